This design comes from an exercise in tuning for small area and a short achievable clock period on the open sky130 flow, not from production work. At most, simulation tests tie the RTL to the original design; equivalence was not proved. The runs stand in the order in which they began. Some may have run side by side, so a run need not build on the results above it, and the first need not be the original design. Some runs may be left out. An edit can pass the tests and still lose a function that they never use. No functional check of the RTL was part of runs 2 and 3.

File: constraint.sdc
create_clock -name core_clock -period 22.0 [get_ports {clk}]
set_input_delay 4.4000 -clock core_clock [delete_from_list [all_inputs] [get_ports {clk}]]
set_output_delay 4.4000 -clock core_clock [all_outputs]
set_load 0.01 [all_outputs]
File: config.mk
export PLATFORM = sky130hd
export DESIGN_NAME = cpu_cpu
export DESIGN_NICKNAME = cpu_cpu
export VERILOG_FILES = /design/flow/design.v
export SDC_FILE = /design/flow/constraint.sdc
export NUM_CORES = 4
export LEC_CHECK = 0
export CAP_MARGIN = 20
export CORE_MARGIN = 2
export CORE_UTILIZATION = 40
export SLEW_MARGIN = 20
File: design.v
module cpu_decoder(code, pc, opcode, regop1, regop2, immop1);
    localparam cpu_code_sz = 256;
    localparam cpu_pc_sz   =   8;
    localparam cpu_inst_opcode_sz = 5;
    localparam cpu_inst_regop_sz  = 3;
    localparam cpu_inst_immop_sz  = 8;
    localparam cpu_inst_opcode_imm =  0;
    localparam cpu_inst_opcode_out =  1;
    localparam cpu_inst_opcode_jmp =  2;
    localparam cpu_inst_opcode_imp =  3;
    localparam cpu_inst_opcode_jlt =  4;
    localparam cpu_inst_opcode_ilt =  5;
    localparam cpu_inst_opcode_jeq =  6;
    localparam cpu_inst_opcode_ieq =  7;
    localparam cpu_inst_opcode_jgt =  8;
    localparam cpu_inst_opcode_igt =  9;
    localparam cpu_inst_opcode_inc = 10;
    localparam cpu_inst_opcode_dec = 11;
    localparam cpu_inst_opcode_add = 12;
    localparam cpu_inst_opcode_sub = 13;
    localparam cpu_inst_opcode_mul = 14;
    localparam cpu_inst_opcode_div = 15;
    localparam cpu_inst_opcode_and = 16;
    localparam cpu_inst_opcode_or  = 17;
    localparam cpu_inst_opcode_xor = 18;
    localparam opsz = cpu_inst_opcode_sz;
    localparam rgsz = cpu_inst_regop_sz;
    localparam imsz = cpu_inst_immop_sz;
    input [cpu_code_sz - 1 : 0] code;
    input [cpu_pc_sz   - 1 : 0] pc;
    output wire [cpu_inst_opcode_sz - 1 : 0] opcode;
    output wire [cpu_inst_regop_sz  - 1 : 0] regop1, regop2;
    output wire [cpu_inst_immop_sz  - 1 : 0] immop1;
    wire [cpu_code_sz + 15 : 0] codex = {16'b0, code};
    wire [cpu_pc_sz : 0] pcx = {1'b0, pc};
    assign opcode = codex[pcx +: opsz];
    assign regop1 =
        opcode == cpu_inst_opcode_imm ? codex[pcx + opsz +: rgsz] :
        opcode == cpu_inst_opcode_out ? codex[pcx + opsz +: rgsz] :
        opcode == cpu_inst_opcode_imp ? codex[pcx + opsz +: rgsz] :
        opcode == cpu_inst_opcode_ilt ? codex[pcx + opsz +: rgsz] :
        opcode == cpu_inst_opcode_ieq ? codex[pcx + opsz +: rgsz] :
        opcode == cpu_inst_opcode_igt ? codex[pcx + opsz +: rgsz] :
        opcode == cpu_inst_opcode_inc ? codex[pcx + opsz +: rgsz] :
        opcode == cpu_inst_opcode_dec ? codex[pcx + opsz +: rgsz] :
        opcode == cpu_inst_opcode_add ? codex[pcx + opsz +: rgsz] :
        opcode == cpu_inst_opcode_sub ? codex[pcx + opsz +: rgsz] :
        opcode == cpu_inst_opcode_mul ? codex[pcx + opsz +: rgsz] :
        opcode == cpu_inst_opcode_div ? codex[pcx + opsz +: rgsz] :
        opcode == cpu_inst_opcode_and ? codex[pcx + opsz +: rgsz] :
        opcode == cpu_inst_opcode_or  ? codex[pcx + opsz +: rgsz] :
        opcode == cpu_inst_opcode_xor ? codex[pcx + opsz +: rgsz] :
        {rgsz{1'b0}};
    assign regop2 =
        opcode == cpu_inst_opcode_add ? codex[pcx + opsz + rgsz +: rgsz] :
        opcode == cpu_inst_opcode_sub ? codex[pcx + opsz + rgsz +: rgsz] :
        opcode == cpu_inst_opcode_mul ? codex[pcx + opsz + rgsz +: rgsz] :
        opcode == cpu_inst_opcode_div ? codex[pcx + opsz + rgsz +: rgsz] :
        opcode == cpu_inst_opcode_and ? codex[pcx + opsz + rgsz +: rgsz] :
        opcode == cpu_inst_opcode_or  ? codex[pcx + opsz + rgsz +: rgsz] :
        opcode == cpu_inst_opcode_xor ? codex[pcx + opsz + rgsz +: rgsz] :
        {rgsz{1'b0}};
    assign immop1 =
        opcode == cpu_inst_opcode_imm ? codex[pcx + opsz + rgsz +: imsz] :
        opcode == cpu_inst_opcode_jmp ? codex[pcx + opsz        +: imsz] :
        opcode == cpu_inst_opcode_jlt ? codex[pcx + opsz        +: imsz] :
        opcode == cpu_inst_opcode_jeq ? codex[pcx + opsz        +: imsz] :
        opcode == cpu_inst_opcode_jgt ? codex[pcx + opsz        +: imsz] :
        {imsz{1'b0}};
endmodule
module cpu_cpu(clk, reset, code, out);
    localparam cpu_code_sz = 256;
    localparam cpu_pc_sz   =   8;
    localparam cpu_reg_sz  =   8;
    localparam cpu_out_sz  =   8;
    localparam cpu_cmp_state_sz = 2;
    localparam cpu_cmp_state_lt = 0;
    localparam cpu_cmp_state_eq = 1;
    localparam cpu_cmp_state_gt = 2;
    localparam cpu_inst_opcode_sz = 5;
    localparam cpu_inst_regop_sz  = 3;
    localparam cpu_inst_immop_sz  = 8;
    localparam cpu_inst_opcode_imm =  0;
    localparam cpu_inst_opcode_out =  1;
    localparam cpu_inst_opcode_jmp =  2;
    localparam cpu_inst_opcode_imp =  3;
    localparam cpu_inst_opcode_jlt =  4;
    localparam cpu_inst_opcode_ilt =  5;
    localparam cpu_inst_opcode_jeq =  6;
    localparam cpu_inst_opcode_ieq =  7;
    localparam cpu_inst_opcode_jgt =  8;
    localparam cpu_inst_opcode_igt =  9;
    localparam cpu_inst_opcode_inc = 10;
    localparam cpu_inst_opcode_dec = 11;
    localparam cpu_inst_opcode_add = 12;
    localparam cpu_inst_opcode_sub = 13;
    localparam cpu_inst_opcode_mul = 14;
    localparam cpu_inst_opcode_div = 15;
    localparam cpu_inst_opcode_and = 16;
    localparam cpu_inst_opcode_or  = 17;
    localparam cpu_inst_opcode_xor = 18;
    localparam cpu_inst_sz_imm = cpu_inst_opcode_sz + cpu_inst_regop_sz + cpu_inst_immop_sz;
    localparam cpu_inst_sz_out = cpu_inst_opcode_sz + cpu_inst_regop_sz;
    localparam cpu_inst_sz_jmp = cpu_inst_opcode_sz + cpu_inst_immop_sz;
    localparam cpu_inst_sz_imp = cpu_inst_opcode_sz + cpu_inst_regop_sz;
    localparam cpu_inst_sz_jlt = cpu_inst_opcode_sz + cpu_inst_immop_sz;
    localparam cpu_inst_sz_ilt = cpu_inst_opcode_sz + cpu_inst_regop_sz;
    localparam cpu_inst_sz_jeq = cpu_inst_opcode_sz + cpu_inst_immop_sz;
    localparam cpu_inst_sz_ieq = cpu_inst_opcode_sz + cpu_inst_regop_sz;
    localparam cpu_inst_sz_jgt = cpu_inst_opcode_sz + cpu_inst_immop_sz;
    localparam cpu_inst_sz_igt = cpu_inst_opcode_sz + cpu_inst_regop_sz;
    localparam cpu_inst_sz_inc = cpu_inst_opcode_sz + cpu_inst_regop_sz;
    localparam cpu_inst_sz_dec = cpu_inst_opcode_sz + cpu_inst_regop_sz;
    localparam cpu_inst_sz_add = cpu_inst_opcode_sz + cpu_inst_regop_sz + cpu_inst_regop_sz;
    localparam cpu_inst_sz_sub = cpu_inst_opcode_sz + cpu_inst_regop_sz + cpu_inst_regop_sz;
    localparam cpu_inst_sz_mul = cpu_inst_opcode_sz + cpu_inst_regop_sz + cpu_inst_regop_sz;
    localparam cpu_inst_sz_div = cpu_inst_opcode_sz + cpu_inst_regop_sz + cpu_inst_regop_sz;
    localparam cpu_inst_sz_and = cpu_inst_opcode_sz + cpu_inst_regop_sz + cpu_inst_regop_sz;
    localparam cpu_inst_sz_or  = cpu_inst_opcode_sz + cpu_inst_regop_sz + cpu_inst_regop_sz;
    localparam cpu_inst_sz_xor = cpu_inst_opcode_sz + cpu_inst_regop_sz + cpu_inst_regop_sz;
    input clk, reset;
    input  [cpu_code_sz - 1 : 0] code;
    output reg [cpu_out_sz  - 1 : 0] out;
    reg [cpu_pc_sz        - 1 : 0] pc;
    reg [cpu_reg_sz       - 1 : 0] regs [ 0 : 7 ];
    reg [cpu_cmp_state_sz - 1 : 0] cmp_state;
    wire [cpu_inst_opcode_sz - 1 : 0] opcode;
    wire [cpu_inst_regop_sz  - 1 : 0] regop1, regop2;
    wire [cpu_inst_immop_sz  - 1 : 0] immop1;
    wire [cpu_reg_sz - 1 : 0] r1 = regs[regop1];
    wire [cpu_reg_sz - 1 : 0] r2 = regs[regop2];
    wire [cpu_reg_sz - 1 : 0] diff = r1 - r2;
    wire [cpu_reg_sz - 1 : 0] r2_after = (regop1 == regop2) ? diff : r2;
    cpu_decoder decoder(code, pc, opcode, regop1, regop2, immop1);
    always @(posedge clk)
    if (reset)
        pc <= 0;
    else
    case (opcode)
        cpu_inst_opcode_imm : begin
            regs[regop1] <= immop1;
            pc <= pc + cpu_inst_sz_imm;
        end
        cpu_inst_opcode_out : begin
            out <= r1;
            pc <= pc + cpu_inst_sz_out;
        end
        cpu_inst_opcode_jmp :
            pc <= immop1;
        cpu_inst_opcode_imp :
            pc <= r1;
        cpu_inst_opcode_jlt :
            if (cmp_state == cpu_cmp_state_lt) pc <= immop1;
            else pc <= pc + cpu_inst_sz_jlt;
        cpu_inst_opcode_ilt :
            if (cmp_state == cpu_cmp_state_lt) pc <= r1;
            else pc <= pc + cpu_inst_sz_ilt;
        cpu_inst_opcode_jeq :
            if (cmp_state == cpu_cmp_state_eq) pc <= immop1;
            else pc <= pc + cpu_inst_sz_jeq;
        cpu_inst_opcode_ieq :
            if (cmp_state == cpu_cmp_state_eq) pc <= r1;
            else pc <= pc + cpu_inst_sz_ieq;
        cpu_inst_opcode_jgt :
            if (cmp_state == cpu_cmp_state_gt) pc <= immop1;
            else pc <= pc + cpu_inst_sz_jgt;
        cpu_inst_opcode_igt :
            if (cmp_state == cpu_cmp_state_gt) pc <= r1;
            else pc <= pc + cpu_inst_sz_igt;
        cpu_inst_opcode_inc : begin
            regs[regop1] <= r1 + 1;
            pc <= pc + cpu_inst_sz_inc;
        end
        cpu_inst_opcode_dec : begin
            regs[regop1] <= r1 - 1;
            pc <= pc + cpu_inst_sz_dec;
        end
        cpu_inst_opcode_add : begin
            regs[regop1] <= r1 + r2;
            pc <= pc + cpu_inst_sz_add;
        end
        cpu_inst_opcode_sub : begin
            regs[regop1] <= diff;
            cmp_state    <= diff <  r2_after ? 0 :
                            diff == r2_after ? 1 :
                                               2 ;
            pc <= pc + cpu_inst_sz_sub;
        end
        cpu_inst_opcode_mul : begin
            regs[regop1] <= r1 * r2;
            pc <= pc + cpu_inst_sz_mul;
        end
        cpu_inst_opcode_div : begin
            regs[regop1] <= (r2 == 0) ? {cpu_reg_sz{1'b1}} : r1 / r2;
            pc <= pc + cpu_inst_sz_div;
        end
        cpu_inst_opcode_and : begin
            regs[regop1] <= r1 & r2;
            pc <= pc + cpu_inst_sz_and;
        end
        cpu_inst_opcode_or  : begin
            regs[regop1] <= r1 | r2;
            pc <= pc + cpu_inst_sz_or ;
        end
        cpu_inst_opcode_xor : begin
            regs[regop1] <= r1 ^ r2;
            pc <= pc + cpu_inst_sz_xor;
        end
        default : ;
    endcase
endmodule
File: run.sh
#!/bin/bash
# synth_recipe.tcl (not shown) runs the flow's synth.tcl, then flattens the netlist and writes it again
# the make line also repeats each setting of config.mk as NAME=value (left out here)
make -C /OpenROAD-flow-scripts/flow DESIGN_CONFIG=/design/flow/config.mk WORK_HOME=/design/flow/orfs CLKGATE_MAP_FILE= SYNTH_SCRIPT=/design/flow/synth_recipe.tcl finish
==> results.py, run 1 <==
metrics = {
    "logic_synthesis": {
        "yosysTopAreaCell": "mux4_2",
        "ys_seq_area_share_pct": 6.47,
        "synth_top_family_by_area": "multiplexers",
        "synth_compound_area_share_pct": 17.4,
        "synth_common_cells": "mux4_2, mux2i_1, nor2_1",
        "synthSimpleGateAreaFrac_pct": 12.9,
        "syn-instance-count": 3735,
        "synth-xor-area-share_pct": 1.42,
        "synth_cell_type_count": 131,
        "synth.net_count": 4100,
        "syn-cell-area_um2": 36800,
        "yosysWarningCount": 1,
        "synth-edff-count": 74,
        "synthArstFlopShare_pct": 0,
        "synth_fa_ha_area_share_pct": 3.92,
        "synthTopCellsByArea": "mux4_2, mux2i_1, edfxtp_1, ha_1, nor2_1",
        "synthMostInstantiatedCell": "mux4_2",
        "muxShareOfSynthArea_pct": 50.7,
        "avgSynthCellArea_um2": 9.86,
        "synth_top_area_share_pct": 35.8,
        "synthFlopType": "edfxtp_1",
        "synth-seq-cells": 82,
    },
    "floorplan": {
        "die_y_um": 307,
        "rows": 111,
        "die_w_um": 307,
        "io_pins": 266,
        "die_area_um2": 94500,
        "coreArea_um2": 91400,
        "initial_core_util_pct": 40.3,
    },
    "clocking": {
        "cts_buffers": 9,
        "htreeDepth": 3,
        "cts_max_path_buffers": 2,
        "clk_latency_ns": 0.37,
        "hold_buffers": 0,
        "cts_tree": "done",
        "numClockSinks": 82,
        "clk_pin_slew_worst_paths_ns": 0.07,
        "root_buffer": "clkbuf_16",
    },
    "setup_path": {
        "cp_data_arrival_time_ns": 20.74,
        "cp-start-kind": "primary input",
        "path_class": "primary input to flop",
        "path_delay_family": "compound AO/OA/AOI/OAI gates",
        "endpoint_kind": "flop",
        "critical_path.max_stage_delay_ns": 0.82,
        "crit_slowest_cell": "clkdlybuf4s50_1",
        "path_common_cell": "o21a_1",
        "crit_buf_inv": 2,
        "critPathRequiredTime_ns": 22.09,
        "cp_max_fo": 13,
    },
    "route": {
        "dr.pass1.iters": 9,
        "ant_nets": 0,
        "drc_errors": 0,
        "avgViaCountPerCell": 8.00,
        "routed_wl_mm": 211,
        "first_iter_violations": 7663,
        "vias": 40000,
        "routedWlPerCell_um": 42.1,
    },
    "sta": {
        "drv_slew": 0,
        "rsz0062_at_grt": "no",
        "hold_viol_final": 0,
        "fmax_mhz": 48.4,
        "min_period_ns": 20.65,
        "maxSlewHeadroom_pct": 16.4,
        "worstMarginPinSlew_ns": 1.25,
        "skew_ns": 0.0217,
        "tns_ns": 0,
        "setup_viol": 0,
        "final.period_utilization_pct": 93.9,
    },
    "finish": {
        "seq_area_um2": 2400,
        "areaGrowthSynthToFinish_pct": 10.6,
        "fillers": 8780,
        "drive_above_1_share_pct": 26.2,
        "nets": 4163,
        "multiInputGateArea_um2": 31900,
    },
    "run": {
        "drv_cap": 0,
    },
    "place": {
        "hpwl_mm": 154,
        "io_buffers": 265,
        "gp_congestion": 1.12,
    },
    "global_routing": {
        "grt_max_degree": 145,
        "grt_pass1_wl_mm": 294,
        "grt_use_total_pct": 43.3,
        "overflow": 0,
        "antenna_found_initial": 22,
        "grt_pass1_vias": 37600,
    },
    "run_status": {
        "status": "no timing/DRC/antenna violations",
    },
    "worst_hold_path": {
        "hp-class": "flop to flop",
    },
}
==> what timing repair did <==
| action | CTS | global route |
|---|---|---|
| endpoints found under the setup margin | 0 | 8 |
| setup buffers | 0 | 6 |
| gates resized for setup | 0 | 14 |
==> placed cells by master (no fill, tap or decap), drive strengths merged, types with 14 or more instances in the layout <==
cell / instances
o221ai: 19
edfxtp: 74
nor2: 314
o32ai: 15
a22oi: 102
diode: 16
or3: 17
a2111oi: 16
o211ai: 38
nor2b: 43
a211oi: 52
or2: 14
fa: 14
xnor2: 36
o22ai: 61
nand2b: 42
o31ai: 14
a21o: 14
mux4: 586
a22o: 19
nand3: 69
and3: 26
nor3: 87
clkdlybuf4s50: 261
mux2: 87
nor4: 23
mux2i: 447
a31oi: 35
nand2: 266
xor2: 16
and2: 33
o21ai: 138
a221oi: 22
o21a: 24
buf: 206
nand4: 22
a21oi: 167
inv: 76
ha: 93
==> metrics by stage <==
stage          hold WS [ns]  area [um^2]  std cells  utilization [%]  worst slack [ns]
4_1_cts               0.672        40600       4982             44.4              1.29
2_1_floorplan         0.708        36800       3735                -              3.43
6_report              0.657        40700       5005             44.6              1.35
5_1_grt               0.711        40700       4992             44.5             0.118
3_3_place_gp          0.670        40300       4966             44.1              1.20
3_5_place_dp          0.659        40300       4966             44.1             0.953
==> kinds of logic (layout without fill, tap and decap cells) <==
| group | Yosys count | after routing |
|---|---|---|
| AO/OA/AOI/OAI | 882 | 882 |
| XOR/XNOR | 53 | 53 |
| adder cells (fa/ha/maj) | 107 | 107 |
| buffers and inverters | 497 | 565 |
| flip-flops | 82 | 82 |
| multiplexers | 1120 | 1120 |
| other | 0 | 16 |
| AND/OR/NAND/NOR | 994 | 994 |
==> flip-flops by register name, indices dropped and copies added (netlist names) <==
| signal | flops |
|---|---|
| out | 8 |
| regs | 64 |
| pc | 8 |
| cmp_state | 2 |
==> worst register-to-register path, delay by kind of cell (launching register included) <==
kind | cells | cell delay, ns
fa+ha+maj | 8 | 2.71
buf+inv | 3 | 1.10
compound gates | 36 | 7.76
mux | 4 | 1.14
flops | 1 | 0.70
simple gates | 27 | 5.04
==> final timing paths <==
check / from / to / slack [ns] / depth (start not counted)
worst max register to register: pc[1]$_SDFFE_PP0P_ / regs[4][0]$_DFFE_PP_ / 3.29 / 78
worst max-delay path: code[215] / regs[4][0]$_DFFE_PP_ / 1.35 / 74
worst min-delay path: pc[6]$_SDFFE_PP0P_ / pc[6]$_SDFFE_PP0P_ / 0.66 / 2
worst min register to register: pc[6]$_SDFFE_PP0P_ / pc[6]$_SDFFE_PP0P_ / 0.66 / 2
==> metal layers <==
metal	wire length (um)	global-route usage, %	vias to the layer above
li1	-	-	15300
met1	71900	52.8	19600
met2	85300	60.9	4079
met3	35800	20.8	960
met4	17400	27.6	32
met5	206	0	-
==> cell type report <==
type                    count  area share [%]
diodes                     16          0.0983
clock buffers              10           0.562
clock inverters             6           0.157
inverters                  78           0.734
multi-input cells        3156            78.4
flip-flops and latches     82            5.90
well taps                1186            3.64
repair buffers            471            10.5
Power of run 1 is left out: the tool's default activity adds up to more than one toggle a clock period on the data nets, which glitch-free logic cannot reach.
==> run 2: changes to the inputs <==
==> design.v (replaced) <==
module cpu_aoi222(a0, s0, a1, s1, a2, s2, y);
    input a0, s0, a1, s1, a2, s2;
    output y;
    assign y = ~((a0 & s0) | (a1 & s1) | (a2 & s2));
endmodule
module cpu_sel8_tail(d6, s6, d7, s7, n0, n1, y);
    input d6, s6, d7, s7, n0, n1;
    output y;
    assign y = ~(n0 & n1 & ~((d6 & s6) | (d7 & s7)));
endmodule
module cpu_sel7_tail(d6, s6, n0, n1, y);
    input d6, s6, n0, n1;
    output y;
    assign y = ~(n0 & n1 & ~(d6 & s6));
endmodule
module cpu_sel8(d, s, y);
    input [7:0] d, s;
    output y;
    wire n0, n1;
    cpu_aoi222    u0(d[0], s[0], d[1], s[1], d[2], s[2], n0);
    cpu_aoi222    u1(d[3], s[3], d[4], s[4], d[5], s[5], n1);
    cpu_sel8_tail u2(d[6], s[6], d[7], s[7], n0, n1, y);
endmodule
module cpu_sel7(d, s, y);
    input [6:0] d, s;
    output y;
    wire n0, n1;
    cpu_aoi222    u0(d[0], s[0], d[1], s[1], d[2], s[2], n0);
    cpu_aoi222    u1(d[3], s[3], d[4], s[4], d[5], s[5], n1);
    cpu_sel7_tail u2(d[6], s[6], n0, n1, y);
endmodule
module cpu_sel4(d, s, y);
    input [3:0] d, s;
    output y;
    assign y = |(d & s);
endmodule
module cpu_decoder(code, pc, inst);
    input  [255:0] code;
    input  [7:0]   pc;
    output [15:0]  inst;
    wire [7:0] sh = 8'b1 << pc[7:5];
    wire [7:0] sm = 8'b1 << pc[4:2];
    wire [3:0] sl = 4'b1 << pc[1:0];
    wire [46:0] s1;
    wire [18:0] s2;
    genvar j, k;
    generate
        for (j = 0; j < 32; j = j + 1) begin : g1
            wire [7:0] t;
            for (k = 0; k < 8; k = k + 1) begin : g1k
                assign t[k] = code[32 * k + j];
            end
            cpu_sel8 u(.d(t), .s(sh), .y(s1[j]));
        end
        for (j = 32; j < 47; j = j + 1) begin : g1e
            wire [6:0] t;
            for (k = 0; k < 7; k = k + 1) begin : g1k
                assign t[k] = code[32 * k + j];
            end
            cpu_sel7 u(.d(t), .s(sh[6:0]), .y(s1[j]));
        end
        for (j = 0; j < 19; j = j + 1) begin : g2
            wire [7:0] t;
            for (k = 0; k < 8; k = k + 1) begin : g2k
                assign t[k] = s1[4 * k + j];
            end
            cpu_sel8 u(.d(t), .s(sm), .y(s2[j]));
        end
        for (j = 0; j < 16; j = j + 1) begin : g3
            cpu_sel4 u(.d(s2[j +: 4]), .s(sl), .y(inst[j]));
        end
    endgenerate
endmodule
module cpu_div(a, b, quo);
    input  [7:0] a, b;
    output [7:0] quo;
    wire [9:0] b1 = {2'b0, b};
    wire [9:0] b2 = {1'b0, b, 1'b0};
    wire [9:0] b3 = b1 + b2;
    wire [7:0] rem [0:4];
    assign rem[4] = 8'b0;
    genvar s;
    generate
        for (s = 3; s >= 0; s = s - 1) begin : gs
            localparam W = 8 - 2 * s;
            wire [W-1:0] x;
            if (W == 2) begin : gx2
                assign x = a[2*s +: 2];
            end else begin : gxn
                assign x = {rem[s + 1][W-3:0], a[2*s +: 2]};
            end
            wire hz1 = b1[9:W] == 0;
            wire hz2 = b2[9:W] == 0;
            wire hz3 = b3[9:W] == 0;
            wire [W:0] d1 = {1'b0, x} - {1'b0, b1[W-1:0]};
            wire [W:0] d2 = {1'b0, x} - {1'b0, b2[W-1:0]};
            wire [W:0] d3 = {1'b0, x} - {1'b0, b3[W-1:0]};
            wire ge1 = hz1 & ~d1[W];
            wire ge2 = hz2 & ~d2[W];
            wire ge3 = hz3 & ~d3[W];
            assign quo[2*s+1] = ge2;
            assign quo[2*s]   = ge3 | (ge1 & ~ge2);
            wire [W-1:0] r = ge3 ? d3[W-1:0] : ge2 ? d2[W-1:0] : ge1 ? d1[W-1:0] : x;
            if (W == 8) begin : gr8
                assign rem[s] = r;
            end else begin : grn
                assign rem[s] = {{(8-W){1'b0}}, r};
            end
        end
    endgenerate
endmodule
module cpu_mul(a, b, p);
    input  [7:0] a, b;
    output [7:0] p;
    assign p = a * b;
endmodule
module cpu_rdport(regs, sel, q);
    input  [63:0] regs;
    input  [7:0]  sel;
    output [7:0]  q;
    genvar j, k;
    generate
        for (j = 0; j < 8; j = j + 1) begin : g
            wire [7:0] t;
            for (k = 0; k < 8; k = k + 1) begin : gk
                assign t[k] = regs[8 * k + j];
            end
            cpu_sel8 u(t, sel, q[j]);
        end
    endgenerate
endmodule
module cpu_cpu(clk, reset, code, out);
    input clk, reset;
    input  [255:0] code;
    output reg [7:0] out;
    reg [7:0] pc;
    reg [7:0] regs [0:7];
    reg [1:0] cmp_state;
    wire [15:0] inst;
    cpu_decoder decoder(.code(code), .pc(pc), .inst(inst));
    wire [4:0] op    = inst[4:0];
    wire [2:0] ra    = inst[7:5];
    wire [2:0] rb    = inst[10:8];
    wire [7:0] imm_i = inst[15:8];
    wire [7:0] imm_j = inst[12:5];
    wire [7:0] ra_oh = 8'b1 << ra;
    wire [7:0] rb_oh = 8'b1 << rb;
    wire [63:0] rflat = {regs[7], regs[6], regs[5], regs[4],
                         regs[3], regs[2], regs[1], regs[0]};
    wire [7:0] a, b;
    cpu_rdport rda(.regs(rflat), .sel(ra_oh), .q(a));
    cpu_rdport rdb(.regs(rflat), .sel(rb_oh), .q(b));
    wire op_inc = op == 5'd10;
    wire op_dec = op == 5'd11;
    wire op_add = op == 5'd12;
    wire op_sub = op == 5'd13;
    wire [7:0] addb = op_add ? b : op_sub ? ~b : {8{op_dec}};
    wire [7:0] sum  = a + addb + {7'b0, op_inc | op_sub};
    wire same = ra == rb;
    wire lt = !same && (sum < b);
    wire eq = same || (sum == b);
    wire [7:0] prod, quo;
    cpu_mul mul(.a(a), .b(b), .p(prod));
    cpu_div div(.a(a), .b(b), .quo(quo));
    reg [7:0] res;
    always @* begin
        case (op)
            5'd14:   res = prod;
            5'd15:   res = quo;
            5'd16:   res = a & b;
            5'd17:   res = a | b;
            5'd18:   res = a ^ b;
            5'd0:    res = imm_i;
            default: res = sum;
        endcase
    end
    wire wr = op == 5'd0 || (op >= 5'd10 && op <= 5'd18);
    reg taken;
    always @* begin
        case (op)
            5'd4, 5'd5: taken = cmp_state == 2'd0;
            5'd6, 5'd7: taken = cmp_state == 2'd1;
            5'd8, 5'd9: taken = cmp_state == 2'd2;
            5'd2, 5'd3: taken = 1'b1;
            default:    taken = 1'b0;
        endcase
    end
    reg [4:0] len;
    always @* begin
        case (op)
            5'd0:                 len = 5'd16;
            5'd1, 5'd5, 5'd7, 5'd9,
            5'd10, 5'd11:         len = 5'd8;
            5'd4, 5'd6, 5'd8:     len = 5'd13;
            5'd12, 5'd13, 5'd14, 5'd15,
            5'd16, 5'd17, 5'd18:  len = 5'd11;
            default:              len = 5'd0;
        endcase
    end
    wire [7:0] target = op[0] ? a : imm_j;
    wire [7:0] pc_seq = pc + {3'b0, len};
    integer k;
    always @(posedge clk) begin
        if (reset)
            pc <= 8'd0;
        else if (taken)
            pc <= target;
        else
            pc <= pc_seq;
        if (!reset) begin
            for (k = 0; k < 8; k = k + 1)
                if (wr && ra_oh[k])
                    regs[k] <= res;
            if (op_sub)
                cmp_state <= lt ? 2'd0 : eq ? 2'd1 : 2'd2;
            if (op == 5'd1)
                out <= a;
        end
    end
endmodule
--- a/config.mk
+++ b/config.mk
@@ -7,5 +7,7 @@
 export LEC_CHECK = 0
 export CAP_MARGIN = 20
 export CORE_MARGIN = 2
-export CORE_UTILIZATION = 40
+export CORE_UTILIZATION = 70
 export SLEW_MARGIN = 20
+export SYNTH_HIERARCHICAL = 1
+export SYNTH_MINIMUM_KEEP_SIZE = 0
==> results.py, run 2 <==
metrics = {
    "floorplan": {
        "io_pins": 266,
        "initial_core_util_pct": 71.4,
        "die_w_um": 129,
        "rows": 45,
        "die_y_um": 129,
    },
    "run_status": {
        "status": "did not finish",
        "stop_error": "[ERROR GPL-0301] Utilization 100.157 % exceeds 100%.",
        "failed_stage": "global placement (3_3_place_gp)",
    },
    "logic_synthesis": {
        "synthMostInstantiatedCell": "a222oi_1",
        "syn-instance-count": 1187,
        "synth_top_area_share_pct": 20.5,
        "synth.net_count": 1583,
        "synth-edff-count": 74,
        "syn-cell-area_um2": 10900,
        "synthArstFlopShare_pct": 0,
        "yosysTopAreaCell": "edfxtp_1",
        "avgSynthCellArea_um2": 9.14,
        "synthTopCellsByArea": "edfxtp_1, a222oi_1, ha_1, a22oi_1, fa_1",
        "synth-seq-cells": 82,
        "yosysWarningCount": 9,
        "synthFlopType": "edfxtp_1",
        "ys_seq_area_share_pct": 21.9,
        "synth_common_cells": "a222oi_1, ha_1, a22oi_1",
        "synth_cell_type_count": 77,
    },
    "place": {
        "io_buffers": 265,
    },
}
-- run 2: cell count changes after synthesis, moves of 102 or more --
cell / delta
nand2_1: -167
clkbuf_1: -148
a222oi_1: +161
o21ai_0: -102
mux2i_1: -439
a21oi_1: -105
mux4_2: -586
nor2_1: -262
-- run 2: cells by family after synthesis --
logic type      after synthesis  share of synthesized area (%)
xor+xnor                     53                           4.60
fa+ha+maj                   138                           17.6
mux                          16                           1.60
buf+inv                      96                           3.75
compound gates              454                           34.0
flops                        82                           21.9
simple gates                348                           16.5
-- run 2: Yosys stat by module, one instance, submodules excluded, a selection --
module | cell area [um^2] | times used
cpu_aoi222 | 10.0 | 164
cpu_sel4 | 18.8 | 16
cpu_mul | 885 | 1
cpu_sel7_tail | 8.76 | 15
cpu_sel8_tail | 12.5 | 67
cpu_cpu | 4540 | 1
==> run 3: changes to the inputs <==
--- a/config.mk
+++ b/config.mk
@@ -6,8 +6,11 @@
 export NUM_CORES = 4
 export LEC_CHECK = 0
 export CAP_MARGIN = 20
+export CELL_PAD_IN_SITES_DETAIL_PLACEMENT = 0
+export CELL_PAD_IN_SITES_GLOBAL_PLACEMENT = 0
 export CORE_MARGIN = 2
-export CORE_UTILIZATION = 70
+export CORE_UTILIZATION = 75
+export PLACE_DENSITY = 0.85
 export SLEW_MARGIN = 20
 export SYNTH_HIERARCHICAL = 1
 export SYNTH_MINIMUM_KEEP_SIZE = 0
==> results.py, run 3 <==
metrics = {
    "logic_synthesis": {
        "ys_seq_area_share_pct": 21.9,
        "synth_common_cells": "a222oi_1, ha_1, a22oi_1",
        "synth_cell_type_count": 77,
        "synthMostInstantiatedCell": "a222oi_1",
        "synth-edff-count": 74,
        "yosysWarningCount": 9,
        "synth.net_count": 1583,
        "synth_top_area_share_pct": 20.5,
        "synthFlopType": "edfxtp_1",
        "syn-instance-count": 1187,
        "avgSynthCellArea_um2": 9.14,
        "yosysTopAreaCell": "edfxtp_1",
        "synthTopCellsByArea": "edfxtp_1, a222oi_1, ha_1, a22oi_1, fa_1",
        "syn-cell-area_um2": 10900,
        "synth-seq-cells": 82,
        "synthArstFlopShare_pct": 0,
    },
    "floorplan": {
        "rows": 43,
        "initial_core_util_pct": 77.6,
        "io_pins": 266,
        "die_y_um": 124,
        "die_w_um": 124,
    },
    "run_status": {
        "stop_error": "[ERROR GPL-0301] Utilization 108.917 % exceeds 100%.",
        "status": "did not finish",
        "failed_stage": "global placement (3_3_place_gp)",
    },
    "place": {
        "io_buffers": 265,
    },
}
[run 3: cell counts after synthesis]
No cell type changed its count.
[run 3: cells by family after synthesis]
logic type / share of synthesized area (%)
buffers and inverters: 3.75
flip-flops: 21.9
adder cells (fa/ha/maj): 17.6
multiplexers: 1.60
AO/OA/AOI/OAI: 34.0
XOR/XNOR: 4.60
AND/OR/NAND/NOR: 16.5
[run 3: Yosys stat by module (local to each module, per instance), a selection]
module,area (um^2),cells,copies in the design,flip-flops and latches
cpu_cpu,4540,397,1,82
cpu_div,2370,292,1,0
cpu_mul,885,102,1,0
cpu_decoder,153,20,1,0
cpu_sel4,18.8,3,16,0
cpu_sel8_tail,12.5,2,67,0
cpu_aoi222,10.0,1,164,0
cpu_sel7_tail,8.76,2,15,0
==> run 4: changes to the inputs <==
--- a/design.v
+++ b/design.v
@@ -77,6 +77,10 @@
     wire [9:0] b1 = {2'b0, b};
     wire [9:0] b2 = {1'b0, b, 1'b0};
     wire [9:0] b3 = b1 + b2;
+    wire [9:0] nb1 = ~b1, nb2 = ~b2, nb3 = ~b3;
+    wire [3:0] hz1 = {1'b1, b[7:6] == 0, b[7:4] == 0, b[7:2] == 0};
+    wire [3:0] hz2 = {~b[7], b[7:5] == 0, b[7:3] == 0, b[7:1] == 0};
+    wire [3:0] hz3 = {b <= 8'd85, b <= 8'd21, b <= 8'd5, b <= 8'd1};
     wire [7:0] rem [0:4];
     assign rem[4] = 8'b0;
     genvar s;
@@ -89,18 +93,37 @@
             end else begin : gxn
                 assign x = {rem[s + 1][W-3:0], a[2*s +: 2]};
             end
-            wire hz1 = b1[9:W] == 0;
-            wire hz2 = b2[9:W] == 0;
-            wire hz3 = b3[9:W] == 0;
-            wire [W:0] d1 = {1'b0, x} - {1'b0, b1[W-1:0]};
-            wire [W:0] d2 = {1'b0, x} - {1'b0, b2[W-1:0]};
-            wire [W:0] d3 = {1'b0, x} - {1'b0, b3[W-1:0]};
-            wire ge1 = hz1 & ~d1[W];
-            wire ge2 = hz2 & ~d2[W];
-            wire ge3 = hz3 & ~d3[W];
+            wire [W:0] d1, d2, d3;
+            wire ge1, ge2, ge3;
+            if (W == 8) begin : gc
+                wire [W:0] w1, w2, w3;
+                assign w1[0] = 1'b0;
+                assign w2[0] = 1'b0;
+                assign w3[0] = 1'b0;
+                genvar i;
+                for (i = 0; i < W; i = i + 1) begin : gw
+                    assign w1[i+1] = (~x[i] & b1[i]) | ((~x[i] | b1[i]) & w1[i]);
+                    assign w2[i+1] = (~x[i] & b2[i]) | ((~x[i] | b2[i]) & w2[i]);
+                    assign w3[i+1] = (~x[i] & b3[i]) | ((~x[i] | b3[i]) & w3[i]);
+                end
+                assign d1 = {W+1{1'b0}};
+                assign d2 = {W+1{1'b0}};
+                assign d3 = {W+1{1'b0}};
+                assign ge1 = hz1[3-s] & ~w1[W];
+                assign ge2 = hz2[3-s] & ~w2[W];
+                assign ge3 = hz3[3-s] & ~w3[W];
+            end else begin : gs
+                assign d1 = {1'b0, x} + {1'b1, nb1[W-1:0]} + 1'b1;
+                assign d2 = {1'b0, x} + {1'b1, nb2[W-1:0]} + 1'b1;
+                assign d3 = {1'b0, x} + {1'b1, nb3[W-1:0]} + 1'b1;
+                assign ge1 = hz1[3-s] & ~d1[W];
+                assign ge2 = hz2[3-s] & ~d2[W];
+                assign ge3 = hz3[3-s] & ~d3[W];
+            end
             assign quo[2*s+1] = ge2;
             assign quo[2*s]   = ge3 | (ge1 & ~ge2);
-            wire [W-1:0] r = ge3 ? d3[W-1:0] : ge2 ? d2[W-1:0] : ge1 ? d1[W-1:0] : x;
+            wire [W-1:0] r = ({W{ge3}} & d3[W-1:0]) | ({W{ge2 & ~ge3}} & d2[W-1:0]) |
+                             ({W{ge1 & ~ge2}} & d1[W-1:0]) | ({W{~ge1}} & x);
             if (W == 8) begin : gr8
                 assign rem[s] = r;
             end else begin : grn
@@ -109,10 +132,32 @@
         end
     endgenerate
 endmodule
+module cpu_fa(a, b, ci, s, c);
+    input a, b, ci;
+    output s, c;
+    assign {c, s} = a + b + ci;
+endmodule
 module cpu_mul(a, b, p);
     input  [7:0] a, b;
     output [7:0] p;
-    assign p = a * b;
+    wire [7:0] r [0:7];
+    genvar i;
+    generate
+        for (i = 0; i < 8; i = i + 1) begin : gr
+            assign r[i] = (a & {8{b[i]}}) << i;
+        end
+    endgenerate
+    wire [7:0] s1 = r[0] ^ r[1] ^ r[2];
+    wire [7:0] c1 = ((r[0] & r[1]) | (r[0] & r[2]) | (r[1] & r[2])) << 1;
+    wire [7:0] s2 = r[3] ^ r[4] ^ r[5];
+    wire [7:0] c2 = ((r[3] & r[4]) | (r[3] & r[5]) | (r[4] & r[5])) << 1;
+    wire [7:0] s3 = s1 ^ c1 ^ s2;
+    wire [7:0] c3 = ((s1 & c1) | (s1 & s2) | (c1 & s2)) << 1;
+    wire [7:0] s4 = c2 ^ r[6] ^ r[7];
+    wire [7:0] c4 = ((c2 & r[6]) | (c2 & r[7]) | (r[6] & r[7])) << 1;
+    wire [7:0] s5 = s3 ^ c3 ^ s4;
+    wire [7:0] c5 = ((s3 & c3) | (s3 & s4) | (c3 & s4)) << 1;
+    assign p = s5 + c5 + c4;
 endmodule
 module cpu_rdport(regs, sel, q);
     input  [63:0] regs;
@@ -128,6 +173,101 @@
             cpu_sel8 u(t, sel, q[j]);
         end
     endgenerate
+endmodule
+module cpu_ha(a, b, s, c);
+    input a, b;
+    output s, c;
+    assign {c, s} = a + b;
+endmodule
+module cpu_sel6(d, s, y);
+    input [5:0] d, s;
+    output y;
+    wire n0, n1;
+    cpu_aoi222 u0(d[0], s[0], d[1], s[1], d[2], s[2], n0);
+    cpu_aoi222 u1(d[3], s[3], d[4], s[4], d[5], s[5], n1);
+    assign y = ~(n0 & n1);
+endmodule
+module cpu_sel3(d, s, y);
+    input [2:0] d, s;
+    output y;
+    wire n;
+    cpu_aoi222 u(d[0], s[0], d[1], s[1], d[2], s[2], n);
+    assign y = ~n;
+endmodule
+module cpu_adder(a, b, en_b, inv, cin, sum, g, p);
+    input  [7:0] a, b;
+    input        en_b, inv, cin;
+    output [7:0] sum, g, p;
+    wire [7:0] bb = (b & {8{en_b}}) ^ {8{inv}};
+    wire [8:0] c;
+    assign c[0] = cin;
+    genvar i;
+    generate
+        for (i = 0; i < 8; i = i + 1) begin : g_bit
+            cpu_ha h(.a(a[i]), .b(bb[i]), .s(p[i]), .c(g[i]));
+            assign c[i+1] = g[i] | (p[i] & c[i]);
+        end
+    endgenerate
+    assign sum = p ^ c[7:0];
+endmodule
+module cpu_cmp(a, d, b, same, lt, eq);
+    input  [7:0] a, d, b;
+    input        same;
+    output       lt, eq;
+    wire [8:0] w;
+    assign w[0] = 1'b0;
+    genvar i;
+    generate
+        for (i = 0; i < 8; i = i + 1) begin : g
+            assign w[i+1] = (~d[i] & b[i]) | ((~d[i] | b[i]) & w[i]);
+        end
+    endgenerate
+    assign lt = !same && w[8];
+    assign eq = same || (a == {b[6:0], 1'b0});
+endmodule
+module cpu_ctrl(op, reset, cmp_state, pc, en_b, inv, cin, s_res, wr, s_pc, is_out, is_sub, seq);
+    input  [4:0] op;
+    input        reset;
+    input  [1:0] cmp_state;
+    input  [7:0] pc;
+    output       en_b, inv, cin;
+    output [5:0] s_res;
+    output       wr;
+    output [2:0] s_pc;
+    output       is_out, is_sub;
+    output [7:0] seq;
+    wire z43 = ~op[4] & ~op[3];
+    wire o01 = ~op[4] & op[3];
+    wire lg  = op[4] & ~op[3] & ~op[2] & ~(op[1] & op[0]);
+    wire as  = o01 & (op[2] ? ~op[1] : op[1]);
+    wire is_imm = z43 & ~op[2] & ~op[1] & ~op[0];
+    wire is_mul = o01 & op[2] & op[1] & ~op[0];
+    wire is_div = o01 & op[2] & op[1] & op[0];
+    wire is_add = o01 & op[2] & ~op[1] & ~op[0];
+    assign is_out = z43 & ~op[2] & ~op[1] & op[0];
+    assign is_sub = o01 & op[2] & ~op[1] & op[0];
+    assign en_b = is_add | is_sub | lg;
+    assign inv  = as & op[0];
+    assign cin  = as & (op[2] ~^ op[0]);
+    assign s_res = {as, lg & (op[1] | op[0]), lg & ~op[1], is_imm, is_div, is_mul};
+    assign wr = is_imm | as | is_mul | is_div | lg;
+    wire jr = ~op[4] & (op[3] ? ~op[2] & ~op[1] : op[2] | op[1]);
+    wire [1:0] k = op[3] ? 2'd2 : {1'b0, op[1]};
+    wire tk = jr & (z43 & ~op[2] | cmp_state == k);
+    assign s_pc = {!reset && !tk, !reset && tk && !op[0], !reset && tk && op[0]};
+    reg [4:0] len;
+    always @* begin
+        case (op)
+            5'd0:                 len = 5'd16;
+            5'd1, 5'd5, 5'd7, 5'd9,
+            5'd10, 5'd11:         len = 5'd8;
+            5'd4, 5'd6, 5'd8:     len = 5'd13;
+            5'd12, 5'd13, 5'd14, 5'd15,
+            5'd16, 5'd17, 5'd18:  len = 5'd11;
+            default:              len = 5'd0;
+        endcase
+    end
+    assign seq = pc + {3'b0, len};
 endmodule
 module cpu_cpu(clk, reset, code, out);
     input clk, reset;
@@ -150,70 +290,36 @@
     wire [7:0] a, b;
     cpu_rdport rda(.regs(rflat), .sel(ra_oh), .q(a));
     cpu_rdport rdb(.regs(rflat), .sel(rb_oh), .q(b));
-    wire op_inc = op == 5'd10;
-    wire op_dec = op == 5'd11;
-    wire op_add = op == 5'd12;
-    wire op_sub = op == 5'd13;
-    wire [7:0] addb = op_add ? b : op_sub ? ~b : {8{op_dec}};
-    wire [7:0] sum  = a + addb + {7'b0, op_inc | op_sub};
-    wire same = ra == rb;
-    wire lt = !same && (sum < b);
-    wire eq = same || (sum == b);
-    wire [7:0] prod, quo;
+    wire en_b, inv, cin, wr, is_out, is_sub;
+    wire [5:0] s_res;
+    wire [2:0] s_pc;
+    wire [7:0] seq;
+    cpu_ctrl ctrl(.op(op), .reset(reset), .cmp_state(cmp_state), .pc(pc),
+                  .en_b(en_b), .inv(inv), .cin(cin), .s_res(s_res), .wr(wr),
+                  .s_pc(s_pc), .is_out(is_out), .is_sub(is_sub), .seq(seq));
+    wire [7:0] sum, g, p, prod, quo, res, pc_next;
+    wire lt, eq;
+    cpu_adder adder(.a(a), .b(b), .en_b(en_b), .inv(inv), .cin(cin), .sum(sum), .g(g), .p(p));
+    cpu_cmp cmp(.a(a), .d(sum), .b(b), .same(ra == rb), .lt(lt), .eq(eq));
     cpu_mul mul(.a(a), .b(b), .p(prod));
     cpu_div div(.a(a), .b(b), .quo(quo));
-    reg [7:0] res;
-    always @* begin
-        case (op)
-            5'd14:   res = prod;
-            5'd15:   res = quo;
-            5'd16:   res = a & b;
-            5'd17:   res = a | b;
-            5'd18:   res = a ^ b;
-            5'd0:    res = imm_i;
-            default: res = sum;
-        endcase
-    end
-    wire wr = op == 5'd0 || (op >= 5'd10 && op <= 5'd18);
-    reg taken;
-    always @* begin
-        case (op)
-            5'd4, 5'd5: taken = cmp_state == 2'd0;
-            5'd6, 5'd7: taken = cmp_state == 2'd1;
-            5'd8, 5'd9: taken = cmp_state == 2'd2;
-            5'd2, 5'd3: taken = 1'b1;
-            default:    taken = 1'b0;
-        endcase
-    end
-    reg [4:0] len;
-    always @* begin
-        case (op)
-            5'd0:                 len = 5'd16;
-            5'd1, 5'd5, 5'd7, 5'd9,
-            5'd10, 5'd11:         len = 5'd8;
-            5'd4, 5'd6, 5'd8:     len = 5'd13;
-            5'd12, 5'd13, 5'd14, 5'd15,
-            5'd16, 5'd17, 5'd18:  len = 5'd11;
-            default:              len = 5'd0;
-        endcase
-    end
-    wire [7:0] target = op[0] ? a : imm_j;
-    wire [7:0] pc_seq = pc + {3'b0, len};
+    genvar j;
+    generate
+        for (j = 0; j < 8; j = j + 1) begin : g_res
+            cpu_sel6 ur(.d({sum[j], p[j], g[j], imm_i[j], quo[j], prod[j]}), .s(s_res), .y(res[j]));
+            cpu_sel3 up(.d({seq[j], imm_j[j], a[j]}), .s(s_pc), .y(pc_next[j]));
+        end
+    endgenerate
     integer k;
     always @(posedge clk) begin
-        if (reset)
-            pc <= 8'd0;
-        else if (taken)
-            pc <= target;
-        else
-            pc <= pc_seq;
+        pc <= pc_next;
         if (!reset) begin
             for (k = 0; k < 8; k = k + 1)
                 if (wr && ra_oh[k])
                     regs[k] <= res;
-            if (op_sub)
+            if (is_sub)
                 cmp_state <= lt ? 2'd0 : eq ? 2'd1 : 2'd2;
-            if (op == 5'd1)
+            if (is_out)
                 out <= a;
         end
     end
==> flow/run.sh (new file) <==
#!/bin/bash
# Standard layout, with the smallest buffer on the ports and timing repair
# aiming 7 ns past the clock period.
set -euo pipefail
bash standard.sh "BUFFER_PORTS_ARGS=-buffer_cell sky130_fd_sc_hd__buf_1" SETUP_SLACK_MARGIN=7 finish > make_finish.log 2>&1
==> standard.sh (new file) <==
#!/bin/bash
# synth_recipe.tcl (not shown) runs the flow's synth.tcl, then flattens the netlist and writes it again
# the make line also repeats each setting of config.mk as NAME=value (left out here)
make -C /OpenROAD-flow-scripts/flow DESIGN_CONFIG=/design/flow/config.mk WORK_HOME=/design/flow/orfs CLKGATE_MAP_FILE= SYNTH_SCRIPT=/design/flow/synth_recipe.tcl "${@:-finish}"
==> config.mk (replaced) <==
export PLATFORM = sky130hd
export DESIGN_NAME = cpu_cpu
export DESIGN_NICKNAME = cpu_cpu
export VERILOG_FILES = /design/flow/design.v
export SDC_FILE = /design/flow/constraint.sdc
export NUM_CORES = 4
export LEC_CHECK = 0
export CAP_MARGIN = 20
export CORE_MARGIN = 2
export CORE_UTILIZATION = 50
export CTS_BUF_LIST = sky130_fd_sc_hd__clkbuf_8
export SLEW_MARGIN = 20
export SYNTH_HIERARCHICAL = 1
export SYNTH_MINIMUM_KEEP_SIZE = 0
removed: run.sh
==> results.py, run 4 <==
metrics = {
    "route": {
        "dr.pass1.iters": 16,
        "first_iter_violations": 2150,
        "drc_errors": 0,
        "avgViaCountPerCell": 7.06,
        "routedWlPerCell_um": 22.5,
        "vias": 11900,
        "ant_nets": 0,
        "routed_wl_mm": 37.9,
    },
    "logic_synthesis": {
        "synth_common_cells": "a222oi_1, a22oi_1, nand2_1",
        "synth_top_family_by_area": "compound AO/OA/AOI/OAI gates",
        "synthTopCellsByArea": "edfxtp_1, a222oi_1, ha_1, a22oi_1, fa_1",
        "synth_top_area_share_pct": 21.4,
        "synthArstFlopShare_pct": 0,
        "synthMostInstantiatedCell": "a222oi_1",
        "syn-instance-count": 1127,
        "ys_seq_area_share_pct": 22.9,
        "synth-edff-count": 74,
        "synth_compound_area_share_pct": 35.1,
        "synthSimpleGateAreaFrac_pct": 18.5,
        "synth-xor-area-share_pct": 4.83,
        "syn-cell-area_um2": 10400,
        "muxShareOfSynthArea_pct": 0.397,
        "synth.net_count": 1488,
        "synth_fa_ha_area_share_pct": 14.6,
        "avgSynthCellArea_um2": 9.22,
        "yosysTopAreaCell": "edfxtp_1",
        "synth_cell_type_count": 84,
        "synthFlopType": "edfxtp_1",
        "synth-seq-cells": 82,
        "yosysWarningCount": 11,
    },
    "floorplan": {
        "rows": 52,
        "die_w_um": 148,
        "coreArea_um2": 20300,
        "die_y_um": 148,
        "io_pins": 266,
        "die_area_um2": 22000,
        "initial_core_util_pct": 51.2,
    },
    "finish": {
        "areaGrowthSynthToFinish_pct": 16.2,
        "layout_commonest_cell": "buf_1",
        "seq_area_um2": 2380,
        "final_cell_mix": "buf_1, a222oi_1, a22oi_1, nand2_1, nand3_1",
        "regMostFlops": "regs",
        "nets": 1767,
        "reg_top3": "regs x64, out x8, pc x8",
        "drive_above_1_share_pct": 7.16,
        "fillers": 1873,
        "diodes": 0,
        "largest_register_ff_count": 64,
        "multiInputGateArea_um2": 7740,
        "fin_util_pct": 59.5,
    },
    "setup_path": {
        "critical_path.max_stage_delay_ns": 0.54,
        "path_common_cell": "a222oi_1",
        "worstSetupEndpoint": "regs[5][0]$_DFFE_PP_",
        "endpoint_kind": "flop",
        "cp-start-kind": "primary input",
        "critPathRequiredTime_ns": 22.06,
        "startpoint": "code[18]",
        "rr_startpoint": "pc[7]$_DFF_P_",
        "reg2reg_setup_slack_ns": 10.55,
        "cp_data_arrival_time_ns": 14.40,
        "rr_worst_depth": 36,
        "r2r_end": "regs[5][0]$_DFFE_PP_",
        "crit_slowest_cell": "a222oi_1",
        "cp_max_fo": 12,
        "path_class": "primary input to flop",
    },
    "sta": {
        "fmax_mhz": 69.8,
        "drv_slew": 0,
        "setup_viol": 0,
        "hold_viol_final": 0,
        "skew_ns": 0.0118,
        "maxSlewHeadroom_pct": 30.6,
        "worstMarginPinSlew_ns": 1.04,
        "tns_ns": 0,
        "rsz0062_at_grt": "no",
        "min_period_ns": 14.34,
        "final.period_utilization_pct": 65.2,
    },
    "global_routing": {
        "grt_pass1_vias": 10800,
        "grt_use_total_pct": 33.4,
        "grt_max_degree": 48,
        "grt_pass1_wl_mm": 58.7,
        "antenna_found_initial": 0,
        "overflow": 0,
    },
    "clocking": {
        "cts_max_path_buffers": 2,
        "numClockSinks": 82,
        "cts_buffers": 9,
        "htreeDepth": 3,
        "clk_latency_ns": 0.37,
        "root_buffer": "clkbuf_8",
        "clk_pin_slew_worst_paths_ns": 0.09,
        "cts_tree": "done",
    },
    "place": {
        "hpwl_mm": 28.1,
        "io_buffers": 265,
        "gp_congestion": 0.936,
    },
    "run": {
        "drv_cap": 0,
    },
    "run_status": {
        "status": "no timing/DRC/antenna violations",
    },
    "worst_hold_path": {
        "hp-class": "flop to flop",
        "worstHoldStart": "pc[0]$_DFF_P_",
    },
}
run 4: layout make-up:
class                      count  area share (%)
clock buffer                   9            1.03
clock inverter                 7           0.580
inverter                      63            1.99
multi-input combinational    960            64.1
sequential                    82            19.7
tap                          270            2.80
timing repair buffer         290            9.79
run 4: worst min path at each step:
stage	end	slack [ns]	depth (start not counted)
floorplan	pc[0]$_DFF_P_	0.63	3
global placement	pc[0]$_DFF_P_	0.66	3
detailed placement	pc[0]$_DFF_P_	0.69	3
CTS	pc[0]$_DFF_P_	0.71	3
global route	pc[0]$_DFF_P_	0.78	3
finish	pc[0]$_DFF_P_	0.71	3
run 4: layer usage:
metal  global-route usage [%]  vias up  share of wire, %
li1                         -     5400                 -
met1                     48.6     5626                42
met2                     52.0      771                44
met3                     3.13       79                10
met4                     11.8        0               3.5
met5                        0        -                 0
run 4: cell families after synthesis:
group	after synthesis
flops	82
xor+xnor	54
mux	4
compound gates	423
simple gates	372
buf+inv	85
fa+ha+maj	107
run 4: modules after synthesis (local to each module, per instance), a selection:
| module | cell area (um^2) | copies in the design | cells inside | flip-flops and latches |
|---|---|---|---|---|
| cpu_cpu | 2640 | 1 | 127 | 82 |
| cpu_cmp | 224 | 1 | 35 | 0 |
| cpu_sel3 | 3.75 | 8 | 1 | 0 |
| cpu_aoi222 | 10.0 | 188 | 1 | 0 |
| cpu_sel8_tail | 12.5 | 67 | 2 | 0 |
| cpu_sel4 | 18.8 | 16 | 3 | 0 |
run 4: repair_timing:
item	in CTS	in global routing
gates resized for setup	0	15
setup buffers	0	3
setup endpoints to repair	0	16
hold buffers	0	0
run 4: worst max-delay path, delay by kind of cell:
kind / cells / cell delay (ns)
buf+inv: 3 / 0.55
simple gates: 13 / 3.69
compound gates: 17 / 4.91
fa+ha+maj: 3 / 0.81
run 4: metrics by stage:
step / hold slack [ns] / cell area (um^2) / cells / setup WS [ns]
floorplan: 0.628 / 10400 / 1127 / 8.30
global placement: 0.663 / 11800 / 1662 / 7.34
detailed placement: 0.689 / 11800 / 1662 / 7.17
CTS: 0.713 / 12000 / 1678 / 7.53
global route: 0.776 / 12100 / 1681 / 7.08
finish: 0.712 / 12100 / 1681 / 7.66
Power of run 4 is left out for the same reason.
==> run 5: changes to the inputs <==
--- a/design.v
+++ b/design.v
@@ -3,31 +3,15 @@
     output y;
     assign y = ~((a0 & s0) | (a1 & s1) | (a2 & s2));
 endmodule
-module cpu_sel8_tail(d6, s6, d7, s7, n0, n1, y);
-    input d6, s6, d7, s7, n0, n1;
-    output y;
-    assign y = ~(n0 & n1 & ~((d6 & s6) | (d7 & s7)));
-endmodule
-module cpu_sel7_tail(d6, s6, n0, n1, y);
-    input d6, s6, n0, n1;
-    output y;
-    assign y = ~(n0 & n1 & ~(d6 & s6));
-endmodule
 module cpu_sel8(d, s, y);
     input [7:0] d, s;
     output y;
-    wire n0, n1;
-    cpu_aoi222    u0(d[0], s[0], d[1], s[1], d[2], s[2], n0);
-    cpu_aoi222    u1(d[3], s[3], d[4], s[4], d[5], s[5], n1);
-    cpu_sel8_tail u2(d[6], s[6], d[7], s[7], n0, n1, y);
+    assign y = |(d & s);
 endmodule
 module cpu_sel7(d, s, y);
     input [6:0] d, s;
     output y;
-    wire n0, n1;
-    cpu_aoi222    u0(d[0], s[0], d[1], s[1], d[2], s[2], n0);
-    cpu_aoi222    u1(d[3], s[3], d[4], s[4], d[5], s[5], n1);
-    cpu_sel7_tail u2(d[6], s[6], n0, n1, y);
+    assign y = |(d & s);
 endmodule
 module cpu_sel4(d, s, y);
     input [3:0] d, s;
==> flow/run.sh (replaced) <==
#!/bin/bash
# Standard layout, with the smallest buffer on the ports and timing repair
# aiming 8.5 ns past the clock period.
set -euo pipefail
bash standard.sh "BUFFER_PORTS_ARGS=-buffer_cell sky130_fd_sc_hd__buf_1" SETUP_SLACK_MARGIN=8.5 finish > make_finish.log 2>&1
==> results.py, run 5 <==
metrics = {
    "run_status": {
        "status": "no timing/DRC/antenna violations",
    },
    "finish": {
        "regMostFlops": "regs",
        "drive_above_1_share_pct": 10.1,
        "nets": 1847,
        "largest_register_ff_count": 64,
        "reg_top3": "regs x64, out x8, pc x8",
        "areaGrowthSynthToFinish_pct": 19.8,
        "layout_commonest_cell": "a22oi_1",
        "final_cell_mix": "a22oi_1, buf_1, ha_1, edfxtp_1",
    },
    "global_routing": {
        "overflow": 0,
        "busiest_layer": "met2",
        "grt_pass1_wl_mm": 63.7,
        "antenna_found_initial": 1,
        "grt_max_degree": 48,
        "grtUsageMet1_pct": 48.9,
        "grt_pass1_vias": 11500,
        "met2_usage_pct": 58.0,
        "met3_usage_pct": 4.60,
        "grt_use_total_pct": 36.3,
    },
    "place": {
        "gp_congestion": 0.946,
        "io_buffers": 265,
        "hpwl_mm": 31.2,
    },
    "clocking": {
        "cts_max_path_buffers": 2,
        "numClockSinks": 82,
        "clk_latency_ns": 0.37,
        "cts_buffers": 9,
        "cts_tree": "done",
        "clk_pin_slew_worst_paths_ns": 0.10,
        "htreeDepth": 3,
        "root_buffer": "clkbuf_8",
    },
    "sta": {
        "final.period_utilization_pct": 59.6,
        "worstMarginPinSlew_ns": 1.16,
        "tns_ns": 0,
        "maxSlewHeadroom_pct": 22.2,
        "hold_viol_final": 0,
        "setup_viol": 0,
        "min_period_ns": 13.12,
        "drv_slew": 0,
        "rsz0062_at_grt": "no",
        "skew_ns": 0.0162,
        "fmax_mhz": 76.2,
    },
    "route": {
        "dr.pass1.iters": 8,
        "ant_nets": 0,
        "vias": 12300,
        "routed_wl_mm": 41.5,
        "first_iter_violations": 1656,
        "drc_errors": 0,
        "routedWlPerCell_um": 23.5,
        "avgViaCountPerCell": 6.97,
    },
    "setup_path": {
        "path_class": "primary input to flop",
        "cp_data_arrival_time_ns": 13.30,
        "rr_worst_depth": 43,
        "critical_path.max_stage_delay_ns": 0.47,
        "r2r_end": "regs[2][0]$_DFFE_PP_",
        "critPathRequiredTime_ns": 22.18,
        "path_common_cell": "inv_1",
        "rr_startpoint": "pc[5]$_DFF_P_",
        "cp-start-kind": "primary input",
        "crit_buf_inv": 8,
        "cp_max_fo": 21,
        "path_delay_family": "compound AO/OA/AOI/OAI gates",
        "reg2reg_setup_slack_ns": 11.52,
        "endpoint_kind": "flop",
        "crit_slowest_cell": "or4_1",
    },
    "logic_synthesis": {
        "synthFlopType": "edfxtp_1",
        "synth_cell_type_count": 81,
        "avgSynthCellArea_um2": 8.96,
        "ys_seq_area_share_pct": 22.5,
        "yosysWarningCount": 11,
        "synth_common_cells": "a22oi_1, ha_1, nand2_1",
        "synth-edff-count": 74,
        "synth_top_area_share_pct": 23.7,
        "synthMostInstantiatedCell": "a22oi_1",
        "syn-cell-area_um2": 10600,
        "yosysTopAreaCell": "a22oi_1",
        "synthTopCellsByArea": "a22oi_1, edfxtp_1, ha_1, fa_1, nand4_1",
        "synthArstFlopShare_pct": 0,
        "synth.net_count": 1541,
        "syn-instance-count": 1180,
        "synth-seq-cells": 82,
    },
    "floorplan": {
        "coreArea_um2": 20900,
        "rows": 53,
        "die_area_um2": 22300,
        "die_w_um": 149,
        "io_pins": 266,
        "die_y_um": 149,
        "initial_core_util_pct": 50.6,
    },
    "worst_hold_path": {
        "min_delay_path_depth": 3,
        "hp-class": "flop to flop",
        "worstHoldEndpoint": "pc[0]$_DFF_P_",
        "worstHoldStart": "pc[0]$_DFF_P_",
    },
    "run": {
        "drv_cap": 0,
    },
}
[run 5: worst max-delay path by stage]
stage | to | start | depth (start not counted) | slack, ns
6_report | regs[2][0]$_DFFE_PP_ | code[32] | 42 | 8.88
5_1_grt | regs[2][0]$_DFFE_PP_ | code[32] | 43 | 8.43
4_1_cts | regs[2][0]$_DFFE_PP_ | code[134] | 41 | 8.53
3_5_place_dp | regs[2][0]$_DFFE_PP_ | code[13] | 40 | 6.96
3_3_place_gp | regs[2][0]$_DFFE_PP_ | code[13] | 40 | 7.23
2_1_floorplan | regs[0][1]$_DFFE_PP_ | code[32] | 42 | 8.61
[run 5: per-layer routing]
metal	up-vias	routed length [um]
met5	-	0
met4	0	2020
met3	118	3540
met2	797	19200
met1	5866	16700
li1	5533	-
[run 5: cell type report]
cell class | count | area [um^2]
diodes | 1 | 2.50
clock buffers | 9 | 124
clock inverters | 7 | 73.8
fillers | 1922 | 8220
inverters | 65 | 258
multi-input cells | 1011 | 8090
flip-flops and latches | 82 | 2380
well taps | 275 | 344
repair buffers | 317 | 1400
[run 5: repair_timing]
item | 4_1_cts | 5_1_grt
resized for setup | 25 | 31
cloned | 0 | 0
pin swaps | 6 | 18
setup endpoints to repair | 16 | 16
hold buffers | 0 | 0
setup buffers | 9 | 13
[run 5: kinds of logic after synthesis]
family | Yosys count | share of synthesized area, %
xor gates and xnor gates | 59 | 5.23
AOI/OAI and AO/OA | 502 | 36.4
muxes | 1 | 0.106
DFF | 82 | 22.5
buffers and inverters | 87 | 3.73
and+or+nand+nor | 339 | 17.4
adders and majority gates | 110 | 14.6
[run 5: modules after synthesis, one instance, submodules excluded, excerpt]
module,flops+latches,times used,cells inside
cpu_ctrl,0,1,82
cpu_sel6,0,8,1
cpu_sel3,0,8,1
cpu_decoder,0,1,20
cpu_mul,0,1,81
cpu_cpu,82,1,127
cpu_adder,0,1,33
cpu_sel7,0,15,4
cpu_aoi222,0,24,1
cpu_cmp,0,1,35
cpu_sel4,0,16,3
cpu_sel8,0,67,5
cpu_ha,0,8,1
cpu_div,0,1,311
[run 5: per-stage QoR]
stage / hold WS, ns / std cells / cell area, um^2 / util [%] / worst slack, ns
2_1_floorplan: 0.628 / 1180 / 10600 / - / 8.61
5_1_grt: 0.726 / 1767 / 12700 / 60.7 / 8.43
3_5_place_dp: 0.674 / 1728 / 12100 / 57.7 / 6.96
3_3_place_gp: 0.669 / 1728 / 12100 / 57.7 / 7.23
6_report: 0.708 / 1767 / 12700 / 60.7 / 8.88
4_1_cts: 0.699 / 1753 / 12400 / 59.5 / 8.53
[run 5: worst reg2reg max path: cells and delay by family, from the launching register on]
kind	cells	cell delay (ns)
compound gates	15	2.67
fa+ha+maj	6	1.78
buf+inv	8	1.04
flops	1	0.62
simple gates	14	4.22
Power of run 5 is left out for the same reason.
==> run 6: changes to the inputs <==
--- a/design.v
+++ b/design.v
@@ -61,7 +61,60 @@
     wire [9:0] b1 = {2'b0, b};
     wire [9:0] b2 = {1'b0, b, 1'b0};
     wire [9:0] b3 = b1 + b2;
-    wire [9:0] nb1 = ~b1, nb2 = ~b2, nb3 = ~b3;
+    wire [9:0] nb1 = ~b1, nb2 = ~b2;
+    reg [3:0] t3w4;
+    always @* begin
+        case (b[2:0])
+            3'd0: t3w4 = 4'd0;
+            3'd1: t3w4 = 4'd3;
+            3'd2: t3w4 = 4'd6;
+            3'd3: t3w4 = 4'd9;
+            3'd4: t3w4 = 4'd12;
+            3'd5: t3w4 = 4'd15;
+            3'd6: t3w4 = 4'd2;
+            3'd7: t3w4 = 4'd5;
+            default: t3w4 = 4'd0;
+        endcase
+    end
+    reg [5:0] t3w6;
+    always @* begin
+        case (b[4:0])
+            5'd0: t3w6 = 6'd0;
+            5'd1: t3w6 = 6'd3;
+            5'd2: t3w6 = 6'd6;
+            5'd3: t3w6 = 6'd9;
+            5'd4: t3w6 = 6'd12;
+            5'd5: t3w6 = 6'd15;
+            5'd6: t3w6 = 6'd18;
+            5'd7: t3w6 = 6'd21;
+            5'd8: t3w6 = 6'd24;
+            5'd9: t3w6 = 6'd27;
+            5'd10: t3w6 = 6'd30;
+            5'd11: t3w6 = 6'd33;
+            5'd12: t3w6 = 6'd36;
+            5'd13: t3w6 = 6'd39;
+            5'd14: t3w6 = 6'd42;
+            5'd15: t3w6 = 6'd45;
+            5'd16: t3w6 = 6'd48;
+            5'd17: t3w6 = 6'd51;
+            5'd18: t3w6 = 6'd54;
+            5'd19: t3w6 = 6'd57;
+            5'd20: t3w6 = 6'd60;
+            5'd21: t3w6 = 6'd63;
+            5'd22: t3w6 = 6'd2;
+            5'd23: t3w6 = 6'd5;
+            5'd24: t3w6 = 6'd8;
+            5'd25: t3w6 = 6'd11;
+            5'd26: t3w6 = 6'd14;
+            5'd27: t3w6 = 6'd17;
+            5'd28: t3w6 = 6'd20;
+            5'd29: t3w6 = 6'd23;
+            5'd30: t3w6 = 6'd26;
+            5'd31: t3w6 = 6'd29;
+            default: t3w6 = 6'd0;
+        endcase
+    end
+    wire [9:0] nb3 = ~b3;
     wire [3:0] hz1 = {1'b1, b[7:6] == 0, b[7:4] == 0, b[7:2] == 0};
     wire [3:0] hz2 = {~b[7], b[7:5] == 0, b[7:3] == 0, b[7:1] == 0};
     wire [3:0] hz3 = {b <= 8'd85, b <= 8'd21, b <= 8'd5, b <= 8'd1};
@@ -77,6 +130,16 @@
             end else begin : gxn
                 assign x = {rem[s + 1][W-3:0], a[2*s +: 2]};
             end
+            wire [W-1:0] m3;
+            if (W == 2) begin : gm2
+                assign m3 = {b[0], b[0]};
+            end else if (W == 4) begin : gm4
+                assign m3 = t3w4;
+            end else if (W == 6) begin : gm6
+                assign m3 = t3w6;
+            end else begin : gm8
+                assign m3 = b3[W-1:0];
+            end
             wire [W:0] d1, d2, d3;
             wire ge1, ge2, ge3;
             if (W == 8) begin : gc
@@ -99,7 +162,7 @@
             end else begin : gs
                 assign d1 = {1'b0, x} + {1'b1, nb1[W-1:0]} + 1'b1;
                 assign d2 = {1'b0, x} + {1'b1, nb2[W-1:0]} + 1'b1;
-                assign d3 = {1'b0, x} + {1'b1, nb3[W-1:0]} + 1'b1;
+                assign d3 = {1'b0, x} + {1'b1, ~m3} + 1'b1;
                 assign ge1 = hz1[3-s] & ~d1[W];
                 assign ge2 = hz2[3-s] & ~d2[W];
                 assign ge3 = hz3[3-s] & ~d3[W];
==> results.py, run 6 <==
metrics = {
    "run_status": {
        "status": "no timing/DRC/antenna violations",
    },
    "floorplan": {
        "rows": 53,
        "die_area_um2": 22500,
        "initial_core_util_pct": 50.9,
        "io_pins": 266,
        "coreArea_um2": 21000,
        "die_y_um": 150,
        "die_w_um": 150,
    },
    "setup_path": {
        "path_class": "primary input to flop",
        "startpoint": "code[186]",
        "cp_data_arrival_time_ns": 13.12,
        "rr_worst_depth": 40,
        "path_delay_family": "compound AO/OA/AOI/OAI gates",
        "r2r_end": "regs[6][0]$_DFFE_PP_",
        "crit_buf_inv": 7,
        "crit_slowest_cell": "or3b_4",
        "critPathRequiredTime_ns": 22.06,
        "reg2reg_setup_slack_ns": 11.60,
        "rr_startpoint": "pc[5]$_DFF_P_",
        "endpoint_kind": "flop",
        "critical_path.max_stage_delay_ns": 0.47,
        "cp-start-kind": "primary input",
        "cp_max_fo": 14,
    },
    "route": {
        "ant_nets": 0,
        "vias": 12200,
        "avgViaCountPerCell": 6.80,
        "routed_wl_mm": 40.8,
        "first_iter_violations": 1396,
        "routedWlPerCell_um": 22.7,
        "dr.pass1.iters": 9,
        "drc_errors": 0,
    },
    "sta": {
        "skew_ns": 0.0109,
        "drv_slew": 0,
        "worstMarginPinSlew_ns": 1.27,
        "fmax_mhz": 76.6,
        "fin_worst_hold_slack_ns": 0.740,
        "hold_viol_final": 0,
        "min_period_ns": 13.06,
        "rsz0062_at_grt": "no",
        "final.period_utilization_pct": 59.4,
        "tns_ns": 0,
        "setup_ws_ns": 8.94,
        "maxSlewHeadroom_pct": 15.3,
        "setup_viol": 0,
    },
    "logic_synthesis": {
        "syn-instance-count": 1192,
        "synth_top_area_share_pct": 23.2,
        "yosysTopAreaCell": "a22oi_1",
        "synthArstFlopShare_pct": 0,
        "synth_common_cells": "a22oi_1, ha_1, nand2_1",
        "synthTopCellsByArea": "a22oi_1, edfxtp_1, ha_1, fa_1, nand4_1",
        "synth-edff-count": 74,
        "yosysWarningCount": 11,
        "ys_seq_area_share_pct": 22.3,
        "synth.net_count": 1556,
        "avgSynthCellArea_um2": 8.95,
        "syn-cell-area_um2": 10700,
        "synthMostInstantiatedCell": "a22oi_1",
        "synthFlopType": "edfxtp_1",
        "synth-seq-cells": 82,
        "synth_cell_type_count": 88,
    },
    "worst_hold_path": {
        "worstHoldEndpoint": "pc[0]$_DFF_P_",
        "min_delay_path_depth": 3,
        "hp-class": "flop to flop",
        "worstHoldStart": "pc[0]$_DFF_P_",
    },
    "finish": {
        "final_cell_mix": "a22oi_1, buf_1, ha_1, edfxtp_1, buf_4",
        "areaGrowthSynthToFinish_pct": 21.8,
        "diodes": 0,
        "reg_top3": "regs x64, out x8, pc x8",
        "drive_above_1_share_pct": 13.2,
        "layout_commonest_cell": "a22oi_1",
        "largest_register_ff_count": 64,
        "regMostFlops": "regs",
        "nets": 1884,
    },
    "global_routing": {
        "grt_max_degree": 48,
        "grt_pass1_wl_mm": 62.1,
        "grt_pass1_vias": 11300,
        "overflow": 0,
        "grt_use_total_pct": 35.0,
        "antenna_found_initial": 0,
    },
    "clocking": {
        "clk_pin_slew_worst_paths_ns": 0.09,
        "clk_latency_ns": 0.36,
        "root_buffer": "clkbuf_8",
        "numClockSinks": 82,
        "cts_buffers": 9,
        "cts_max_path_buffers": 2,
        "cts_tree": "done",
        "htreeDepth": 3,
    },
    "place": {
        "gp_congestion": 0.953,
        "io_buffers": 265,
        "hpwl_mm": 30.4,
        "post-place-ws_ns": 7.34,
    },
    "run": {
        "drv_cap": 0,
    },
}
run 6: layout make-up:
class | count | area, um^2
sequential | 82 | 2380
tap | 275 | 344
clock buffer | 9 | 124
inverter | 69 | 283
timing repair buffer | 340 | 1590
clock inverter | 7 | 73.8
fill | 1894 | 7960
multi-input combinational | 1018 | 8200
run 6: logic make-up (layout without fill, tap and decap cells):
| logic type | Yosys count | count (layout) | synth area share [%] |
|---|---|---|---|
| fa+ha+maj | 114 | 114 | 14.9 |
| xor+xnor | 56 | 56 | 4.80 |
| buf+inv | 93 | 425 | 3.90 |
| mux | 3 | 3 | 0.281 |
| simple gates | 340 | 341 | 17.5 |
| flops | 82 | 82 | 22.3 |
| compound gates | 504 | 504 | 36.3 |
run 6: worst max path at each step:
stage | endpoint | slack, ns | cells past startpoint
floorplan | regs[0][0]$_DFFE_PP_ | 9.11 | 38
global placement | regs[0][0]$_DFFE_PP_ | 7.28 | 38
detailed placement | regs[0][0]$_DFFE_PP_ | 7.34 | 39
CTS | regs[6][0]$_DFFE_PP_ | 8.52 | 40
global route | regs[6][0]$_DFFE_PP_ | 8.45 | 42
finish | regs[6][0]$_DFFE_PP_ | 8.94 | 39
run 6: per-stage QoR:
stage | cells | utilization (%) | instance area (um^2)
after floorplan | 1192 | - | 10700
after global placement | 1732 | 57.6 | 12100
after detailed placement | 1732 | 57.6 | 12100
after CTS | 1752 | 59.4 | 12400
after global routing | 1800 | 62.0 | 13000
final | 1800 | 62.0 | 13000
run 6: modules after synthesis, one instance, submodules excluded, excerpt:
module	cell area [um^2]	flops+latches	cells	times used
cpu_sel3	3.75	0	1	8
cpu_sel6	3.75	0	1	8
cpu_sel8	36.3	0	5	67
cpu_div	2500	0	322	1
cpu_cmp	224	0	35	1
cpu_adder	256	0	33	1
cpu_ha	12.5	0	1	8
run 6: worst min-delay path: stages, from the launching register on:
cell and delay, ns:
dfxtp_1 0.41, ha_1 0.17, a222oi_1 0.09, inv_1 0.05
run 6: repair_timing:
item                                    4_1_cts  5_1_grt
endpoints found under the setup margin       16       16
hold buffers                                  0        0
resized for setup                            28       53
pin swaps                                     2       32
gates cloned                                  0        1
setup buffers                                 4       47
run 6: layer usage:
metal	up-vias	global-route usage (%)	wire length, um	share of wire (%)
met3	99	6.07	3600	8.8
met1	5779	46.3	16400	40
li1	5594	-	-	-
met4	0	13.6	1560	3.8
met2	761	57.1	19300	47
met5	-	0	0	0
Power of run 6 is left out for the same reason.
==> run 7: changes to the inputs <==
==> design.v: back to that of run 5 <==
==> flow/run.sh (replaced) <==
#!/bin/bash
# Standard layout, with the smallest buffer on the ports and timing repair
# aiming 10 ns past the clock period.
set -euo pipefail
bash standard.sh "BUFFER_PORTS_ARGS=-buffer_cell sky130_fd_sc_hd__buf_1" SETUP_SLACK_MARGIN=10 finish > make_finish.log 2>&1
==> results.py, run 7 <==
metrics = {
    "sta": {
        "rsz0062_at_grt": "yes",
        "min_period_ns": 12.71,
        "fmax_mhz": 78.7,
        "tns_ns": 0,
        "drv_slew": 0,
        "setup_viol": 0,
        "worstMarginPinSlew_ns": 0.980,
        "hold_viol_final": 0,
        "final.period_utilization_pct": 57.8,
        "maxSlewHeadroom_pct": 34.7,
        "skew_ns": 0.0158,
    },
    "logic_synthesis": {
        "yosysTopAreaCell": "a22oi_1",
        "synth_top_area_share_pct": 23.7,
        "avgSynthCellArea_um2": 8.96,
        "syn-cell-area_um2": 10600,
        "synth-edff-count": 74,
        "ys_seq_area_share_pct": 22.5,
        "synth_cell_type_count": 81,
        "synthFlopType": "edfxtp_1",
        "synthArstFlopShare_pct": 0,
        "synth_common_cells": "a22oi_1, ha_1, nand2_1",
        "synthMostInstantiatedCell": "a22oi_1",
        "syn-instance-count": 1180,
        "synth.net_count": 1541,
        "synthTopCellsByArea": "a22oi_1, edfxtp_1, ha_1, fa_1, nand4_1",
        "yosysWarningCount": 11,
        "synth-seq-cells": 82,
    },
    "floorplan": {
        "initial_core_util_pct": 50.6,
        "rows": 53,
        "die_y_um": 149,
        "die_area_um2": 22300,
        "io_pins": 266,
        "die_w_um": 149,
        "coreArea_um2": 20900,
    },
    "setup_path": {
        "endpoint_kind": "flop",
        "critPathRequiredTime_ns": 22.06,
        "rr_worst_depth": 42,
        "crit_slowest_cell": "a222oi_1",
        "critical_path.max_stage_delay_ns": 0.40,
        "cp_max_fo": 8,
        "cp-start-kind": "primary input",
        "path_common_cell": "buf_4",
        "path_class": "primary input to flop",
        "cp_data_arrival_time_ns": 12.78,
    },
    "global_routing": {
        "overflow": 0,
        "grt_pass1_vias": 12400,
        "grt_use_total_pct": 39.9,
        "grt_max_degree": 48,
        "grt_pass1_wl_mm": 69.4,
        "antenna_found_initial": 5,
    },
    "route": {
        "vias": 13300,
        "first_iter_violations": 1824,
        "routedWlPerCell_um": 24.6,
        "avgViaCountPerCell": 6.97,
        "routed_wl_mm": 47.1,
        "dr.pass1.iters": 10,
        "drc_errors": 0,
        "ant_nets": 0,
    },
    "clocking": {
        "clk_pin_slew_worst_paths_ns": 0.09,
        "root_buffer": "clkbuf_8",
        "cts_max_path_buffers": 2,
        "cts_tree": "done",
        "cts_buffers": 9,
        "htreeDepth": 3,
        "clk_latency_ns": 0.36,
        "numClockSinks": 82,
    },
    "worst_hold_path": {
        "min_delay_path_depth": 3,
        "hp-class": "flop to flop",
    },
    "finish": {
        "drive_above_1_share_pct": 24.1,
        "fillers": 1710,
        "nets": 1988,
        "regMostFlops": "regs",
        "final_cell_mix": "a22oi_1, buf_1, buf_4, edfxtp_1, nand4_1",
        "reg_top3": "regs x64, out x8, pc x8",
        "layout_commonest_cell": "a22oi_1",
        "final_cells": 1912,
        "largest_register_ff_count": 64,
        "areaGrowthSynthToFinish_pct": 37.5,
    },
    "place": {
        "dp_cells": 1727,
        "gp_congestion": 0.959,
        "hpwl_mm": 32.4,
        "io_buffers": 265,
    },
    "run": {
        "drv_cap": 0,
    },
    "run_status": {
        "status": "no timing/DRC/antenna violations",
    },
}
-- run 7: changes by cell type in the layout (fill, tap and decap cells not counted), sizes merged, moves of 5 or more --
cell	before	now
a21oi	32	27
buf	340	455
diode	0	5
nand2b	5	10
nor2b	17	12
a21o	11	17
-- run 7: path summary, 6_finish.rpt --
| kind | startpoint | endpoint | slack [ns] |
|---|---|---|---|
| max | code[88] | regs[6][0]$_DFFE_PP_ | 9.29 |
| min reg2reg | pc[0]$_DFF_P_ | pc[0]$_DFF_P_ | 0.73 |
| min | pc[0]$_DFF_P_ | pc[0]$_DFF_P_ | 0.73 |
| max reg2reg | pc[5]$_DFF_P_ | regs[6][0]$_DFFE_PP_ | 11.76 |
-- run 7: layout make-up --
class                      count  area [um^2]  area share [%]
multi-input combinational   1013         8720            60.0
timing repair buffer         456         2600            17.9
sequential                    82         2380            16.4
tap                          275          344            2.37
inverter                      65          293            2.01
clock buffer                   9          124           0.852
clock inverter                 7         66.3           0.456
antenna                        5         12.5          0.0860
-- run 7: Yosys stat by module (local to each module, per instance), excerpt --
module	times used	cell area, um^2
cpu_cpu	1	2640
cpu_div	1	2390
cpu_mul	1	768
cpu_ctrl	1	559
cpu_adder	1	256
cpu_cmp	1	224
cpu_decoder	1	153
cpu_sel8	67	36.3
cpu_sel7	15	30.0
cpu_sel4	16	18.8
cpu_ha	8	12.5
cpu_aoi222	24	10.0
cpu_sel3	8	3.75
cpu_sel6	8	3.75
-- run 7: critical path: cells and delay by family --
family / cells / cell delay, ns
AOI/OAI and AO/OA: 16 / 3.53
adders and majority gates: 3 / 0.83
buffers and inverters: 11 / 1.73
and+or+nand+nor: 12 / 2.25
-- run 7: kinds of logic after synthesis --
family	share of synthesized area (%)
buffers and inverters	3.73
xor gates and xnor gates	5.23
DFF	22.5
adders and majority gates	14.6
AOI/OAI and AO/OA	36.4
and+or+nand+nor	17.4
muxes	0.106
-- run 7: repair_timing --
item | CTS | global route
endpoints found under the setup margin | 29 | 34
hold buffers | 0 | 0
resized for setup | 141 | 52
buffers inserted | 109 | 51
pin swaps | 102 | 85
gates cloned | 2 | 1
endpoints found under the hold margin | 0 | 0
-- run 7: per-layer routing --
layer	part of all wire (%)	GRT usage [%]	wire (um)
met1	38	51.3	17700
met2	47	65.0	22200
met3	10	6.37	4770
met4	5.3	20.1	2480
met5	0	0	0
-- run 7: stage by stage --
stage	area (um^2)	hold slack (ns)	setup slack (ns)	utilization, %
after global routing	14500	0.786	8.92	69.6
after global placement	12200	0.660	8.21	58.3
final	14500	0.733	9.29	69.6
after CTS	13900	0.702	9.70	66.4
after floorplan	10800	0.628	9.69	-
after detailed placement	12200	0.680	8.16	58.3
Power of run 7 is left out for the same reason.
==> run 8: changes to the inputs <==
==> flow/run.sh (replaced) <==
#!/bin/bash
# Standard layout, with the smallest buffer on the ports and timing repair
# aiming 8 ns past the clock period.
set -euo pipefail
bash standard.sh "BUFFER_PORTS_ARGS=-buffer_cell sky130_fd_sc_hd__buf_1" SETUP_SLACK_MARGIN=8 finish > make_finish.log 2>&1
==> results.py, run 8 <==
metrics = {
    "setup_path": {
        "path_common_cell": "nand4_1",
        "critPathRequiredTime_ns": 22.20,
        "r2r_end": "regs[1][0]$_DFFE_PP_",
        "cp-start-kind": "primary input",
        "endpoint_kind": "flop",
        "rr_startpoint": "pc[5]$_DFF_P_",
        "path_class": "primary input to flop",
        "critical_path.max_stage_delay_ns": 0.47,
        "cp_max_fo": 18,
        "rr_worst_depth": 42,
        "reg2reg_setup_slack_ns": 11.30,
        "crit_slowest_cell": "or4_1",
        "cp_data_arrival_time_ns": 13.63,
    },
    "finish": {
        "regMostFlops": "regs",
        "reg_top3": "regs x64, out x8, pc x8",
        "final_cell_mix": "a22oi_1, buf_1, ha_1, edfxtp_1, nand2_1",
        "areaGrowthSynthToFinish_pct": 18.7,
        "nets": 1833,
        "fin_util_pct": 60.1,
        "layout_commonest_cell": "a22oi_1",
        "largest_register_ff_count": 64,
        "drive_above_1_share_pct": 9.07,
    },
    "route": {
        "drc_errors": 0,
        "dr.pass1.iters": 9,
        "routedWlPerCell_um": 23.6,
        "routed_wl_mm": 41.4,
        "ant_nets": 0,
        "vias": 12200,
        "avgViaCountPerCell": 6.98,
        "first_iter_violations": 1667,
    },
    "logic_synthesis": {
        "synth-edff-count": 74,
        "avgSynthCellArea_um2": 8.96,
        "synth_top_area_share_pct": 23.7,
        "synthMostInstantiatedCell": "a22oi_1",
        "synthArstFlopShare_pct": 0,
        "ys_seq_area_share_pct": 22.5,
        "synth.net_count": 1541,
        "synth_common_cells": "a22oi_1, ha_1, nand2_1",
        "yosysWarningCount": 11,
        "synthTopCellsByArea": "a22oi_1, edfxtp_1, ha_1, fa_1, nand4_1",
        "syn-instance-count": 1180,
        "synth_cell_type_count": 81,
        "syn-cell-area_um2": 10600,
        "yosysTopAreaCell": "a22oi_1",
        "synth-seq-cells": 82,
        "synthFlopType": "edfxtp_1",
    },
    "global_routing": {
        "grt_use_total_pct": 36.0,
        "overflow": 0,
        "grt_pass1_vias": 11300,
        "grt_pass1_wl_mm": 63.1,
        "antenna_found_initial": 1,
        "grt_max_degree": 48,
    },
    "clocking": {
        "root_buffer": "clkbuf_8",
        "clk_pin_slew_worst_paths_ns": 0.09,
        "cts_tree": "done",
        "hold_buffers": 0,
        "cts_max_path_buffers": 2,
        "clk_latency_ns": 0.36,
        "htreeDepth": 3,
        "cts_buffers": 9,
        "numClockSinks": 82,
    },
    "floorplan": {
        "io_pins": 266,
        "coreArea_um2": 20900,
        "die_area_um2": 22300,
        "rows": 53,
        "die_w_um": 149,
        "die_y_um": 149,
        "initial_core_util_pct": 50.6,
    },
    "sta": {
        "tns_ns": 0,
        "min_period_ns": 13.43,
        "setup_viol": 0,
        "fmax_mhz": 74.5,
        "skew_ns": 0.0166,
        "final.period_utilization_pct": 61.0,
        "maxSlewHeadroom_pct": 24.2,
        "drv_slew": 0,
        "rsz0062_at_grt": "no",
        "worstMarginPinSlew_ns": 1.13,
        "hold_viol_final": 0,
    },
    "run_status": {
        "status": "no timing/DRC/antenna violations",
    },
    "worst_hold_path": {
        "hp-class": "flop to flop",
        "worstHoldEndpoint": "pc[0]$_DFF_P_",
        "worstHoldStart": "pc[0]$_DFF_P_",
        "min_delay_path_depth": 3,
    },
    "place": {
        "gp_congestion": 0.972,
        "io_buffers": 265,
        "hpwl_mm": 31.2,
    },
    "run": {
        "drv_cap": 0,
    },
}
==> run 8: worst max-delay path, delay by kind of cell <==
family	cells	cell delay, ns
and+or+nand+nor	12	2.67
adders and majority gates	6	2.02
AOI/OAI and AO/OA	16	3.50
buffers and inverters	7	0.99
==> run 8: cell families after synthesis <==
group | after synthesis | share of synthesized area (%)
AO/OA/AOI/OAI | 502 | 36.4
multiplexers | 1 | 0.106
AND/OR/NAND/NOR | 339 | 17.4
XOR/XNOR | 59 | 5.23
buffers and inverters | 87 | 3.73
flip-flops | 82 | 22.5
adder cells (fa/ha/maj) | 110 | 14.6
==> run 8: modules after synthesis, one instance, submodules excluded, excerpt <==
| module | flip-flops and latches | times used | cell area (um^2) | cells |
|---|---|---|---|---|
| cpu_cpu | 82 | 1 | 2640 | 127 |
| cpu_decoder | 0 | 1 | 153 | 20 |
| cpu_mul | 0 | 1 | 768 | 81 |
| cpu_adder | 0 | 1 | 256 | 33 |
| cpu_aoi222 | 0 | 24 | 10.0 | 1 |
| cpu_sel7 | 0 | 15 | 30.0 | 4 |
| cpu_cmp | 0 | 1 | 224 | 35 |
| cpu_sel6 | 0 | 8 | 3.75 | 1 |
| cpu_sel4 | 0 | 16 | 18.8 | 3 |
| cpu_sel3 | 0 | 8 | 3.75 | 1 |
| cpu_ctrl | 0 | 1 | 559 | 82 |
| cpu_div | 0 | 1 | 2390 | 311 |
| cpu_sel8 | 0 | 67 | 36.3 | 5 |
| cpu_ha | 0 | 8 | 12.5 | 1 |
==> run 8: how the worst max path moves through the flow <==
stage	from	endpoint	slack [ns]	cells after the start
finish	code[125]	regs[1][0]$_DFFE_PP_	8.57	41
global route	code[34]	regs[1][0]$_DFFE_PP_	8.01	42
CTS	code[32]	regs[1][0]$_DFFE_PP_	8.01	40
detailed placement	code[125]	regs[0][0]$_DFFE_PP_	6.64	40
global placement	code[125]	regs[0][0]$_DFFE_PP_	6.91	40
floorplan	code[32]	regs[0][1]$_DFFE_PP_	8.42	42
==> run 8: area by class of cell <==
class	instances	area, um^2
multi-input combinational	1011	8060
timing repair buffer	303	1290
inverter	65	255
clock buffer	9	124
sequential	82	2380
clock inverter	7	106
fill	1911	8330
tap	275	344
antenna	1	2.50
==> run 8: per-layer routing <==
metal,vias to the layer above,share of wire (%),track usage [%]
met5,-,0,0
met3,81,8.7,4.48
met4,0,3.2,12.0
met1,5841,41,49.7
li1,5509,-,-
met2,804,47,58.4
==> run 8: what timing repair did <==
action | 4_1_cts | 5_1_grt
pin swaps | 4 | 12
cloned | 0 | 0
setup endpoints to repair | 16 | 16
setup buffers | 6 | 7
gates resized for setup | 19 | 32
==> run 8: per-stage QoR <==
stage | cell area, um^2 | worst slack, ns | instances | hold WS (ns)
global placement | 12000 | 6.91 | 1723 | 0.657
global route | 12600 | 8.01 | 1753 | 0.747
finish | 12600 | 8.57 | 1753 | 0.706
detailed placement | 12000 | 6.64 | 1723 | 0.684
floorplan | 10600 | 8.42 | 1180 | 0.628
CTS | 12400 | 8.01 | 1745 | 0.705
Power of run 8 is left out for the same reason.
==> run 9: changes to the inputs <==
==> flow/run.sh (replaced) <==
#!/bin/bash
# Standard layout, with the smallest buffer on the ports and timing repair
# aiming 9 ns past the clock period.
set -euo pipefail
bash standard.sh "BUFFER_PORTS_ARGS=-buffer_cell sky130_fd_sc_hd__buf_1" SETUP_SLACK_MARGIN=9 finish > make_finish.log 2>&1
==> results.py, run 9 <==
metrics = {
    "sta": {
        "hold_viol_final": 0,
        "worstMarginPinSlew_ns": 1.10,
        "rsz0062_at_grt": "no",
        "setup_viol": 0,
        "tns_ns": 0,
        "final.period_utilization_pct": 58.0,
        "drv_slew": 0,
        "maxSlewHeadroom_pct": 26.3,
        "fmax_mhz": 78.4,
        "min_period_ns": 12.75,
        "skew_ns": 0.0210,
    },
    "setup_path": {
        "critical_path.max_stage_delay_ns": 0.46,
        "cp_max_fo": 8,
        "critPathRequiredTime_ns": 22.22,
        "path_class": "primary input to flop",
        "crit_slowest_cell": "or4_1",
        "rr_startpoint": "pc[5]$_DFF_P_",
        "cp_data_arrival_time_ns": 12.97,
        "r2r_end": "regs[2][0]$_DFFE_PP_",
        "reg2reg_setup_slack_ns": 12.07,
        "rr_worst_depth": 43,
        "cp-start-kind": "primary input",
        "endpoint_kind": "flop",
    },
    "logic_synthesis": {
        "syn-instance-count": 1180,
        "synth_common_cells": "a22oi_1, ha_1, nand2_1",
        "synthFlopType": "edfxtp_1",
        "yosysWarningCount": 11,
        "synth-seq-cells": 82,
        "avgSynthCellArea_um2": 8.96,
        "syn-cell-area_um2": 10600,
        "synthMostInstantiatedCell": "a22oi_1",
        "ys_seq_area_share_pct": 22.5,
        "synthArstFlopShare_pct": 0,
        "synthTopCellsByArea": "a22oi_1, edfxtp_1, ha_1, fa_1, nand4_1",
        "synth.net_count": 1541,
        "synth_top_area_share_pct": 23.7,
        "synth-edff-count": 74,
        "yosysTopAreaCell": "a22oi_1",
        "synth_cell_type_count": 81,
    },
    "global_routing": {
        "met3_usage_pct": 5.21,
        "grt_max_degree": 48,
        "grt_pass1_vias": 11400,
        "antenna_found_initial": 1,
        "overflow": 0,
        "grt_use_total_pct": 37.1,
        "busiest_layer": "met2",
        "grtUsageMet1_pct": 49.6,
        "grt_pass1_wl_mm": 64.7,
        "met2_usage_pct": 59.6,
    },
    "place": {
        "hpwl_mm": 31.7,
        "io_buffers": 265,
        "gp_congestion": 0.985,
    },
    "clocking": {
        "cts_tree": "done",
        "cts_buffers": 9,
        "root_buffer": "clkbuf_8",
        "hold_buffers": 0,
        "numClockSinks": 82,
        "clk_pin_slew_worst_paths_ns": 0.11,
        "cts_max_path_buffers": 2,
        "htreeDepth": 3,
        "clk_latency_ns": 0.38,
    },
    "finish": {
        "regMostFlops": "regs",
        "largest_register_ff_count": 64,
        "drive_above_1_share_pct": 16.5,
        "reg_top3": "regs x64, out x8, pc x8",
        "final_cell_mix": "a22oi_1, buf_1, buf_4, edfxtp_1",
        "layout_commonest_cell": "a22oi_1",
        "nets": 1916,
        "areaGrowthSynthToFinish_pct": 27.4,
    },
    "floorplan": {
        "rows": 53,
        "io_pins": 266,
        "initial_core_util_pct": 50.6,
        "coreArea_um2": 20900,
        "die_y_um": 149,
        "die_w_um": 149,
        "die_area_um2": 22300,
    },
    "route": {
        "dr.pass1.iters": 11,
        "vias": 12700,
        "first_iter_violations": 1704,
        "drc_errors": 0,
        "routedWlPerCell_um": 24.1,
        "ant_nets": 0,
        "routed_wl_mm": 44.3,
        "avgViaCountPerCell": 6.93,
    },
    "run": {
        "drv_cap": 0,
    },
    "worst_hold_path": {
        "hp-class": "flop to flop",
        "worstHoldEndpoint": "pc[0]$_DFF_P_",
        "worstHoldStart": "pc[0]$_DFF_P_",
        "min_delay_path_depth": 3,
    },
    "run_status": {
        "status": "no timing/DRC/antenna violations",
    },
}
-- run 9: cells by family after synthesis --
group,after synthesis,synth area share (%)
compound gates,502,36.4
simple gates,339,17.4
fa+ha+maj,110,14.6
buf+inv,87,3.73
flops,82,22.5
xor+xnor,59,5.23
mux,1,0.106
-- run 9: worst max-delay path by stage --
stage          startpoint                   end  slack (ns)  depth (start not counted)
2_1_floorplan    code[32]  regs[0][1]$_DFFE_PP_        9.03                         42
3_3_place_gp    code[177]  regs[0][0]$_DFFE_PP_        7.74                         40
3_5_place_dp    code[177]  regs[0][1]$_DFFE_PP_        7.48                         41
4_1_cts          code[33]  regs[2][0]$_DFFE_PP_        9.01                         42
5_1_grt          code[32]  regs[7][1]$_DFFE_PP_        8.88                         41
6_report         code[36]  regs[2][0]$_DFFE_PP_        9.25                         42
-- run 9: per-stage QoR --
stage	hold slack (ns)	utilization [%]	setup slack, ns	cells	area [um^2]
3_3_place_gp	0.689	57.9	7.74	1727	12100
4_1_cts	0.742	60.4	9.01	1760	12600
6_report	0.749	64.5	9.25	1837	13500
5_1_grt	0.808	64.5	8.88	1836	13500
3_5_place_dp	0.722	57.9	7.48	1727	12100
2_1_floorplan	0.628	-	9.03	1180	10600
-- run 9: cell type report --
type	instances	area, um^2
Antenna cell	2	5.00
Clock buffer	9	124
Clock inverter	7	81.3
Fill cell	1841	7420
Inverter	65	280
Multi-Input combinational cell	1013	8280
Sequential cell	82	2380
Tap cell	275	344
Timing Repair Buffer	384	1980
-- run 9: metal layers --
metal / routed length [um] / up-vias
li1: - / 5669
met1: 17500 / 6053
met2: 20300 / 875
met3: 4130 / 134
met4: 2340 / 0
met5: 0 / -
-- run 9: modules after synthesis (local to each module, per instance), a selection --
| module | flops+latches | area (um^2) |
|---|---|---|
| cpu_aoi222 | 0 | 10.0 |
| cpu_ha | 0 | 12.5 |
| cpu_decoder | 0 | 153 |
| cpu_div | 0 | 2390 |
| cpu_sel3 | 0 | 3.75 |
| cpu_sel4 | 0 | 18.8 |
| cpu_mul | 0 | 768 |
| cpu_adder | 0 | 256 |
| cpu_sel8 | 0 | 36.3 |
| cpu_sel6 | 0 | 3.75 |
| cpu_cmp | 0 | 224 |
| cpu_cpu | 82 | 2640 |
| cpu_sel7 | 0 | 30.0 |
| cpu_ctrl | 0 | 559 |
-- run 9: worst max-delay path, delay by kind of cell --
kind	cells	cell delay (ns)
compound gates	15	3.27
simple gates	13	2.51
fa+ha+maj	6	1.82
buf+inv	8	0.93
-- run 9: repair_timing --
action	CTS	global route
cloned	0	4
pin swaps	16	67
setup buffers	17	71
setup endpoints to repair	16	16
resized for setup	42	63
Power of run 9 is left out for the same reason.
==> run 10: changes to the inputs <==
==> flow/run.sh (replaced) <==
#!/bin/bash
# Standard layout, with the smallest buffer on the ports and timing repair
# aiming 8.5 ns past the clock period.
set -euo pipefail
bash standard.sh "BUFFER_PORTS_ARGS=-buffer_cell sky130_fd_sc_hd__buf_1" SETUP_SLACK_MARGIN=8.5 finish > make_finish.log 2>&1
--- a/config.mk
+++ b/config.mk
@@ -7,7 +7,7 @@
 export LEC_CHECK = 0
 export CAP_MARGIN = 20
 export CORE_MARGIN = 2
-export CORE_UTILIZATION = 50
+export CORE_UTILIZATION = 60
 export CTS_BUF_LIST = sky130_fd_sc_hd__clkbuf_8
 export SLEW_MARGIN = 20
 export SYNTH_HIERARCHICAL = 1
==> results.py, run 10 <==
metrics = {
    "logic_synthesis": {
        "syn-cell-area_um2": 10600,
        "synth_cell_type_count": 81,
        "synth_common_cells": "a22oi_1, ha_1, nand2_1",
        "ys_seq_area_share_pct": 22.5,
        "synthTopCellsByArea": "a22oi_1, edfxtp_1, ha_1, fa_1, nand4_1",
        "synth.net_count": 1541,
        "synth-edff-count": 74,
        "synthMostInstantiatedCell": "a22oi_1",
        "synth-seq-cells": 82,
        "synth_top_area_share_pct": 23.7,
        "avgSynthCellArea_um2": 8.96,
        "synthFlopType": "edfxtp_1",
        "yosysWarningCount": 11,
        "yosysTopAreaCell": "a22oi_1",
        "syn-instance-count": 1180,
        "synthArstFlopShare_pct": 0,
    },
    "route": {
        "dr.pass1.iters": 9,
        "ant_nets": 0,
        "first_iter_violations": 2155,
        "drc_errors": 0,
        "routedWlPerCell_um": 22.5,
        "vias": 12600,
        "routed_wl_mm": 39.0,
        "avgViaCountPerCell": 7.29,
    },
    "clocking": {
        "cts_max_path_buffers": 2,
        "cts_tree": "done",
        "root_buffer": "clkbuf_8",
        "clk_pin_slew_worst_paths_ns": 0.10,
        "cts_buffers": 9,
        "clk_latency_ns": 0.37,
        "numClockSinks": 82,
        "htreeDepth": 3,
    },
    "place": {
        "place_area_um2": 12000,
        "io_buffers": 265,
        "gp_congestion": 0.974,
        "hpwl_mm": 28.3,
    },
    "finish": {
        "diodes": 0,
        "final_cell_mix": "a22oi_1, buf_1, ha_1, edfxtp_1, nand4_1",
        "regMostFlops": "regs",
        "drive_above_1_share_pct": 11.8,
        "layout_commonest_cell": "a22oi_1",
        "largest_register_ff_count": 64,
        "areaGrowthSynthToFinish_pct": 21.1,
        "nets": 1865,
        "reg_top3": "regs x64, out x8, pc x8",
        "final_cell_area_um2": 12800,
    },
    "setup_path": {
        "critical_path.max_stage_delay_ns": 0.46,
        "crit_slowest_cell": "or4_1",
        "cp-start-kind": "primary input",
        "endpoint_kind": "flop",
        "cp_max_fo": 8,
        "path_class": "primary input to flop",
        "critPathRequiredTime_ns": 22.17,
        "cp_data_arrival_time_ns": 13.44,
    },
    "global_routing": {
        "grt_use_total_pct": 39.6,
        "grt_pass1_vias": 11300,
        "grt_max_degree": 48,
        "antenna_found_initial": 0,
        "overflow": 0,
        "grt_pass1_wl_mm": 58.9,
    },
    "sta": {
        "tns_ns": 0,
        "final.period_utilization_pct": 60.3,
        "hold_viol_final": 0,
        "drv_slew": 0,
        "skew_ns": 0.0130,
        "rsz0062_at_grt": "no",
        "setup_viol": 0,
        "maxSlewHeadroom_pct": 22.4,
        "worstMarginPinSlew_ns": 1.16,
        "fin_worst_hold_slack_ns": 0.704,
        "min_period_ns": 13.26,
        "fmax_mhz": 75.4,
    },
    "floorplan": {
        "die_y_um": 137,
        "rows": 48,
        "initial_core_util_pct": 61.4,
        "io_pins": 266,
        "die_area_um2": 18700,
        "die_w_um": 137,
        "coreArea_um2": 17200,
    },
    "run_status": {
        "status": "no timing/DRC/antenna violations",
    },
    "run": {
        "drv_cap": 0,
    },
    "worst_hold_path": {
        "hp-class": "flop to flop",
    },
}
[run 10: cell types whose count changed in the layout (fill, tap and decap cells not counted), sizes merged]
cell / previous run / this run
clkbuf: 11 / 9
diode: 2 / 0
nand2: 80 / 79
clkinvlp: 7 / 6
clkinv: 3 / 2
inv: 62 / 64
buf: 382 / 334
[run 10: kinds of logic (layout without fill, tap and decap cells)]
kind of cell	count (synthesis)	in the layout	synth area share, %
AOI/OAI and AO/OA	502	502	36.4
xor gates and xnor gates	59	59	5.23
adders and majority gates	110	110	14.6
buffers and inverters	87	415	3.73
DFF	82	82	22.5
muxes	1	1	0.106
and+or+nand+nor	339	340	17.4
[run 10: timing repair]
item                       4_1_cts  5_1_grt
pin swaps                        7       36
hold buffers                     0        0
gates cloned                     0        1
resized for setup               26       45
setup endpoints to repair       16       16
buffers inserted                 7       36
[run 10: metal layers]
metal / up-vias / share of wire [%] / track usage [%]
li1: 5585 / - / -
met1: 5844 / 38 / 53.9
met2: 1065 / 46 / 64.4
met3: 140 / 12 / 5.44
met4: 0 / 3.8 / 14.6
met5: - / 0 / 0
[run 10: Yosys stat by module, one instance, submodules excluded, excerpt]
module,area (um^2),times used,cells,flip-flops and latches
cpu_sel3,3.75,8,1,0
cpu_ha,12.5,8,1,0
cpu_mul,768,1,81,0
cpu_sel4,18.8,16,3,0
cpu_cmp,224,1,35,0
cpu_div,2390,1,311,0
cpu_sel6,3.75,8,1,0
cpu_sel7,30.0,15,4,0
[run 10: worst paths after layout]
| path | start | end | slack (ns) | cells after the start |
|---|---|---|---|---|
| setup / recovery | code[32] | regs[3][0]$_DFFE_PP_ | 8.74 | 44 |
| hold / removal | pc[0]$_DFF_P_ | pc[0]$_DFF_P_ | 0.70 | 3 |
| setup reg to reg | pc[5]$_DFF_P_ | regs[3][0]$_DFFE_PP_ | 11.37 | 43 |
| hold reg to reg | pc[0]$_DFF_P_ | pc[0]$_DFF_P_ | 0.70 | 3 |
[run 10: area by class of cell]
class / instances / area [um^2]
clock inverters: 7 / 73.8
fillers: 1328 / 4430
repair buffers: 334 / 1550
inverters: 65 / 262
clock buffers: 9 / 124
well taps: 225 / 282
multi-input cells: 1012 / 8130
flip-flops and latches: 82 / 2380
[run 10: worst max-delay path: cells and delay by family]
family                     cells  cell delay, ns
AOI/OAI and AO/OA             17            3.75
buffers and inverters          9            1.31
adders and majority gates      5            1.50
and+or+nand+nor               13            2.50
[run 10: metrics by stage]
stage / std cells / setup slack (ns) / util [%]
floorplan: 1180 / 8.61 / -
global placement: 1674 / 7.29 / 69.4
detailed placement: 1674 / 7.09 / 69.4
CTS: 1697 / 8.53 / 71.6
global route: 1734 / 8.38 / 74.3
finish: 1734 / 8.74 / 74.3
Power of run 10 is left out for the same reason.
==> run 11: changes to the inputs <==
--- a/config.mk
+++ b/config.mk
@@ -7,7 +7,7 @@
 export LEC_CHECK = 0
 export CAP_MARGIN = 20
 export CORE_MARGIN = 2
-export CORE_UTILIZATION = 60
+export CORE_UTILIZATION = 45
 export CTS_BUF_LIST = sky130_fd_sc_hd__clkbuf_8
 export SLEW_MARGIN = 20
 export SYNTH_HIERARCHICAL = 1
==> results.py, run 11 <==
metrics = {
    "place": {
        "post-place-ws_ns": 6.83,
        "gp_congestion": 0.929,
        "io_buffers": 265,
        "place_area_um2": 12100,
        "hpwl_mm": 32.0,
    },
    "worst_hold_path": {
        "hp-class": "flop to flop",
        "worstHoldStart": "pc[0]$_DFF_P_",
    },
    "setup_path": {
        "path_common_cell": "nand4_1",
        "startpoint": "code[90]",
        "critPathRequiredTime_ns": 22.08,
        "path_class": "primary input to flop",
        "crit_buf_inv": 6,
        "endpoint_kind": "flop",
        "rr_startpoint": "pc[5]$_DFF_P_",
        "critical_path.max_stage_delay_ns": 0.46,
        "cp_data_arrival_time_ns": 13.10,
        "path_delay_family": "compound AO/OA/AOI/OAI gates",
        "cp_max_fo": 9,
        "cp-start-kind": "primary input",
        "crit_slowest_cell": "a2111oi_4",
    },
    "clocking": {
        "cts_max_path_buffers": 2,
        "cts_buffers": 9,
        "clk_latency_ns": 0.38,
        "clk_pin_slew_worst_paths_ns": 0.10,
        "numClockSinks": 82,
        "hold_buffers": 0,
        "htreeDepth": 3,
        "root_buffer": "clkbuf_8",
        "cts_tree": "done",
    },
    "global_routing": {
        "grt_use_total_pct": 33.7,
        "grt_pass1_vias": 11600,
        "grt_max_degree": 48,
        "grt_pass1_wl_mm": 65.3,
        "antenna_found_initial": 4,
        "overflow": 0,
    },
    "finish": {
        "nets": 1878,
        "areaGrowthSynthToFinish_pct": 23.6,
        "fillers": 2237,
        "seq_area_um2": 2380,
        "largest_register_ff_count": 64,
        "drive_above_1_share_pct": 13.2,
        "reg_top3": "regs x64, out x8, pc x8",
        "regMostFlops": "regs",
        "final_cell_area_um2": 13100,
        "layout_commonest_cell": "a22oi_1",
        "final_cell_mix": "a22oi_1, buf_1, buf_4, ha_1, edfxtp_1",
        "fin_util_pct": 56.2,
        "multiInputGateArea_um2": 8160,
    },
    "logic_synthesis": {
        "avgSynthCellArea_um2": 8.96,
        "synth_top_area_share_pct": 23.7,
        "synthTopCellsByArea": "a22oi_1, edfxtp_1, ha_1, fa_1, nand4_1",
        "synth-seq-cells": 82,
        "ys_seq_area_share_pct": 22.5,
        "synthFlopType": "edfxtp_1",
        "synthArstFlopShare_pct": 0,
        "yosysWarningCount": 11,
        "synth-edff-count": 74,
        "synth_common_cells": "a22oi_1, ha_1, nand2_1",
        "yosysTopAreaCell": "a22oi_1",
        "synthMostInstantiatedCell": "a22oi_1",
        "syn-instance-count": 1180,
        "synth.net_count": 1541,
        "synth_cell_type_count": 81,
        "syn-cell-area_um2": 10600,
    },
    "route": {
        "first_iter_violations": 1629,
        "avgViaCountPerCell": 6.74,
        "ant_nets": 0,
        "drc_errors": 0,
        "dr.pass1.iters": 10,
        "vias": 12400,
        "routedWlPerCell_um": 23.3,
        "routed_wl_mm": 43.0,
    },
    "floorplan": {
        "die_area_um2": 24700,
        "die_y_um": 157,
        "coreArea_um2": 23300,
        "rows": 56,
        "die_w_um": 157,
        "io_pins": 266,
        "initial_core_util_pct": 45.5,
    },
    "run": {
        "drv_cap": 0,
    },
    "sta": {
        "final.period_utilization_pct": 59.1,
        "setup_viol": 0,
        "min_period_ns": 13.01,
        "hold_viol_final": 0,
        "maxSlewHeadroom_pct": 21.3,
        "setup_ws_ns": 8.99,
        "worstMarginPinSlew_ns": 1.18,
        "tns_ns": 0,
        "skew_ns": 0.0134,
        "fmax_mhz": 76.9,
        "drv_slew": 0,
        "rsz0062_at_grt": "no",
    },
    "run_status": {
        "status": "no timing/DRC/antenna violations",
    },
}
## run 11: repair_timing
item | CTS | global route
gates cloned | 0 | 2
pin swaps | 8 | 41
endpoints found under the setup margin | 16 | 16
resized for setup | 31 | 54
setup buffers | 7 | 46
## run 11: worst reg2reg max path: cells and delay by family (launching register included)
kind | cells | cell delay (ns)
adders and majority gates | 6 | 1.85
AOI/OAI and AO/OA | 15 | 3.18
DFF | 1 | 0.62
buffers and inverters | 5 | 0.66
and+or+nand+nor | 14 | 3.89
## run 11: cell type report
cell class                 count  share of cell area, %
clock buffer                   9                  0.947
tap                          319                   3.05
timing repair buffer         347                   12.7
antenna                        4                 0.0765
inverter                      65                   2.06
clock inverter                 7                  0.584
sequential                    82                   18.2
multi-input combinational   1012                   62.4
## run 11: per-module statistics from Yosys, one instance, submodules excluded, excerpt
| module | flip-flops and latches | cell area [um^2] |
|---|---|---|
| cpu_cpu | 82 | 2640 |
| cpu_ctrl | 0 | 559 |
| cpu_cmp | 0 | 224 |
| cpu_sel8 | 0 | 36.3 |
| cpu_ha | 0 | 12.5 |
| cpu_aoi222 | 0 | 10.0 |
| cpu_sel3 | 0 | 3.75 |
## run 11: per-layer routing
metal	vias up	global-route usage (%)	share of wire, %
met5	-	0	0
met4	0	10.8	3.0
met3	103	3.47	7.4
met2	728	56.4	48
met1	5993	45.8	42
li1	5611	-	-
## run 11: logic make-up (layout without fill, tap and decap cells)
kind of cell	Yosys count	count (layout)	share of synthesized area [%]
AO/OA/AOI/OAI	502	502	36.4
flip-flops	82	82	22.5
buffers and inverters	87	428	3.73
multiplexers	1	1	0.106
XOR/XNOR	59	59	5.23
other	0	4	0
AND/OR/NAND/NOR	339	340	17.4
adder cells (fa/ha/maj)	110	110	14.6
## run 11: final timing paths
check | slack (ns) | endpoint | cells after the start
worst max register to register | 11.52 | regs[3][0]$_DFFE_PP_ | 40
worst min-delay path | 0.72 | pc[0]$_DFF_P_ | 3
worst min register to register | 0.72 | pc[0]$_DFF_P_ | 3
worst max-delay path | 8.99 | regs[3][0]$_DFFE_PP_ | 40
## run 11: stage by stage
| step | instances | hold slack (ns) |
|---|---|---|
| after global placement | 1770 | 0.673 |
| after CTS | 1793 | 0.713 |
| final | 1845 | 0.720 |
| after floorplan | 1180 | 0.628 |
| after detailed placement | 1770 | 0.686 |
| after global routing | 1845 | 0.743 |
Power of run 11 is left out for the same reason.

==> separate check: timing with driven ports <==
How much do the figures lean on ideal ports? The routed layouts below were timed once more, with nothing changed but the port constraints. Step 1 (the two cells are an assumption about what drives the block):
set clk [get_ports {clk}]
set_driving_cell -lib_cell sky130_fd_sc_hd__clkbuf_16 $clk
set_driving_cell -lib_cell sky130_fd_sc_hd__buf_2 [delete_from_list [all_inputs] $clk]
Step 2 moves the port delays by t, midway between the first and last clock arrival at a register: inputs arrive t later, outputs are due t later. That takes back most of the time a late clock gives input paths. Slacks: ideal / step 1 / step 2; pairs: ideal / step 1.
run	t, ns	slack for setup (ns)	slew at the worst register clock pin (ns)	cell pins on the clock port's net
run 1	0.412	1.350 / 1.354 / 0.942	0.08 / 0.08	1
run 4	0.401	7.664 / 7.679 / 7.278	0.09 / 0.09	1
run 5	0.399	8.879 / 8.883 / 8.484	0.10 / 0.10	1
run 6	0.395	8.941 / 8.940 / 8.545	0.10 / 0.10	1
run 7	0.396	9.287 / 9.299 / 8.903	0.10 / 0.10	1
run 8	0.391	8.573 / 8.587 / 8.196	0.10 / 0.10	1
run 9	0.404	9.249 / 9.254 / 8.850	0.11 / 0.11	1
run 10	0.394	8.736 / 8.748 / 8.354	0.10 / 0.10	1
run 11	0.403	8.988 / 8.991 / 8.588	0.10 / 0.10	1
After both steps setup and hold are still met in every run listed. For run 1, which loses most, drivers alone change the setup slack by +0.004 ns; drivers and shift together by -0.408 ns.
